This design comes from an exercise in tuning for small area and a short achievable clock period on the open sky130 flow, not from production work. Function was checked by simulation only, so behaviour that the tests miss may differ from the original. Order is by start time. A run may have started before the one above it ended, and the first run may already hold edits. Some runs may be left out. An edit can pass the tests and still lose a function that they never use. Power figures rest on the tool's default switching activity, not on a simulated workload.

**flow/design.v**
```verilog
module memory_driver
    (
        input                               clk                 ,
        input                               rst                 ,
        input          [32      -1:0]       concatenated        ,
        input                               wr_en               ,
        input                               rd_en               ,
        output reg     [32      -1:0]       concatenated_out    ,
        output reg                          empty               ,
        output reg                          full
    );
    reg [31:0] fifo_ram [0:63];
    reg [6:0]  fifo_counter;
    reg [5:0]  wr_pointer;
    reg [5:0]  rd_pointer;
    reg [31:0] stage_data;
    reg [5:0]  stage_addr;
    reg        stage_valid;
    reg        stage_bypass;
    wire rd_ok = rd_en & ~empty;
    wire wr_ok = wr_en & (~full | rd_en);
    wire one      = (fifo_counter == 7'd1);
    wire almost   = (fifo_counter == 7'd63);
    always @(posedge clk) begin
        stage_data <= concatenated;
        stage_addr <= wr_pointer;
        if (stage_valid)
            fifo_ram[stage_addr] <= stage_data;
    end
    wire [63:0] rd_sel = 64'd1 << rd_pointer;
    reg  [31:0] read_data;
    integer i;
    always @(*) begin
        read_data = stage_bypass ? stage_data : 32'd0;
        for (i = 0; i < 64; i = i + 1)
            read_data = read_data | (fifo_ram[i] & {32{rd_sel[i] & ~stage_bypass}});
    end
    always @(posedge clk) begin
        if (rd_ok)
            concatenated_out <= read_data;
    end
    always @(posedge clk) begin
        if (rst) begin
            fifo_counter <= 7'd0;
            wr_pointer   <= 6'd0;
            rd_pointer   <= 6'd0;
            empty        <= 1'b1;
            full         <= 1'b0;
            stage_valid  <= 1'b0;
            stage_bypass <= 1'b0;
        end else begin
            fifo_counter <= fifo_counter + {6'd0, wr_ok} - {6'd0, rd_ok};
            if (wr_ok) wr_pointer <= wr_pointer + 6'd1;
            if (rd_ok) rd_pointer <= rd_pointer + 6'd1;
            empty        <= (empty & ~wr_en) | (one & rd_en & ~wr_en);
            full         <= (full & ~(rd_en & ~wr_en)) | (almost & wr_en & ~rd_en);
            stage_valid  <= wr_ok;
            stage_bypass <= wr_en & (empty | (one & rd_en));
        end
    end
endmodule
```
**flow/run.sh**
```bash
#!/bin/bash
# synth_recipe.tcl (not shown) runs the flow's synth.tcl, then flattens the netlist and writes it again
# the make line also repeats each setting of config.mk as NAME=value (left out here)
make -C /OpenROAD-flow-scripts/flow DESIGN_CONFIG=/design/flow/config.mk WORK_HOME=/design/flow/orfs CLKGATE_MAP_FILE= SYNTH_SCRIPT=/design/flow/synth_recipe.tcl finish
```
**flow/config.mk**
```make
export PLATFORM = sky130hd
export DESIGN_NAME = memory_driver
export DESIGN_NICKNAME = memory_driver
export VERILOG_FILES = /design/flow/design.v
export SDC_FILE = /design/flow/constraint.sdc
export NUM_CORES = 4
export LEC_CHECK = 0
export CAP_MARGIN = 20
export CORE_MARGIN = 2
export CORE_UTILIZATION = 40
export SLEW_MARGIN = 20
```
**flow/constraint.sdc**
```tcl
create_clock -name core_clock -period 5.0 [get_ports {clk}]
set_input_delay 1.0000 -clock core_clock [delete_from_list [all_inputs] [get_ports {clk}]]
set_output_delay 1.0000 -clock core_clock [all_outputs]
set_load 0.01 [all_outputs]
```
==> summary.txt, run 1 <==
Run status
  – Result of the run: timing/DRC/antenna clean

Detailed routing
  – Router iterations before antenna repair: 6
  – Average wire length per cell after detail routing: 45.12 µm
  – Number of design-rule violations left by the first detailed-router iteration: 12.30k
  – Routed wire length: 329900 µm
  – Via count: 50.70k
  – Remaining antenna violation count: 0
  – DRC violations left: 0
  – DR vias/cell: 6.935

Synthesis
  – Distinct cells, synth: 69
  – Total nets after synthesis: 4342
  – Share of synthesized registers carrying an async set or reset: 0%
  – Top area cells in the synthesized netlist: sky130_fd_sc_hd__edfxtp_1 81%, sky130_fd_sc_hd__a22oi_1 9.2%, sky130_fd_sc_hd__dfxtp_1 1.6%
  – Synthesized area: 0.07725 mm²
  – Fraction of the yosys area taken by sequential cells: 82.43%
  – Share of the synthesized area in the top cell type: 80.85%
  – FF+latch count, synth: 2141
  – Number of flops mapped to enable cells by yosys: 2080
  – Mean Syn Cell Area: 18.02 µm²
  – Instance count of the mapped netlist: 4287
  – Top FF cell, synth: sky130_fd_sc_hd__edfxtp_1
  – Cell accounting for the most synthesized area: sky130_fd_sc_hd__edfxtp_1
  – Number of synthesis warnings: 1

Power
  – Internal power consumption: 28.94 mW
  – Combinational group share of total power: 2.6%
  – Net switching share of the total power: 21.39%
  – Worst-case vdd ir drop: 0.0003099 V
  – Static power due to leakage: 28.57 nW
  – Pwr per Cell Area: 406.6 mW/mm²
  – Flop pwr share: 54.0%
  – Power share of the clock group: 43.4%
  – Net switching power figure: 7.877 mW

STA
  – Final hold violation count: 0
  – Number of max-slew violations in the final report: 0
  – Final setup viols: 0
  – Pin slew with the least headroom to its limit: 1266 ps
  – Worst slew margin relative to its limit: 15.41%
  – RSZ-0062 raised after global routing: no
  – Min cycle time layout: 4072 ps
  – Timing-limited maximum frequency: 0.2456 GHz
  – Period utilisation layout: 81.44%
  – Clock tree skew after final layout: 74.99 ps
  – Setup total negative slack: 0 ps
  – Post-route setup slack: 928.2 ps
  – Final hold slack: 367.0 ps

Clocking
  – Clk Tree Root Cell: sky130_fd_sc_hd__clkbuf_16
  – Number of H-tree levels: 4
  – CTS Hold Buffers Added: 0
  – Clock slew at the register clock pins of the worst setup and hold paths: 70 ps
  – Maximum clock path buffer count: 3
  – Number of buffers added by the clock tree synthesis step: 208
  – Count of cells resized by post-cts repair: 0
  – Post CTS Setup Buffer Count: 0
  – Clock latency at the later pin of the worst-skew pair: 890 ps
  – Number of sinks handled by clock tree synthesis: 2141
  – TritonCTS clock tree: done

Worst setup path
  – CP Depth: 8
  – Most used cell, CP: sky130_fd_sc_hd__buf_4
  – Number of buffers and inverters on the critical path: 2
  – Worst stage delay on the critical path: 950 ps
  – Kind of launch point of the worst setup path: register
  – Library cell contributing the largest single delay on the critical path: sky130_fd_sc_hd__buf_4
  – WS Path Type: register to register
  – Delay-heaviest family, CP: simple AND/OR/NAND/NOR gates
  – Maximum net fanout on the critical path: 24
  – Worst path required time: 5670 ps
  – Critical R2R Capture: concatenated_out[21]$_DFFE_PP_
  – Startpoint of the lowest-slack register-to-register path: rd_pointer[2]$_SDFFE_PP0P_
  – Register-to-Register Setup Slack: 930 ps
  – Data arrival at the endpoint of the critical path: 4740 ps
  – Worst Reg-to-Reg Cells: 8
  – Kind of end point of the critical path: register
  – Critical Path, Cell by Cell: or2_1 > buf_4 > nor3_2 > buf_4 > a21oi_1 > nand4_1 > nor4_1 > nand3_1

Global routing
  – Antenna violations before repair: 19
  – Number of global-route vias before repair: 46.28k
  – Maximum number of pins on one net before global-route repair: 66
  – Gr ovfl total: 0
  – Wire length of the first global-routing pass: 429500 µm
  – Total Routing Usage GR: 32.83%

Final layout
  – Area Overhead vs Synth: 17.23%
  – NumNets Final: 4648
  – Final non-filler cell total: 7311
  – Share of cells above drive strength 1: 15.63%

Placed design
  – Detailed-placement wirelength estimate: 182800 µm
  – Port-buffer cells: 69
  – Post-placement worst setup slack: 749.7 ps
  – Final estimated routing congestion in global placement: 0.9231
  – Count of placed standard cells including taps: 6908

Floorplan
  – DIE AREA: 0.1967 mm²
  – Initial core utilization: 40.20%
  – Io pins: 70
  – Width of the die: 443.5 µm
  – Cell Rows: 161
  – Height of the die: 443.5 µm
  – Core area: 0.1922 mm²

Hold path
  – Worst hold path startpoint: wr_pointer[5]$_SDFFE_PP0P_
  – Classification of the worst-slack hold path: register to register
  – Number of cells on the worst hold path: 0
  – Hold Path End: stage_addr[5]$_DFF_P_

Flow run
  – Max-cap violation count: 0
==> state kept, by name (all words and copies together) (netlist names), 6 cells and up <==
signal and flops:
fifo_counter 7, concatenated_out 32, stage_addr 6, stage_data 32, rd_pointer 6, wr_pointer 6, fifo_ram 2048
==> worst max-delay path by stage <==
| stage | from | to | slack [ps] |
|---|---|---|---|
| final | rd_pointer[2]$_SDFFE_PP0P_ | concatenated_out[21]$_DFFE_PP_ | 930 |
| after global routing | rd_pointer[2]$_SDFFE_PP0P_ | concatenated_out[14]$_DFFE_PP_ | 1120 |
| after CTS | rd_pointer[2]$_SDFFE_PP0P_ | concatenated_out[21]$_DFFE_PP_ | 1240 |
| after detailed placement | wr_en | fifo_counter[6]$_SDFF_PP0_ | 750 |
| after global placement | rd_en | fifo_counter[6]$_SDFF_PP0_ | 520 |
| after floorplan | rd_en | fifo_counter[6]$_SDFF_PP0_ | 350 |
==> per-layer routing <==
metal	share of wire, %	vias up	GRT usage (%)
met5	0.018	-	0
met4	7.4	8	19.64
met2	43	5476	47.92
li1	-	18400	-
met3	17	1207	11.32
met1	33	25610	42.36
==> cells by family after synthesis <==
family | Yosys count | share of synthesized area, %
AOI/OAI and AO/OA | 1054 | 10.27
xor gates and xnor gates | 12 | 0.1361
adders and majority gates | 19 | 0.3175
buffers and inverters | 247 | 1.356
DFF | 2141 | 82.43
muxes | 29 | 0.3871
and+or+nand+nor | 785 | 5.100
==> cells in the mapped netlist, types with 7 or more instances <==
cell type / n
sky130_fd_sc_hd__a2bb2oi_1: 7
sky130_fd_sc_hd__nor2_1: 150
sky130_fd_sc_hd__nor3_1: 88
sky130_fd_sc_hd__buf_4: 7
sky130_fd_sc_hd__a222oi_1: 7
sky130_fd_sc_hd__nand3_1: 29
sky130_fd_sc_hd__inv_1: 18
sky130_fd_sc_hd__a32oi_1: 17
sky130_fd_sc_hd__nand2_1: 235
sky130_fd_sc_hd__buf_1: 16
sky130_fd_sc_hd__xor2_1: 8
sky130_fd_sc_hd__ha_1: 18
sky130_fd_sc_hd__clkbuf_1: 151
sky130_fd_sc_hd__edfxtp_1: 2080
sky130_fd_sc_hd__mux2i_1: 22
sky130_fd_sc_hd__nor4_1: 34
sky130_fd_sc_hd__nand4_1: 160
sky130_fd_sc_hd__buf_2: 49
sky130_fd_sc_hd__and3_1: 8
sky130_fd_sc_hd__nor2b_1: 13
sky130_fd_sc_hd__a21oi_1: 26
sky130_fd_sc_hd__nand2b_1: 11
sky130_fd_sc_hd__dfxtp_1: 61
sky130_fd_sc_hd__a22oi_1: 945
sky130_fd_sc_hd__mux2_2: 7
sky130_fd_sc_hd__a22o_1: 24
==> per-stage QoR <==
stage | instance area (µm²) | power (mW) | utilization, %
2_1_floorplan | 77250 | 20.70 | -
3_3_place_gp | 83470 | 21.19 | 43.43
3_5_place_dp | 83630 | 21.19 | 43.52
4_1_cts | 90500 | 36.71 | 47.09
5_1_grt | 90530 | 37.46 | 47.11
6_report | 90560 | 36.82 | 47.12
==> final cells by class <==
class	instances	area, µm²
inverter	18	67.56
clock inverter	126	1319
antenna	12	30.03
sequential	2141	63740
timing repair buffer	325	3271
clock buffer	264	5559
multi-input combinational	1899	13410
fill	16060	101600
tap	2526	3161
==> cells in the final DEF (no fill, tap or decap), types with 47 or more instances in the layout <==
cell type / count
sky130_fd_sc_hd__nor2_4: 109
sky130_fd_sc_hd__a22oi_1: 945
sky130_fd_sc_hd__nor3_1: 78
sky130_fd_sc_hd__clkbuf_16: 211
sky130_fd_sc_hd__clkdlybuf4s50_1: 68
sky130_fd_sc_hd__edfxtp_1: 2080
sky130_fd_sc_hd__buf_4: 206
sky130_fd_sc_hd__nor2_1: 47
sky130_fd_sc_hd__nand2_1: 235
sky130_fd_sc_hd__nand4_1: 160
==> power by group through the flow <==
stage / logic, mW / clock network (mW) / registers, mW
after floorplan: 0.375 / 0 / 20.3
after global placement: 0.922 / 0 / 20.3
after detailed placement: 0.925 / 0 / 20.3
after CTS: 0.929 / 15.9 / 19.9
after global routing: 1.01 / 16.6 / 19.9
final: 0.973 / 16.0 / 19.9
==> inputs of run 2 (changes only) <==
==> flow/design.v (replaced) <==
module memory_driver
    (
        input                               clk                 ,
        input                               rst                 ,
        input          [32      -1:0]       concatenated        ,
        input                               wr_en               ,
        input                               rd_en               ,
        output reg     [32      -1:0]       concatenated_out    ,
        output reg                          empty               ,
        output reg                          full
    );
    reg [2047:0] fifo_ram;           
    reg [6:0]    fifo_counter;       
    reg [5:0]    wr_pointer;         
    reg [63:0]   rd_sel;             
    reg [31:0]   stage_data;
    reg [63:0]   row_we;             
    reg          stage_bypass;       
    reg          one;                
    reg          almost;             
    wire rd_ok = rd_en & ~empty;
    wire wr_ok = wr_en & (~full | rd_en);
    integer i;
    always @(posedge clk) begin
        stage_data <= concatenated;
        for (i = 0; i < 64; i = i + 1)
            if (row_we[i])
                fifo_ram[32*i +: 32] <= stage_data;
    end
    reg [31:0] read_data;
    always @(*) begin
        read_data = stage_bypass ? stage_data : 32'd0;
        for (i = 0; i < 64; i = i + 1)
            read_data = read_data | (fifo_ram[32*i +: 32] & {32{rd_sel[i] & ~stage_bypass}});
    end
    always @(posedge clk) begin
        if (rd_ok)
            concatenated_out <= read_data;
    end
    wire [6:0] count_up   = fifo_counter + 7'd1;
    wire [6:0] count_down = fifo_counter - 7'd1;
    wire       two        = (fifo_counter == 7'd2);
    wire       sixty_two  = (fifo_counter == 7'd62);
    always @(posedge clk) begin
        if (rst) begin
            fifo_counter <= 7'd0;
            wr_pointer   <= 6'd0;
            rd_sel       <= 64'd1;
            row_we       <= 64'd0;
            stage_bypass <= 1'b0;
            empty        <= 1'b1;
            full         <= 1'b0;
            one          <= 1'b0;
            almost       <= 1'b0;
        end else begin
            case ({wr_ok, rd_ok})
                2'b10:   fifo_counter <= count_up;
                2'b01:   fifo_counter <= count_down;
                default: fifo_counter <= fifo_counter;
            endcase
            if (wr_ok) wr_pointer <= wr_pointer + 6'd1;
            if (rd_ok) rd_sel <= {rd_sel[62:0], rd_sel[63]};
            for (i = 0; i < 64; i = i + 1)
                row_we[i] <= wr_ok & (wr_pointer == i);
            stage_bypass <= wr_en & (empty | (one & rd_en));
            empty  <= (empty & ~wr_en) | (one & rd_en & ~wr_en);
            full   <= (full & ~(rd_en & ~wr_en)) | (almost & wr_en & ~rd_en);
            one    <= wr_ok ? (rd_ok ? one    : empty)
                            : (rd_ok ? two    : one);
            almost <= wr_ok ? (rd_ok ? almost : sixty_two)
                            : (rd_ok ? full   : almost);
        end
    end
endmodule
--- a/flow/config.mk
+++ b/flow/config.mk
@@ -7,5 +7,6 @@
 export LEC_CHECK = 0
 export CAP_MARGIN = 20
 export CORE_MARGIN = 2
-export CORE_UTILIZATION = 40
+export CORE_UTILIZATION = 55
+export SETUP_SLACK_MARGIN = 2.6
 export SLEW_MARGIN = 20
==> run 2 against run 1 <==
  * Fmax rose by 54%
  * Highest routed layer unchanged
  * Sequential power rose by 5%
  * Critical path type is now register to output pin
  * Critical endpoint is now concatenated_out[15]
  * Utilization rose by 16 points
  * Global-route usage rose by 11 points
  * Die area fell by 25%
==> summary.txt, run 2 <==
Power
  – Net switching share of the total power: 20.47% (was 21.39%)
  – Power share of the clock group: 42.8% (was 43.4%)
  – Internal power consumption: 29.68 mW (was 28.94 mW)
  – Combinational group share of total power: 1.3% (was 2.6%)
  – Net switching power figure: 7.639 mW (was 7.877 mW)
  – Static power due to leakage: 28.38 nW (was 28.57 nW)
  – Pwr per Cell Area: 411.6 mW/mm² (was 406.6 mW/mm²)
  – Worst-case vdd ir drop: 0.0003882 V (was 0.0003099 V)
  – Flop pwr share: 55.9% (was 54.0%)
  – Overall Power: 37.32 mW (was 36.82 mW)

Floorplan
  – Cell Rows: 139 (was 161)
  – Io pins: 70 (unchanged)
  – Height of the die: 383.8 µm (was 443.5 µm)
  – Core area: 0.1435 mm² (was 0.1922 mm²)
  – DIE AREA: 0.1473 mm² (was 0.1967 mm²)
  – Width of the die: 383.8 µm (was 443.5 µm)
  – Initial core utilization: 55.30% (was 40.20%)

Global routing
  – Antenna violations before repair: 9 (was 19)
  – Wire length of the first global-routing pass: 421000 µm (was 429500 µm)
  – Number of global-route vias before repair: 45.68k (was 46.28k)
  – Gr ovfl total: 0 (unchanged)
  – Maximum number of pins on one net before global-route repair: 66 (unchanged)
  – Total Routing Usage GR: 43.69% (was 32.83%)

Final layout
  – Most common library cell in the layout ignoring fill and taps: sky130_fd_sc_hd__edfxtp_1 (unchanged)
  – Filler instances: 10.03k (was 16.06k)
  – Area of the multi-input gates: 0.01244 mm² (was 0.01341 mm²)
  – Flip-flop count of the largest register, all copies and words added: 2048 (unchanged)
  – Sequential standard cell area: 0.06646 mm² (was 0.06374 mm²)
  – Largest registers in the final layout: fifo_ram (2048), rd_sel (64), row_we (64) (was fifo_ram (2048), concatenated_out (32), stage_data (32))
  – Area Overhead vs Synth: 14.28% (was 17.23%)
  – NumNets Final: 4530 (was 4648)
  – Final core area utilization: 63.19% (was 47.12%)
  – Register ranked first by flip-flop count: fifo_ram (unchanged)
  – Most used cells in the layout excluding fill and tap cells: 2080 x sky130_fd_sc_hd__edfxtp_1, 484 x sky130_fd_sc_hd__a22oi_1, 239 x sky130_fd_sc_hd__a22o_1 (was 2080 x sky130_fd_sc_hd__edfxtp_1, 945 x sky130_fd_sc_hd__a22oi_1, 235 x sky130_fd_sc_hd__nand2_1)
  – Share of cells above drive strength 1: 16.10% (was 15.63%)

Clocking
  – Clock latency at the later pin of the worst-skew pair: 860 ps (was 890 ps)
  – Number of H-tree levels: 4 (unchanged)
  – Clk Tree Root Cell: sky130_fd_sc_hd__clkbuf_16 (unchanged)
  – Number of buffers added by the clock tree synthesis step: 217 (was 208)
  – TritonCTS clock tree: done (unchanged)
  – Maximum clock path buffer count: 3 (unchanged)
  – Number of sinks handled by clock tree synthesis: 2258 (was 2141)
  – Clock slew at the register clock pins of the worst setup and hold paths: 60 ps (was 70 ps)
  – CTS Hold Buffers Added: 0 (unchanged)

Placed design
  – Port-buffer cells: 69 (unchanged)
  – Post-placement worst setup slack: 1157 ps (was 749.7 ps)
  – Final estimated routing congestion in global placement: 0.8390 (was 0.9231)
  – Detailed-placement wirelength estimate: 161000 µm (was 182800 µm)

Detailed routing
  – Number of design-rule violations left by the first detailed-router iteration: 12.07k (was 12.30k)
  – Routed wire length: 325000 µm (was 329900 µm)
  – DRC violations left: 0 (unchanged)
  – Via count: 50.60k (was 50.70k)
  – Router iterations before antenna repair: 7 (was 6)
  – DR vias/cell: 7.688 (was 6.935)
  – Average wire length per cell after detail routing: 49.38 µm (was 45.12 µm)
  – Remaining antenna violation count: 0 (unchanged)

STA
  – Pin slew with the least headroom to its limit: 1312 ps (was 1266 ps)
  – Period utilisation layout: 53.03% (was 81.44%)
  – Number of max-slew violations in the final report: 0 (unchanged)
  – Min cycle time layout: 2651 ps (was 4072 ps)
  – Final hold slack: 510.7 ps (was 367.0 ps)
  – Timing-limited maximum frequency: 0.3772 GHz (was 0.2456 GHz)
  – Post-route setup slack: 2349 ps (was 928.2 ps)
  – Final setup viols: 0 (unchanged)
  – Setup total negative slack: 0 ps (unchanged)
  – RSZ-0062 raised after global routing: yes (was no)
  – Worst slew margin relative to its limit: 12.51% (was 15.41%)
  – Final hold violation count: 0 (unchanged)
  – Clock tree skew after final layout: 32.38 ps (was 74.99 ps)

Worst setup path
  – Kind of end point of the critical path: output pin (was register)
  – Library cell contributing the largest single delay on the critical path: sky130_fd_sc_hd__edfxtp_1 (was sky130_fd_sc_hd__buf_4)
  – Worst path required time: 4000 ps (was 5670 ps)
  – Maximum net fanout on the critical path: 1 (was 24)
  – Data arrival at the endpoint of the critical path: 1650 ps (was 4740 ps)
  – Number of buffers and inverters on the critical path: 1 (was 2)
  – WS Path Type: register to output pin (was register to register)
  – Delay-heaviest family, CP: flip-flops (was simple AND/OR/NAND/NOR gates)
  – Kind of launch point of the worst setup path: register (unchanged)
  – Critical Path, Cell by Cell: buf_6 (was or2_1 > buf_4 > nor3_2 > buf_4 > a21oi_1 > nand4_1 > nor4_1 > nand3_1)
  – Worst stage delay on the critical path: 570 ps (was 950 ps)

Synthesis
  – Instance count of the mapped netlist: 4307 (was 4287)
  – Number of flops mapped to enable cells by yosys: 2080 (unchanged)
  – Top area cells in the synthesized netlist: sky130_fd_sc_hd__edfxtp_1 79%, sky130_fd_sc_hd__a22oi_1 4.6%, sky130_fd_sc_hd__dfxtp_1 4.5% (was sky130_fd_sc_hd__edfxtp_1 81%, sky130_fd_sc_hd__a22oi_1 9.2%, sky130_fd_sc_hd__dfxtp_1 1.6%)
  – Mean Syn Cell Area: 18.42 µm² (was 18.02 µm²)
  – Most repeated cell in the gate-level netlist after synthesis: sky130_fd_sc_hd__edfxtp_1 (unchanged)
  – FF+latch count, synth: 2258 (was 2141)
  – Synthesized area: 0.07934 mm² (was 0.07725 mm²)
  – Cell accounting for the most synthesized area: sky130_fd_sc_hd__edfxtp_1 (unchanged)
  – Fraction of the yosys area taken by sequential cells: 83.22% (was 82.43%)
  – Commonest cells post-synth: 2080 x sky130_fd_sc_hd__edfxtp_1, 484 x sky130_fd_sc_hd__a22oi_1, 239 x sky130_fd_sc_hd__a22o_1 (was 2080 x sky130_fd_sc_hd__edfxtp_1, 945 x sky130_fd_sc_hd__a22oi_1, 235 x sky130_fd_sc_hd__nand2_1)
  – Share of the synthesized area in the top cell type: 78.73% (was 80.85%)
  – Top FF cell, synth: sky130_fd_sc_hd__edfxtp_1 (unchanged)
  – Number of synthesis warnings: 1 (unchanged)
  – Distinct cells, synth: 41 (was 69)
  – Share of synthesized registers carrying an async set or reset: 0% (unchanged)
  – Total nets after synthesis: 4354 (was 4342)

Flow run
  – Max-cap violation count: 0 (unchanged)

Hold path
  – Classification of the worst-slack hold path: register to register (unchanged)

Run status
  – Result of the run: timing/DRC/antenna clean (unchanged)
## run 2: area by class of cell
cell class | instances | area share, %
clock buffers | 310 | 6.782
clock inverters | 97 | 0.7673
repair buffers | 252 | 2.732
diodes | 7 | 0.01932
multi-input cells | 1744 | 13.73
flip-flops and latches | 2258 | 73.30
well taps | 1903 | 2.626
inverters | 10 | 0.04692
## run 2: path summary, 6_finish.rpt
| kind | startpoint | to | slack (ps) | depth (start not counted) |
|---|---|---|---|---|
| setup / recovery | concatenated_out[15]$_DFFE_PP_ | concatenated_out[15] | 2350 | 1 |
| hold / removal | rd_sel[52]$_SDFFE_PP0P_ | rd_sel[52]$_SDFFE_PP0P_ | 510 | 2 |
| setup reg to reg | rd_sel[26]$_SDFFE_PP0P_ | concatenated_out[22]$_DFFE_PP_ | 2500 | 5 |
| hold reg to reg | rd_sel[52]$_SDFFE_PP0P_ | rd_sel[52]$_SDFFE_PP0P_ | 510 | 2 |
## run 2: per-layer routing
layer | vias to the layer above | GRT usage [%] | routed length, µm | share of wire (%)
met5 | - | 0 | 50 | 0.015
met3 | 1167 | 12.27 | 55110 | 17
li1 | 18320 | - | - | -
met4 | 8 | 23.50 | 22960 | 7.1
met1 | 25940 | 60.78 | 109100 | 34
met2 | 5159 | 63.01 | 137700 | 42
## run 2: what timing repair did
item,CTS,global route
gates cloned,0,2
pin swaps,5,12
endpoints found under the setup margin,131,57
gates resized for setup,261,47
buffers inserted,9,20
## run 2: per-stage QoR
stage	cells	instance area, µm²
after floorplan	4307	79420
after global placement	6132	82800
after detailed placement	6132	82800
after CTS	6548	90070
after global routing	6574	90650
final	6581	90670
## run 2: kinds of logic (layout without fill, tap and decap cells)
group,after synthesis,after routing,synth area share (%)
buffers and inverters,305,669,1.550
AO/OA/AOI/OAI,1141,1141,11.28
adder cells (fa/ha/maj),11,11,0.1829
multiplexers,3,3,0.03943
flip-flops,2258,2258,83.22
AND/OR/NAND/NOR,582,582,3.649
XOR/XNOR,7,7,0.07728
other,0,7,0
## run 2: power groups by stage
stage | Clock, mW | Combinational, mW | Sequential, mW
after floorplan | 0 | 0.195 | 21.2
after global placement | 0 | 0.443 | 21.3
after detailed placement | 0 | 0.448 | 21.3
after CTS | 15.9 | 0.453 | 20.9
after global routing | 16.6 | 0.515 | 20.9
final | 16.0 | 0.492 | 20.9
==> inputs of run 3 (changes only) <==
--- a/flow/design.v
+++ b/flow/design.v
@@ -11,6 +11,8 @@
     );
     reg [2047:0] fifo_ram;           
     reg [6:0]    fifo_counter;       
+    reg          wr_last;            
+    reg          rd_last;            
     reg [5:0]    wr_pointer;         
     reg [63:0]   rd_sel;             
     reg [31:0]   stage_data;
@@ -34,16 +36,20 @@
             read_data = read_data | (fifo_ram[32*i +: 32] & {32{rd_sel[i] & ~stage_bypass}});
     end
     always @(posedge clk) begin
-        if (rd_ok)
+        if (rst)
+            concatenated_out <= 32'd0;
+        else if (rd_ok)
             concatenated_out <= read_data;
     end
-    wire [6:0] count_up   = fifo_counter + 7'd1;
-    wire [6:0] count_down = fifo_counter - 7'd1;
-    wire       two        = (fifo_counter == 7'd2);
-    wire       sixty_two  = (fifo_counter == 7'd62);
+    wire [6:0] count = wr_last ? (rd_last ? fifo_counter : fifo_counter + 7'd1)
+                               : (rd_last ? fifo_counter - 7'd1 : fifo_counter);
+    wire       two        = (count == 7'd2);
+    wire       sixty_two  = (count == 7'd62);
     always @(posedge clk) begin
         if (rst) begin
             fifo_counter <= 7'd0;
+            wr_last      <= 1'b0;
+            rd_last      <= 1'b0;
             wr_pointer   <= 6'd0;
             rd_sel       <= 64'd1;
             row_we       <= 64'd0;
@@ -53,11 +59,9 @@
             one          <= 1'b0;
             almost       <= 1'b0;
         end else begin
-            case ({wr_ok, rd_ok})
-                2'b10:   fifo_counter <= count_up;
-                2'b01:   fifo_counter <= count_down;
-                default: fifo_counter <= fifo_counter;
-            endcase
+            fifo_counter <= count;
+            wr_last      <= wr_ok;
+            rd_last      <= rd_ok;
             if (wr_ok) wr_pointer <= wr_pointer + 6'd1;
             if (rd_ok) rd_sel <= {rd_sel[62:0], rd_sel[63]};
             for (i = 0; i < 64; i = i + 1)
--- a/flow/config.mk
+++ b/flow/config.mk
@@ -8,5 +8,7 @@
 export CAP_MARGIN = 20
 export CORE_MARGIN = 2
 export CORE_UTILIZATION = 55
-export SETUP_SLACK_MARGIN = 2.6
+export CTS_CLUSTER_DIAMETER = 80
+export CTS_CLUSTER_SIZE = 25
+export SETUP_SLACK_MARGIN = 2.7
 export SLEW_MARGIN = 20
==> run 3 against run 2 <==
  * Still clean
  * Synthesized cell count grew 1.1%
  * Sequential share of layout area rose by 3.0 points
  * Critical path depth rose by 5
  * Fmax is 10% higher
  * Area after synthesis increased by 0.30%
  * Utilization shrank 2.7 points
  * Critical path type is now register to register
  * Largest power group unchanged
==> summary.txt, run 3 <==
Synthesis
  – FF+latch count, synth: 2260 (was 2258)
  – Synthesized area: 0.07958 mm² (was 0.07934 mm²)
  – Share of synthesized registers carrying an async set or reset: 0% (unchanged)
  – Instance count of the mapped netlist: 4353 (was 4307)
  – Top FF cell, synth: sky130_fd_sc_hd__edfxtp_1 (unchanged)
  – Main combinational cell family by area after synthesis: compound AO/OA/AOI/OAI gates (unchanged)
  – Distinct cells, synth: 52 (was 41)
  – Mean Syn Cell Area: 18.28 µm² (was 18.42 µm²)
  – Mux share of post-synthesis cell area: 0.01258% (was 0.03943%)
  – Total nets after synthesis: 4395 (was 4354)
  – Commonest cells post-synth: 2048 x sky130_fd_sc_hd__edfxtp_1, 456 x sky130_fd_sc_hd__a22oi_1, 279 x sky130_fd_sc_hd__a221oi_1 (was 2080 x sky130_fd_sc_hd__edfxtp_1, 484 x sky130_fd_sc_hd__a22oi_1, 239 x sky130_fd_sc_hd__a22o_1)
  – Top area cells in the synthesized netlist: sky130_fd_sc_hd__edfxtp_1 77%, sky130_fd_sc_hd__dfxtp_1 5.3%, sky130_fd_sc_hd__a22oi_1 4.3% (was sky130_fd_sc_hd__edfxtp_1 79%, sky130_fd_sc_hd__a22oi_1 4.6%, sky130_fd_sc_hd__dfxtp_1 4.5%)
  – Cell accounting for the most synthesized area: sky130_fd_sc_hd__edfxtp_1 (unchanged)
  – Adder and majority cell fraction of the synthesized area: 0.09434% (was 0.1829%)
  – Fraction of the yosys area taken by sequential cells: 82.61% (was 83.22%)
  – Share of the synthesized area in the top cell type: 77.28% (was 78.73%)
  – Number of synthesis warnings: 1 (unchanged)
  – Synthesized-area fraction occupied by xor and xnor cells: 0.1211% (was 0.07727%)
  – Number of flops mapped to enable cells by yosys: 2048 (was 2080)
  – Most repeated cell in the gate-level netlist after synthesis: sky130_fd_sc_hd__edfxtp_1 (unchanged)
  – Compound-gate portion of the synthesized area: 11.79% (was 11.28%)
  – Basic-gate share of the synthesized area counting and, or, nand and nor cells: 3.659% (was 3.649%)

Power
  – Overall Power: 31.58 mW (was 37.32 mW)
  – Worst-case vdd ir drop: 0.0002666 V (was 0.0003882 V)
  – Static power due to leakage: 26.42 nW (was 28.38 nW)
  – Pwr per Cell Area: 363.5 mW/mm² (was 411.6 mW/mm²)

Clocking
  – Maximum clock path buffer count: 3 (unchanged)
  – Clock latency at the later pin of the worst-skew pair: 790 ps (was 860 ps)
  – Clock slew at the register clock pins of the worst setup and hold paths: 100 ps (was 60 ps)
  – Number of sinks handled by clock tree synthesis: 2260 (was 2258)
  – Clk Tree Root Cell: sky130_fd_sc_hd__clkbuf_16 (unchanged)
  – TritonCTS clock tree: done (unchanged)
  – Number of buffers added by the clock tree synthesis step: 105 (was 217)
  – Number of H-tree levels: 3 (was 4)

Global routing
  – Antenna violations before repair: 20 (was 9)
  – Wire length of the first global-routing pass: 427500 µm (was 421000 µm)
  – Gr ovfl total: 0 (unchanged)
  – Total Routing Usage GR: 44.46% (was 43.69%)
  – Maximum number of pins on one net before global-route repair: 103 (was 66)
  – Number of global-route vias before repair: 45.37k (was 45.68k)

Worst setup path
  – Register-to-Register Setup Slack: 2600 ps (was 2500 ps)
  – Library cell contributing the largest single delay on the critical path: sky130_fd_sc_hd__dfxtp_2 (was sky130_fd_sc_hd__edfxtp_1)
  – Kind of launch point of the worst setup path: register (unchanged)
  – Worst path required time: 5670 ps (was 4000 ps)
  – Critical R2R Capture: concatenated_out[12]$_SDFFE_PP0P_ (was concatenated_out[22]$_DFFE_PP_)
  – Delay-heaviest family, CP: buffers and inverters (was flip-flops)
  – Kind of end point of the critical path: register (was output pin)
  – WS Path Type: register to register (was register to output pin)
  – Number of buffers and inverters on the critical path: 2 (was 1)
  – Data arrival at the endpoint of the critical path: 3070 ps (was 1650 ps)
  – Startpoint of the lowest-slack register-to-register path: rd_sel[50]$_SDFFE_PP0P_ (was rd_sel[26]$_SDFFE_PP0P_)
  – Worst Reg-to-Reg Cells: 6 (was 5)
  – Worst stage delay on the critical path: 740 ps (was 570 ps)
  – Maximum net fanout on the critical path: 19 (was 1)
  – Critical Path, Cell by Cell: buf_6 > buf_4 > a22oi_1 > nand4_1 > nor3_1 > a211oi_1 (was buf_6)

Placed design
  – Port-buffer cells: 69 (unchanged)
  – Cell area after placement: 0.08289 mm² (was 0.08280 mm²)
  – Final estimated routing congestion in global placement: 0.8598 (was 0.8390)
  – Detailed-placement wirelength estimate: 165900 µm (was 161000 µm)

STA
  – Number of max-slew violations in the final report: 0 (unchanged)
  – Period utilisation layout: 48.01% (was 53.03%)
  – Worst slew margin relative to its limit: 10.60% (was 12.51%)
  – Pin slew with the least headroom to its limit: 1341 ps (was 1312 ps)
  – Final hold slack: 477.1 ps (was 510.7 ps)
  – Final setup viols: 0 (unchanged)
  – Timing-limited maximum frequency: 0.4166 GHz (was 0.3772 GHz)
  – Setup total negative slack: 0 ps (unchanged)
  – Min cycle time layout: 2400 ps (was 2651 ps)
  – Final hold violation count: 0 (unchanged)
  – RSZ-0062 raised after global routing: yes (unchanged)
  – Clock tree skew after final layout: 35.71 ps (was 32.38 ps)

Detailed routing
  – Average wire length per cell after detail routing: 51.63 µm (was 49.38 µm)
  – Via count: 50.80k (was 50.60k)
  – Number of design-rule violations left by the first detailed-router iteration: 11.45k (was 12.07k)
  – Router iterations before antenna repair: 19 (was 7)
  – DRC violations left: 0 (unchanged)
  – DR vias/cell: 7.947 (was 7.688)
  – Remaining antenna violation count: 0 (unchanged)
  – Routed wire length: 330000 µm (was 325000 µm)

Flow run
  – Max-cap violation count: 0 (unchanged)

Floorplan
  – DIE AREA: 0.1477 mm² (was 0.1473 mm²)
  – Initial core utilization: 55.40% (was 55.30%)
  – Height of the die: 384.4 µm (was 383.8 µm)
  – Core area: 0.1437 mm² (was 0.1435 mm²)
  – Width of the die: 384.4 µm (was 383.8 µm)
  – Cell Rows: 139 (unchanged)
  – Io pins: 70 (unchanged)

Final layout
  – NumNets Final: 4439 (was 4530)
  – Largest registers in the final layout: fifo_ram (2048), rd_sel (64), row_we (64) (unchanged)
  – Filler instances: 10.51k (was 10.03k)
  – Most common library cell in the layout ignoring fill and taps: sky130_fd_sc_hd__edfxtp_1 (unchanged)
  – Register ranked first by flip-flop count: fifo_ram (unchanged)
  – Most used cells in the layout excluding fill and tap cells: 2048 x sky130_fd_sc_hd__edfxtp_1, 455 x sky130_fd_sc_hd__a22oi_1, 268 x sky130_fd_sc_hd__a221oi_1 (was 2080 x sky130_fd_sc_hd__edfxtp_1, 484 x sky130_fd_sc_hd__a22oi_1, 239 x sky130_fd_sc_hd__a22o_1)
  – Area Overhead vs Synth: 9.152% (was 14.28%)
  – Flip-flop count of the largest register, all copies and words added: 2048 (unchanged)
  – Final core area utilization: 60.47% (was 63.19%)
  – Finished layout cell area: 0.08686 mm² (was 0.09067 mm²)
  – Sequential standard cell area: 0.06624 mm² (was 0.06646 mm²)
  – Share of cells above drive strength 1: 13.17% (was 16.10%)
  – Area of the multi-input gates: 0.01269 mm² (was 0.01244 mm²)

Hold path
  – Worst hold path startpoint: row_we[0]$_SDFF_PP0_ (was rd_sel[52]$_SDFFE_PP0P_)
  – Number of cells on the worst hold path: 0 (was 2)
  – Hold Path End: fifo_ram[27]$_DFFE_PP_ (was rd_sel[52]$_SDFFE_PP0P_)
  – Classification of the worst-slack hold path: register to register (unchanged)

Run status
  – Result of the run: timing/DRC/antenna clean (unchanged)
[run 3: cell count changes after synthesis, sizes merged, moves of 34 or more]
cell	delta
nand3	-35
a21oi	-52
buf	+89
clkbuf	-77
dfxtp	+34
a221oi	+47
[run 3: how the worst max path moves through the flow]
stage / startpoint / to / slack, ps / depth (start not counted)
3_3_place_gp: rd_en / concatenated_out[0]$_SDFFE_PP0P_ / 1620 / 7
2_1_floorplan: rd_en / concatenated_out[10]$_SDFFE_PP0P_ / 2770 / 6
5_1_grt: concatenated_out[9]$_SDFFE_PP0P_ / concatenated_out[9] / 2620 / 1
4_1_cts: concatenated_out[9]$_SDFFE_PP0P_ / concatenated_out[9] / 2610 / 1
3_5_place_dp: rd_en / concatenated_out[1]$_SDFFE_PP0P_ / 1600 / 7
6_report: rd_sel[50]$_SDFFE_PP0P_ / concatenated_out[12]$_SDFFE_PP0P_ / 2600 / 6
[run 3: per-layer routing]
layer / vias up / wire [µm] / global-route usage (%)
met5: - / 354 / 0
met1: 26140 / 109000 / 60.37
met3: 1177 / 53740 / 12.39
met4: 22 / 24650 / 25.67
met2: 5318 / 142200 / 64.98
li1: 18140 / - / -
[run 3: worst register-to-register path, delay by kind of cell, from the launching register on]
kind	cells	cell delay, ps
buf+inv	2	840
simple gates	2	300
flops	1	740
compound gates	2	420
[run 3: timing repair]
item                                    4_1_cts  5_1_grt
gates resized for setup                     296       50
gates cloned                                  2        0
hold buffers                                  0        0
pin swaps                                     1        0
buffers inserted                             11        5
endpoints found under the setup margin      154      105
[run 3: layout make-up]
type	instances	share of cell area, %
multi-input cells	1778	14.61
diodes	8	0.02305
well taps	1903	2.741
flip-flops and latches	2260	76.26
clock inverters	24	0.2578
repair buffers	242	2.629
inverters	10	0.04609
clock buffers	167	3.440
[run 3: power breakdown]
group | switching (mW) | total (mW) | internal (mW)
registers | 0.255 | 20.8 | 20.6
logic | 0.359 | 0.524 | 0.165
clock network | 5.96 | 10.2 | 4.25
[run 3: metrics by stage]
step / worst slack, ps / instances
finish: 2600 / 6392
global route: 2621 / 6385
CTS: 2610 / 6377
detailed placement: 1600 / 6173
global placement: 1617 / 6173
floorplan: 2775 / 4353
[run 3: kinds of logic (layout without fill, tap and decap cells)]
family / count (synthesis) / after routing
compound gates: 1185 / 1185
xor+xnor: 11 / 11
fa+ha+maj: 6 / 6
buf+inv: 317 / 443
flops: 2260 / 2260
mux: 1 / 1
other cells: 0 / 8
simple gates: 573 / 575
==> inputs of run 4 (changes only) <==
--- a/flow/design.v
+++ b/flow/design.v
@@ -29,12 +29,19 @@
             if (row_we[i])
                 fifo_ram[32*i +: 32] <= stage_data;
     end
-    reg [31:0] read_data;
-    always @(*) begin
-        read_data = stage_bypass ? stage_data : 32'd0;
-        for (i = 0; i < 64; i = i + 1)
-            read_data = read_data | (fifo_ram[32*i +: 32] & {32{rd_sel[i] & ~stage_bypass}});
-    end
+    wire [31:0] ram_data;
+    genvar b;
+    generate
+        for (b = 0; b < 32; b = b + 1) begin : g_bit
+            wire [63:0] column;
+            genvar r;
+            for (r = 0; r < 64; r = r + 1) begin : g_row
+                assign column[r] = fifo_ram[32*r + b];
+            end
+            read_or64 u_or (.d(column), .s(rd_sel), .y(ram_data[b]));
+        end
+    endgenerate
+    wire [31:0] read_data = stage_bypass ? stage_data : ram_data;
     always @(posedge clk) begin
         if (rst)
             concatenated_out <= 32'd0;
@@ -76,3 +83,45 @@
         end
     end
 endmodule
+module read_or64
+    (
+        input  [63:0] d,
+        input  [63:0] s,
+        output        y
+    );
+    wire [21:0] n;
+    genvar g;
+    generate
+        for (g = 0; g < 21; g = g + 1) begin : g_aoi3
+            aoi222 u (.a(d[3*g +: 3]), .b(s[3*g +: 3]), .y(n[g]));
+        end
+    endgenerate
+    nand2 u21 (.a({d[63], s[63]}), .y(n[21]));
+    wire [5:0] p;
+    nand4 u_p0 (.a(n[3:0]),   .y(p[0]));
+    nand4 u_p1 (.a(n[7:4]),   .y(p[1]));
+    nand4 u_p2 (.a(n[11:8]),  .y(p[2]));
+    nand4 u_p3 (.a(n[15:12]), .y(p[3]));
+    nand4 u_p4 (.a(n[19:16]), .y(p[4]));
+    nand2 u_p5 (.a(n[21:20]), .y(p[5]));
+    wire [2:0] q;
+    nor2 u_q0 (.a(p[1:0]), .y(q[0]));
+    nor2 u_q1 (.a(p[3:2]), .y(q[1]));
+    nor2 u_q2 (.a(p[5:4]), .y(q[2]));
+    nand3 u_y (.a(q), .y(y));
+endmodule
+module aoi222 (input [2:0] a, input [2:0] b, output y);
+    assign y = ~((a[0] & b[0]) | (a[1] & b[1]) | (a[2] & b[2]));
+endmodule
+module nand4 (input [3:0] a, output y);
+    assign y = ~&a;
+endmodule
+module nand3 (input [2:0] a, output y);
+    assign y = ~&a;
+endmodule
+module nand2 (input [1:0] a, output y);
+    assign y = ~&a;
+endmodule
+module nor2 (input [1:0] a, output y);
+    assign y = ~|a;
+endmodule
--- a/flow/config.mk
+++ b/flow/config.mk
@@ -12,3 +12,5 @@
 export CTS_CLUSTER_SIZE = 25
 export SETUP_SLACK_MARGIN = 2.7
 export SLEW_MARGIN = 20
+export SYNTH_HIERARCHICAL = 1
+export SYNTH_MINIMUM_KEEP_SIZE = 0
==> run 4 against run 3 <==
  * Fmax shrank 1.6%
  * Cell count decreased by 4.4%
  * Register-to-register slack worse by 40 ps
  * Die area decreased by 3.3%
  * Critical path depth is 1 higher
  * Non-clock buffer count grew 26
  * Synthesized cell count shrank 13%
  * Utilization grew 1.5 points
  * Via count is 17% lower
  * Combinational power is 33% higher
  * Critical path type unchanged
  * Largest cell class unchanged
  * Highest routed layer unchanged
==> summary.txt, run 4 <==
Run status
  – Result of the run: timing/DRC/antenna clean (unchanged)

Detailed routing
  – Routed wire length: 216700 µm (was 330000 µm)
  – DRC violations left: 0 (unchanged)
  – DR vias/cell: 6.936 (was 7.947)
  – Number of design-rule violations left by the first detailed-router iteration: 8100 (was 11.45k)
  – Router iterations before antenna repair: 12 (was 19)
  – Remaining antenna violation count: 0 (unchanged)
  – Via count: 42.39k (was 50.80k)
  – Average wire length per cell after detail routing: 35.46 µm (was 51.63 µm)

Synthesis
  – Commonest cells post-synth: 2048 x sky130_fd_sc_hd__edfxtp_1, 672 x sky130_fd_sc_hd__a222oi_1, 212 x sky130_fd_sc_hd__dfxtp_1, 212 x sky130_fd_sc_hd__nand2_1, 208 x sky130_fd_sc_hd__nor2_1 (was 2048 x sky130_fd_sc_hd__edfxtp_1, 456 x sky130_fd_sc_hd__a22oi_1, 279 x sky130_fd_sc_hd__a221oi_1)
  – Share of synthesized registers carrying an async set or reset: 0% (unchanged)
  – Mean Syn Cell Area: 20.19 µm² (was 18.28 µm²)
  – Top area cells in the synthesized netlist: sky130_fd_sc_hd__edfxtp_1 80%, sky130_fd_sc_hd__a222oi_1 8.7%, sky130_fd_sc_hd__dfxtp_1 5.5% (was sky130_fd_sc_hd__edfxtp_1 77%, sky130_fd_sc_hd__dfxtp_1 5.3%, sky130_fd_sc_hd__a22oi_1 4.3%)
  – Share of the synthesized area in the top cell type: 79.98% (was 77.28%)
  – Synthesized area: 0.07689 mm² (was 0.07958 mm²)
  – Number of synthesis warnings: 7 (was 1)
  – Top FF cell, synth: sky130_fd_sc_hd__edfxtp_1 (unchanged)
  – Instance count of the mapped netlist: 3808 (was 4353)
  – Total nets after synthesis: 3850 (was 4395)
  – Most repeated cell in the gate-level netlist after synthesis: sky130_fd_sc_hd__edfxtp_1 (unchanged)
  – Distinct cells, synth: 39 (was 52)
  – FF+latch count, synth: 2260 (unchanged)
  – Number of flops mapped to enable cells by yosys: 2048 (unchanged)
  – Cell accounting for the most synthesized area: sky130_fd_sc_hd__edfxtp_1 (unchanged)
  – Fraction of the yosys area taken by sequential cells: 85.50% (was 82.61%)

Worst setup path
  – Worst path required time: 5630 ps (was 5670 ps)
  – Worst stage delay on the critical path: 470 ps (was 740 ps)
  – Kind of launch point of the worst setup path: register (unchanged)
  – Number of buffers and inverters on the critical path: 1 (was 2)
  – Kind of end point of the critical path: register (unchanged)
  – WS Path Type: register to register (unchanged)
  – Library cell contributing the largest single delay on the critical path: sky130_fd_sc_hd__nand4_1 (was sky130_fd_sc_hd__dfxtp_2)
  – Maximum net fanout on the critical path: 5 (was 19)
  – Data arrival at the endpoint of the critical path: 3070 ps (about the same)
  – Critical Path, Cell by Cell: clkbuf_16 > a222oi_1 > nand4_1 > nor2_4 > nand3_1 > mux2i_1 > a211oi_1 (was buf_6 > buf_4 > a22oi_1 > nand4_1 > nor3_1 > a211oi_1)
  – Delay-heaviest family, CP: simple AND/OR/NAND/NOR gates (was buffers and inverters)
  – Worst Reg-to-Reg Cells: 7 (was 6)
  – CP Depth: 7 (was 6)

Placed design
  – Detailed-placement wirelength estimate: 115500 µm (was 165900 µm)
  – Final estimated routing congestion in global placement: 0.8414 (was 0.8598)
  – Port-buffer cells: 69 (unchanged)
  – Post-placement worst setup slack: 1612 ps (was 1600 ps)

Floorplan
  – Initial core utilization: 55.24% (was 55.40%)
  – Width of the die: 377.9 µm (was 384.4 µm)
  – DIE AREA: 0.1428 mm² (was 0.1477 mm²)
  – Cell Rows: 137 (was 139)
  – Io pins: 70 (unchanged)
  – Height of the die: 377.9 µm (was 384.4 µm)
  – Core area: 0.1392 mm² (was 0.1437 mm²)

STA
  – Setup total negative slack: 0 ps (unchanged)
  – Worst slew margin relative to its limit: 20.68% (was 10.60%)
  – Post-route setup slack: 2560 ps (was 2600 ps)
  – Min cycle time layout: 2440 ps (was 2400 ps)
  – Period utilisation layout: 48.81% (was 48.01%)
  – Clock tree skew after final layout: 43.64 ps (was 35.71 ps)
  – Number of max-slew violations in the final report: 0 (unchanged)
  – Final hold slack: 500.4 ps (was 477.1 ps)
  – Pin slew with the least headroom to its limit: 1190 ps (was 1341 ps)
  – Final hold violation count: 0 (unchanged)
  – Timing-limited maximum frequency: 0.4098 GHz (was 0.4166 GHz)
  – RSZ-0062 raised after global routing: yes (unchanged)
  – Final setup viols: 0 (unchanged)

Final layout
  – Final core area utilization: 61.95% (was 60.47%)
  – Flip-flop count of the largest register, all copies and words added: 2048 (unchanged)
  – Share of cells above drive strength 1: 15.41% (was 13.17%)
  – NumNets Final: 4180 (was 4439)
  – Most common library cell in the layout ignoring fill and taps: sky130_fd_sc_hd__edfxtp_1 (unchanged)
  – Area Overhead vs Synth: 12.14% (was 9.152%)
  – Largest registers in the final layout: fifo_ram (2048), rd_sel (64), row_we (64) (unchanged)
  – Filler instances: 9902 (was 10.51k)
  – Register ranked first by flip-flop count: fifo_ram (unchanged)
  – Most used cells in the layout excluding fill and tap cells: 2048 x sky130_fd_sc_hd__edfxtp_1, 672 x sky130_fd_sc_hd__a222oi_1, 211 x sky130_fd_sc_hd__nand2_1 (was 2048 x sky130_fd_sc_hd__edfxtp_1, 455 x sky130_fd_sc_hd__a22oi_1, 268 x sky130_fd_sc_hd__a221oi_1)

Global routing
  – Gr ovfl total: 0 (unchanged)
  – Number of global-route vias before repair: 39.83k (was 45.37k)
  – Total Routing Usage GR: 30.13% (was 44.46%)
  – Maximum number of pins on one net before global-route repair: 80 (was 103)
  – Antenna violations before repair: 2 (was 20)
  – Wire length of the first global-routing pass: 301000 µm (was 427500 µm)

Hold path
  – Number of cells on the worst hold path: 2 (was 0)
  – Classification of the worst-slack hold path: register to register (unchanged)

Power
  – Pwr per Cell Area: 368.3 mW/mm² (was 363.5 mW/mm²)
  – Worst-case vdd ir drop: 0.0003011 V (was 0.0002666 V)
  – Overall Power: 31.76 mW (was 31.58 mW)
  – Net switching share of the total power: 20.19% (was 20.83%)
  – Combinational group share of total power: 2.2% (was 1.7%)
  – Net switching power figure: 6.411 mW (was 6.579 mW)
  – Power share of the clock group: 32.5% (was 32.4%)
  – Static power due to leakage: 26.59 nW (was 26.42 nW)
  – Flop pwr share: 65.3% (was 66.0%)
  – Internal power consumption: 25.34 mW (was 25.00 mW)

Clocking
  – Clock latency at the later pin of the worst-skew pair: 770 ps (was 790 ps)
  – TritonCTS clock tree: done (unchanged)
  – Clock slew at the register clock pins of the worst setup and hold paths: 100 ps (about the same)
  – Number of H-tree levels: 3 (unchanged)
  – Maximum clock path buffer count: 3 (unchanged)
  – Number of sinks handled by clock tree synthesis: 2260 (unchanged)
  – Number of buffers added by the clock tree synthesis step: 106 (was 105)
  – Clk Tree Root Cell: sky130_fd_sc_hd__clkbuf_16 (unchanged)
  – CTS Hold Buffers Added: 0 (unchanged)

Flow run
  – Max-cap violation count: 0 (unchanged)
-- run 4: cell types whose count changed after synthesis, moves of 50 or more --
cell / previous run / this run
sky130_fd_sc_hd__clkbuf_1: 150 / 43
sky130_fd_sc_hd__buf_2: 120 / 0
sky130_fd_sc_hd__a22o_1: 264 / 0
sky130_fd_sc_hd__nor2_1: 94 / 208
sky130_fd_sc_hd__a221oi_1: 279 / 0
sky130_fd_sc_hd__a22oi_1: 456 / 1
sky130_fd_sc_hd__a222oi_1: 8 / 672
sky130_fd_sc_hd__nand2_1: 162 / 212
-- run 4: routing by layer --
metal | GRT usage (%) | wire, µm
met1 | 44.24 | 84720
met2 | 46.52 | 100400
met3 | 5.046 | 23550
met4 | 10.01 | 7930
met5 | 0 | 107
-- run 4: power by group through the flow --
stage | Sequential [mW] | Clock [mW] | Combinational, mW
after floorplan | 21.2 | 0 | 0.170
after global placement | 21.2 | 0 | 0.618
after detailed placement | 21.2 | 0 | 0.627
after CTS | 20.7 | 10.4 | 0.674
after global routing | 20.8 | 11.1 | 0.734
final | 20.7 | 10.3 | 0.696
-- run 4: per-stage QoR --
stage                     area (µm²)  std cells
final                          86220       6111
after global routing           86220       6109
after CTS                      85590       6078
after detailed placement       80810       5825
after global placement         80800       5825
after floorplan                76890       3808
-- run 4: layout make-up --
cell class	count	area (µm²)	share of cell area [%]
clock buffer	182	3172	3.679
sequential	2260	66110	76.68
multi-input combinational	1496	11540	13.39
inverter	6	22.52	0.02612
timing repair buffer	268	2726	3.162
tap	1876	2347	2.722
clock inverter	20	290.3	0.3367
antenna	3	7.507	0.008707
-- run 4: worst reg2reg max path: stages (launching register included) --
cell	delay, ps
sky130_fd_sc_hd__dfxtp_4	430
sky130_fd_sc_hd__clkbuf_16	200
sky130_fd_sc_hd__a222oi_1	380
sky130_fd_sc_hd__nand4_1	470
sky130_fd_sc_hd__nor2_4	340
sky130_fd_sc_hd__nand3_1	130
sky130_fd_sc_hd__mux2i_1	250
sky130_fd_sc_hd__a211oi_1	120
-- run 4: logic make-up after synthesis --
kind of cell             after synthesis  synth area share, %
flip-flops                          2260                85.50
AO/OA/AOI/OAI                        789                9.648
AND/OR/NAND/NOR                      655                3.935
buffers and inverters                 54               0.2636
multiplexers                          34               0.4426
XOR/XNOR                              10               0.1139
adder cells (fa/ha/maj)                6              0.09763
-- run 4: per-module statistics from Yosys (local to each module, per instance), a selection --
module,area [µm²],copies in the design,flip-flops and latches
memory_driver,68400,1,2260
aoi222,10.01,672,0
nor2,3.754,96,0
nand2,3.754,64,0
nand4,6.256,160,0
nand3,5.005,32,0
-- run 4: what timing repair did --
action	CTS	global route
gates cloned	6	5
pin swaps	89	101
gates resized for setup	460	62
buffers inserted	45	24
setup endpoints to repair	176	52
endpoints found under the hold margin	0	0
-- run 4: path summary, 6_finish.rpt --
check                           slack (ps)                                end                               from
worst max register to register        2560  concatenated_out[13]$_SDFFE_PP0P_            rd_sel[12]$_SDFFE_PP0P_
worst min register to register         500  concatenated_out[10]$_SDFFE_PP0P_  concatenated_out[10]$_SDFFE_PP0P_
worst max-delay path                  2560  concatenated_out[13]$_SDFFE_PP0P_            rd_sel[12]$_SDFFE_PP0P_
worst min-delay path                   500  concatenated_out[10]$_SDFFE_PP0P_  concatenated_out[10]$_SDFFE_PP0P_
==> inputs of run 5 (changes only) <==
--- a/flow/design.v
+++ b/flow/design.v
@@ -15,19 +15,15 @@
     reg          rd_last;            
     reg [5:0]    wr_pointer;         
     reg [63:0]   rd_sel;             
-    reg [31:0]   stage_data;
-    reg [63:0]   row_we;             
-    reg          stage_bypass;       
     reg          one;                
     reg          almost;             
     wire rd_ok = rd_en & ~empty;
     wire wr_ok = wr_en & (~full | rd_en);
     integer i;
     always @(posedge clk) begin
-        stage_data <= concatenated;
         for (i = 0; i < 64; i = i + 1)
-            if (row_we[i])
-                fifo_ram[32*i +: 32] <= stage_data;
+            if (wr_ok && wr_pointer == i)
+                fifo_ram[32*i +: 32] <= concatenated;
     end
     wire [31:0] ram_data;
     genvar b;
@@ -41,12 +37,11 @@
             read_or64 u_or (.d(column), .s(rd_sel), .y(ram_data[b]));
         end
     endgenerate
-    wire [31:0] read_data = stage_bypass ? stage_data : ram_data;
     always @(posedge clk) begin
         if (rst)
             concatenated_out <= 32'd0;
         else if (rd_ok)
-            concatenated_out <= read_data;
+            concatenated_out <= ram_data;
     end
     wire [6:0] count = wr_last ? (rd_last ? fifo_counter : fifo_counter + 7'd1)
                                : (rd_last ? fifo_counter - 7'd1 : fifo_counter);
@@ -59,8 +54,6 @@
             rd_last      <= 1'b0;
             wr_pointer   <= 6'd0;
             rd_sel       <= 64'd1;
-            row_we       <= 64'd0;
-            stage_bypass <= 1'b0;
             empty        <= 1'b1;
             full         <= 1'b0;
             one          <= 1'b0;
@@ -71,9 +64,6 @@
             rd_last      <= rd_ok;
             if (wr_ok) wr_pointer <= wr_pointer + 6'd1;
             if (rd_ok) rd_sel <= {rd_sel[62:0], rd_sel[63]};
-            for (i = 0; i < 64; i = i + 1)
-                row_we[i] <= wr_ok & (wr_pointer == i);
-            stage_bypass <= wr_en & (empty | (one & rd_en));
             empty  <= (empty & ~wr_en) | (one & rd_en & ~wr_en);
             full   <= (full & ~(rd_en & ~wr_en)) | (almost & wr_en & ~rd_en);
             one    <= wr_ok ? (rd_ok ? one    : empty)
==> run 5 against run 4 <==
  * Sequential power down 4%
  * Non-clock buffer count up 112
  * Still clean
  * First-iteration DRC count up 32%
  * Die area is 2.8% lower
  * Highest routed layer unchanged
  * Register-to-register slack got worse by 400 ps
  * Largest power group unchanged
  * Synthesized cell count down 2.7%
  * Total power down 3.7%
  * Flip-flop and latch count shrank 97
  * Critical path depth grew 1
  * Sequential share of layout area down 2.3 points
  * Combinational power rose by about 40%
==> summary.txt, run 5 <==
Floorplan
  – Height of the die: 372.6 µm (was 377.9 µm)
  – Cell Rows: 135 (was 137)
  – Core area: 0.1351 mm² (was 0.1392 mm²)
  – Initial core utilization: 55.29% (was 55.24%)
  – Io pins: 70 (unchanged)
  – Width of the die: 372.6 µm (was 377.9 µm)
  – DIE AREA: 0.1388 mm² (was 0.1428 mm²)

Final layout
  – Final core area utilization: 63.69% (was 61.95%)
  – Share of cells above drive strength 1: 19.29% (was 15.41%)
  – Most used cells in the layout excluding fill and tap cells: 2048 x sky130_fd_sc_hd__edfxtp_1, 672 x sky130_fd_sc_hd__a222oi_1, 254 x sky130_fd_sc_hd__nand2_1 (was 2048 x sky130_fd_sc_hd__edfxtp_1, 672 x sky130_fd_sc_hd__a222oi_1, 211 x sky130_fd_sc_hd__nand2_1)
  – Flip-flop count of the largest register, all copies and words added: 2048 (unchanged)
  – Most common library cell in the layout ignoring fill and taps: sky130_fd_sc_hd__edfxtp_1 (unchanged)
  – Area Overhead vs Synth: 15.18% (was 12.14%)
  – Register ranked first by flip-flop count: fifo_ram (unchanged)
  – Largest registers in the final layout: fifo_ram (2048), rd_sel (64), concatenated_out (32) (was fifo_ram (2048), rd_sel (64), row_we (64))
  – NumNets Final: 4218 (was 4180)

Hold path
  – Worst hold path startpoint: rd_sel[62]$_SDFFE_PP0P_ (was concatenated_out[10]$_SDFFE_PP0P_)
  – Classification of the worst-slack hold path: register to register (unchanged)
  – Number of cells on the worst hold path: 2 (unchanged)

Synthesis
  – Total nets after synthesis: 3747 (was 3850)
  – Top area cells in the synthesized netlist: sky130_fd_sc_hd__edfxtp_1 82%, sky130_fd_sc_hd__a222oi_1 9.0%, sky130_fd_sc_hd__dfxtp_1 3.1% (was sky130_fd_sc_hd__edfxtp_1 80%, sky130_fd_sc_hd__a222oi_1 8.7%, sky130_fd_sc_hd__dfxtp_1 5.5%)
  – Most repeated cell in the gate-level netlist after synthesis: sky130_fd_sc_hd__edfxtp_1 (unchanged)
  – Number of flops mapped to enable cells by yosys: 2048 (unchanged)
  – Instance count of the mapped netlist: 3705 (was 3808)
  – Synthesized area: 0.07471 mm² (was 0.07689 mm²)
  – FF+latch count, synth: 2163 (was 2260)
  – Mean Syn Cell Area: 20.17 µm² (was 20.19 µm²)
  – Commonest cells post-synth: 2048 x sky130_fd_sc_hd__edfxtp_1, 672 x sky130_fd_sc_hd__a222oi_1, 276 x sky130_fd_sc_hd__nand2_1 (was 2048 x sky130_fd_sc_hd__edfxtp_1, 672 x sky130_fd_sc_hd__a222oi_1, 212 x sky130_fd_sc_hd__dfxtp_1, 212 x sky130_fd_sc_hd__nand2_1, 208 x sky130_fd_sc_hd__nor2_1)
  – Cell accounting for the most synthesized area: sky130_fd_sc_hd__edfxtp_1 (unchanged)
  – Top FF cell, synth: sky130_fd_sc_hd__edfxtp_1 (unchanged)
  – Number of synthesis warnings: 7 (unchanged)
  – Distinct cells, synth: 44 (was 39)
  – Share of the synthesized area in the top cell type: 82.31% (was 79.98%)
  – Fraction of the yosys area taken by sequential cells: 85.39% (was 85.50%)
  – Share of synthesized registers carrying an async set or reset: 0% (unchanged)

Power
  – Net switching share of the total power: 20.94% (was 20.19%)
  – Pwr per Cell Area: 355.5 mW/mm² (was 368.3 mW/mm²)
  – Internal power consumption: 24.19 mW (was 25.34 mW)
  – Net switching power figure: 6.407 mW (was 6.411 mW)
  – Overall Power: 30.59 mW (was 31.76 mW)
  – Power share of the clock group: 31.8% (was 32.5%)
  – Static power due to leakage: 26.64 nW (was 26.59 nW)
  – Flop pwr share: 65.0% (was 65.3%)
  – Combinational group share of total power: 3.2% (was 2.2%)
  – Worst-case vdd ir drop: 0.0003444 V (was 0.0003011 V)

STA
  – Clock tree skew after final layout: 30.95 ps (was 43.64 ps)
  – Final hold violation count: 0 (unchanged)
  – Final setup viols: 0 (unchanged)
  – Number of max-slew violations in the final report: 0 (unchanged)
  – RSZ-0062 raised after global routing: yes (unchanged)
  – Min cycle time layout: 2842 ps (was 2440 ps)
  – Pin slew with the least headroom to its limit: 1200 ps (was 1190 ps)
  – Setup total negative slack: 0 ps (unchanged)
  – Period utilisation layout: 56.84% (was 48.81%)
  – Post-route setup slack: 2158 ps (was 2560 ps)
  – Timing-limited maximum frequency: 0.3518 GHz (was 0.4098 GHz)
  – Worst slew margin relative to its limit: 19.97% (was 20.68%)

Global routing
  – Routing usage on met2: 48.53% (was 46.52%)
  – Wire length of the first global-routing pass: 318000 µm (was 301000 µm)
  – Total Routing Usage GR: 33.63% (was 30.13%)
  – Gr ovfl total: 0 (unchanged)
  – Maximum number of pins on one net before global-route repair: 72 (was 80)
  – GRT busiest layer: met1 (was met2)
  – Number of global-route vias before repair: 40.23k (was 39.83k)
  – Antenna violations before repair: 6 (was 2)
  – Fraction of met3 tracks used by global routing: 8.040% (was 5.046%)
  – Fraction of met1 tracks used by global routing: 50.21% (was 44.24%)

Clocking
  – Clk Tree Root Cell: sky130_fd_sc_hd__clkbuf_16 (unchanged)
  – TritonCTS clock tree: done (unchanged)
  – Clock slew at the register clock pins of the worst setup and hold paths: 100 ps (about the same)
  – Number of sinks handled by clock tree synthesis: 2163 (was 2260)
  – CTS Hold Buffers Added: 0 (unchanged)
  – Maximum clock path buffer count: 3 (unchanged)
  – Number of H-tree levels: 3 (unchanged)
  – Number of buffers added by the clock tree synthesis step: 102 (was 106)
  – Clock latency at the later pin of the worst-skew pair: 760 ps (was 770 ps)

Worst setup path
  – Kind of launch point of the worst setup path: register (unchanged)
  – Startpoint of the lowest-slack register-to-register path: rd_sel[41]$_SDFFE_PP0P_ (was rd_sel[12]$_SDFFE_PP0P_)
  – WS Path Type: register to register (unchanged)
  – Worst setup path startpoint: rd_sel[41]$_SDFFE_PP0P_ (was rd_sel[12]$_SDFFE_PP0P_)
  – Kind of end point of the critical path: register (unchanged)
  – Worst Reg-to-Reg Cells: 8 (was 7)
  – Maximum net fanout on the critical path: 8 (was 5)
  – Worst path required time: 5610 ps (was 5630 ps)
  – Data arrival at the endpoint of the critical path: 3460 ps (was 3070 ps)

Flow run
  – Max-cap violation count: 0 (unchanged)

Placed design
  – Post-placement worst setup slack: 915.1 ps (was 1612 ps)
  – Final estimated routing congestion in global placement: 0.9153 (was 0.8414)
  – Detailed-placement wirelength estimate: 133600 µm (was 115500 µm)
  – Port-buffer cells: 69 (unchanged)

Detailed routing
  – Average wire length per cell after detail routing: 38.93 µm (was 35.46 µm)
  – Routed wire length: 235300 µm (was 216700 µm)
  – Router iterations before antenna repair: 12 (unchanged)
  – Number of design-rule violations left by the first detailed-router iteration: 10.67k (was 8100)
  – DRC violations left: 0 (unchanged)
  – DR vias/cell: 7.221 (was 6.936)
  – Via count: 43.64k (was 42.39k)
  – Remaining antenna violation count: 0 (unchanged)

Run status
  – Result of the run: timing/DRC/antenna clean (unchanged)
[run 5: path summary, 6_finish.rpt]
kind                                                    endpoint  slack (ps)
worst max-delay path            concatenated_out[9]$_SDFFE_PP0P_        2160
worst min-delay path                     rd_sel[62]$_SDFFE_PP0P_         460
worst max register to register  concatenated_out[9]$_SDFFE_PP0P_        2160
worst min register to register           rd_sel[62]$_SDFFE_PP0P_         460
[run 5: layout make-up]
| class | count | area [µm²] |
|---|---|---|
| multi-input combinational | 1522 | 12400 |
| clock inverter | 23 | 249.0 |
| clock buffer | 166 | 2940 |
| antenna | 2 | 5.005 |
| inverter | 7 | 26.28 |
| sequential | 2163 | 63980 |
| timing repair buffer | 380 | 4229 |
| fill | 9169 | 49070 |
| tap | 1781 | 2228 |
[run 5: per-stage QoR]
| stage | cells | area [µm²] | hold slack, ps |
|---|---|---|---|
| after global routing | 6042 | 86050 | 475.2 |
| after floorplan | 3705 | 75210 | 480.5 |
| after CTS | 6018 | 85590 | 437.6 |
| after global placement | 5629 | 78760 | 444.7 |
| after detailed placement | 5629 | 78770 | 448.1 |
| final | 6044 | 86060 | 462.1 |
[run 5: logic make-up after synthesis]
| group | Yosys count | share of synthesized area, % |
|---|---|---|
| xor gates and xnor gates | 12 | 0.1507 |
| muxes | 4 | 0.05359 |
| adders and majority gates | 6 | 0.1005 |
| and+or+nand+nor | 683 | 4.172 |
| DFF | 2163 | 85.39 |
| AOI/OAI and AO/OA | 785 | 9.812 |
| buffers and inverters | 52 | 0.3182 |
[run 5: worst max-delay path, stage by stage, from the launching register on]
cell and delay (ps):
sky130_fd_sc_hd__dfxtp_4 380, sky130_fd_sc_hd__buf_6 130, sky130_fd_sc_hd__buf_16 140, sky130_fd_sc_hd__a222oi_1 900
sky130_fd_sc_hd__nand4_1 530, sky130_fd_sc_hd__nor2_4 320, sky130_fd_sc_hd__nand3_2 140, sky130_fd_sc_hd__nand2_2 100
sky130_fd_sc_hd__a21oi_2 60
[run 5: what timing repair did]
action	CTS	global route
gates resized for setup	558	60
hold endpoints to repair	0	0
pin swaps	242	51
gates cloned	44	4
setup endpoints to repair	2117	1279
setup buffers	156	18
[run 5: per-module statistics from Yosys, one instance, submodules excluded, a selection]
module | cells | times used | flops+latches | cell area (µm²)
aoi222 | 1 | 672 | 0 | 10.01
memory_driver | 2681 | 1 | 2163 | 66230
nand2 | 1 | 64 | 0 | 3.754
nand3 | 1 | 32 | 0 | 5.005
nand4 | 1 | 160 | 0 | 6.256
nor2 | 1 | 96 | 0 | 3.754
[run 5: power groups by stage]
| stage | Clock, mW | Sequential [mW] | Combinational, mW |
|---|---|---|---|
| floorplan | 0 | 20.3 | 0.196 |
| global placement | 0 | 20.3 | 0.848 |
| detailed placement | 0 | 20.3 | 0.880 |
| CTS | 9.79 | 19.9 | 0.938 |
| global route | 10.4 | 19.9 | 0.987 |
| finish | 9.74 | 19.9 | 0.974 |
[run 5: routing by layer]
metal	vias to the layer above	share of wire, %
li1	17510	-
met1	22370	37
met2	3443	44
met3	324	15
met4	2	4.2
met5	-	0.0055
==> inputs of run 6 (changes only) <==
--- a/flow/design.v
+++ b/flow/design.v
@@ -15,17 +15,21 @@
     reg          rd_last;            
     reg [5:0]    wr_pointer;         
     reg [63:0]   rd_sel;             
+    reg [31:0]   stage_data;
+    reg [63:0]   row_we;             
+    reg          stage_bypass;       
     reg          one;                
     reg          almost;             
     wire rd_ok = rd_en & ~empty;
     wire wr_ok = wr_en & (~full | rd_en);
     integer i;
     always @(posedge clk) begin
+        stage_data <= concatenated;
         for (i = 0; i < 64; i = i + 1)
-            if (wr_ok && wr_pointer == i)
-                fifo_ram[32*i +: 32] <= concatenated;
+            if (row_we[i])
+                fifo_ram[32*i +: 32] <= stage_data;
     end
-    wire [31:0] ram_data;
+    wire [31:0] read_data;
     genvar b;
     generate
         for (b = 0; b < 32; b = b + 1) begin : g_bit
@@ -34,19 +38,24 @@
             for (r = 0; r < 64; r = r + 1) begin : g_row
                 assign column[r] = fifo_ram[32*r + b];
             end
-            read_or64 u_or (.d(column), .s(rd_sel), .y(ram_data[b]));
+            read_or64 u_or (.d(column), .s(rd_sel),
+                            .e(stage_data[b]), .es(stage_bypass),
+                            .y(read_data[b]));
         end
     endgenerate
     always @(posedge clk) begin
         if (rst)
             concatenated_out <= 32'd0;
         else if (rd_ok)
-            concatenated_out <= ram_data;
+            concatenated_out <= read_data;
     end
     wire [6:0] count = wr_last ? (rd_last ? fifo_counter : fifo_counter + 7'd1)
                                : (rd_last ? fifo_counter - 7'd1 : fifo_counter);
     wire       two        = (count == 7'd2);
     wire       sixty_two  = (count == 7'd62);
+    wire [63:0] rd_row      = rd_sel | (row_we & {64{stage_bypass}});
+    wire [63:0] rd_row_next = rd_ok ? {rd_row[62:0], rd_row[63]} : rd_row;
+    wire        bypass_next = wr_en & (empty | (one & rd_en));
     always @(posedge clk) begin
         if (rst) begin
             fifo_counter <= 7'd0;
@@ -54,6 +63,8 @@
             rd_last      <= 1'b0;
             wr_pointer   <= 6'd0;
             rd_sel       <= 64'd1;
+            row_we       <= 64'd0;
+            stage_bypass <= 1'b0;
             empty        <= 1'b1;
             full         <= 1'b0;
             one          <= 1'b0;
@@ -63,7 +74,10 @@
             wr_last      <= wr_ok;
             rd_last      <= rd_ok;
             if (wr_ok) wr_pointer <= wr_pointer + 6'd1;
-            if (rd_ok) rd_sel <= {rd_sel[62:0], rd_sel[63]};
+            rd_sel       <= bypass_next ? 64'd0 : rd_row_next;
+            for (i = 0; i < 64; i = i + 1)
+                row_we[i] <= wr_ok & (wr_pointer == i);
+            stage_bypass <= bypass_next;
             empty  <= (empty & ~wr_en) | (one & rd_en & ~wr_en);
             full   <= (full & ~(rd_en & ~wr_en)) | (almost & wr_en & ~rd_en);
             one    <= wr_ok ? (rd_ok ? one    : empty)
@@ -77,9 +91,11 @@
     (
         input  [63:0] d,
         input  [63:0] s,
+        input         e,
+        input         es,
         output        y
     );
-    wire [21:0] n;
+    wire [22:0] n;
     genvar g;
     generate
         for (g = 0; g < 21; g = g + 1) begin : g_aoi3
@@ -87,13 +103,14 @@
         end
     endgenerate
     nand2 u21 (.a({d[63], s[63]}), .y(n[21]));
+    nand2 u22 (.a({e, es}), .y(n[22]));
     wire [5:0] p;
     nand4 u_p0 (.a(n[3:0]),   .y(p[0]));
     nand4 u_p1 (.a(n[7:4]),   .y(p[1]));
     nand4 u_p2 (.a(n[11:8]),  .y(p[2]));
     nand4 u_p3 (.a(n[15:12]), .y(p[3]));
     nand4 u_p4 (.a(n[19:16]), .y(p[4]));
-    nand2 u_p5 (.a(n[21:20]), .y(p[5]));
+    nand3 u_p5 (.a(n[22:20]), .y(p[5]));
     wire [2:0] q;
     nor2 u_q0 (.a(p[1:0]), .y(q[0]));
     nor2 u_q1 (.a(p[3:2]), .y(q[1]));
==> run 6 against run 5 <==
  * Wire length fell by 6.3%
  * Hold slack improved by 17 ps
  * Cell count grew 3.3%
  * Still clean
  * Via count is 0.16% lower
  * Critical path depth decreased by 1
  * Non-clock buffer count shrank 150
  * Largest cell class unchanged
  * Clock skew rose by 27 ps
  * Cell area increased by 0.51%
==> summary.txt, run 6 <==
Detailed routing
  – DR vias/cell: 6.979 (was 7.221)
  – Routed wire length: 220500 µm (was 235300 µm)
  – DRC violations left: 0 (unchanged)
  – Number of design-rule violations left by the first detailed-router iteration: 8201 (was 10.67k)
  – Average wire length per cell after detail routing: 35.31 µm (was 38.93 µm)
  – Via count: 43.57k (was 43.64k)
  – Remaining antenna violation count: 0 (unchanged)
  – Router iterations before antenna repair: 13 (was 12)

Clocking
  – Clk Tree Root Cell: sky130_fd_sc_hd__clkbuf_16 (unchanged)
  – Clock slew at the register clock pins of the worst setup and hold paths: 100 ps (about the same)
  – Number of buffers added by the clock tree synthesis step: 109 (was 102)
  – TritonCTS clock tree: done (unchanged)
  – Maximum clock path buffer count: 3 (unchanged)
  – Clock latency at the later pin of the worst-skew pair: 780 ps (was 760 ps)
  – Number of H-tree levels: 3 (unchanged)
  – CTS Hold Buffers Added: 0 (unchanged)
  – Number of sinks handled by clock tree synthesis: 2260 (was 2163)

Power
  – Power share of the clock group: 32.5% (was 31.8%)
  – Flop pwr share: 65.4% (was 65.0%)
  – Static power due to leakage: 26.60 nW (was 26.64 nW)
  – Combinational group share of total power: 2.0% (was 3.2%)
  – Net switching share of the total power: 20.46% (was 20.94%)
  – Internal power consumption: 25.23 mW (was 24.19 mW)
  – Net switching power figure: 6.492 mW (was 6.407 mW)
  – Pwr per Cell Area: 366.8 mW/mm² (was 355.5 mW/mm²)
  – Worst-case vdd ir drop: 0.0003531 V (was 0.0003444 V)

STA
  – Min cycle time layout: 2384 ps (was 2842 ps)
  – RSZ-0062 raised after global routing: yes (unchanged)
  – Clock tree skew after final layout: 57.45 ps (was 30.95 ps)
  – Period utilisation layout: 47.67% (was 56.84%)
  – Setup total negative slack: 0 ps (unchanged)
  – Pin slew with the least headroom to its limit: 1175 ps (was 1200 ps)
  – Final setup viols: 0 (unchanged)
  – Worst slew margin relative to its limit: 21.70% (was 19.97%)
  – Final hold slack: 479.5 ps (was 462.1 ps)
  – Number of max-slew violations in the final report: 0 (unchanged)
  – Final hold violation count: 0 (unchanged)
  – Timing-limited maximum frequency: 0.4195 GHz (was 0.3518 GHz)

Final layout
  – Flip-flop count of the largest register, all copies and words added: 2048 (unchanged)
  – Register ranked first by flip-flop count: fifo_ram (unchanged)
  – Largest registers in the final layout: fifo_ram (2048), rd_sel (64), row_we (64) (was fifo_ram (2048), rd_sel (64), concatenated_out (32))
  – NumNets Final: 4306 (was 4218)
  – Final non-filler cell total: 6243 (was 6044)
  – Most used cells in the layout excluding fill and tap cells: 2048 x sky130_fd_sc_hd__edfxtp_1, 672 x sky130_fd_sc_hd__a222oi_1, 335 x sky130_fd_sc_hd__nand2_1 (was 2048 x sky130_fd_sc_hd__edfxtp_1, 672 x sky130_fd_sc_hd__a222oi_1, 254 x sky130_fd_sc_hd__nand2_1)
  – Area Overhead vs Synth: 11.04% (was 15.18%)
  – Share of cells above drive strength 1: 15.30% (was 19.29%)
  – Most common library cell in the layout ignoring fill and taps: sky130_fd_sc_hd__edfxtp_1 (unchanged)

Floorplan
  – Cell Rows: 138 (was 135)
  – Initial core utilization: 55.22% (was 55.29%)
  – Width of the die: 380.3 µm (was 372.6 µm)
  – Core area: 0.1411 mm² (was 0.1351 mm²)
  – DIE AREA: 0.1447 mm² (was 0.1388 mm²)
  – Height of the die: 380.3 µm (was 372.6 µm)
  – Io pins: 70 (unchanged)

Worst setup path
  – Worst setup path startpoint: rd_sel[12]$_SDFF_PP0_ (was rd_sel[41]$_SDFFE_PP0P_)
  – Data arrival at the endpoint of the critical path: 3020 ps (was 3460 ps)
  – Kind of launch point of the worst setup path: register (unchanged)
  – Startpoint of the lowest-slack register-to-register path: rd_sel[12]$_SDFF_PP0_ (was rd_sel[41]$_SDFFE_PP0P_)
  – Maximum net fanout on the critical path: 9 (was 8)
  – Kind of end point of the critical path: register (unchanged)
  – WS Path Type: register to register (unchanged)
  – Worst path required time: 5640 ps (was 5610 ps)

Placed design
  – Detailed-placement wirelength estimate: 119600 µm (was 133600 µm)
  – Final estimated routing congestion in global placement: 0.8437 (was 0.9153)
  – Port-buffer cells: 69 (unchanged)
  – Count of placed standard cells including taps: 6016 (was 5629)

Synthesis
  – Most repeated cell in the gate-level netlist after synthesis: sky130_fd_sc_hd__edfxtp_1 (unchanged)
  – Fraction of the yosys area taken by sequential cells: 84.40% (was 85.39%)
  – Commonest cells post-synth: 2048 x sky130_fd_sc_hd__edfxtp_1, 672 x sky130_fd_sc_hd__a222oi_1, 338 x sky130_fd_sc_hd__nand2_1 (was 2048 x sky130_fd_sc_hd__edfxtp_1, 672 x sky130_fd_sc_hd__a222oi_1, 276 x sky130_fd_sc_hd__nand2_1)
  – Share of the synthesized area in the top cell type: 78.95% (was 82.31%)
  – Top area cells in the synthesized netlist: sky130_fd_sc_hd__edfxtp_1 79%, sky130_fd_sc_hd__a222oi_1 8.6%, sky130_fd_sc_hd__dfxtp_1 5.4% (was sky130_fd_sc_hd__edfxtp_1 82%, sky130_fd_sc_hd__a222oi_1 9.0%, sky130_fd_sc_hd__dfxtp_1 3.1%)
  – Number of synthesis warnings: 7 (unchanged)
  – Synthesized area: 0.07790 mm² (was 0.07471 mm²)
  – Instance count of the mapped netlist: 3979 (was 3705)
  – FF+latch count, synth: 2260 (was 2163)
  – Distinct cells, synth: 49 (was 44)
  – Mean Syn Cell Area: 19.58 µm² (was 20.17 µm²)
  – Cell accounting for the most synthesized area: sky130_fd_sc_hd__edfxtp_1 (unchanged)
  – Top FF cell, synth: sky130_fd_sc_hd__edfxtp_1 (unchanged)
  – Share of synthesized registers carrying an async set or reset: 0% (unchanged)
  – Number of flops mapped to enable cells by yosys: 2048 (unchanged)
  – Total nets after synthesis: 4021 (was 3747)

Global routing
  – Total Routing Usage GR: 29.91% (was 33.63%)
  – Wire length of the first global-routing pass: 307700 µm (was 318000 µm)
  – Number of global-route vias before repair: 41.15k (was 40.23k)
  – Gr ovfl total: 0 (unchanged)
  – Maximum number of pins on one net before global-route repair: 98 (was 72)
  – Antenna violations before repair: 7 (was 6)

Flow run
  – Max-cap violation count: 0 (unchanged)

Hold path
  – Classification of the worst-slack hold path: register to register (unchanged)
  – Worst hold path startpoint: concatenated_out[24]$_SDFFE_PP0P_ (was rd_sel[62]$_SDFFE_PP0P_)

Run status
  – Result of the run: timing/DRC/antenna clean (unchanged)
[run 6: changes by cell type in the layout (fill, tap and decap cells not counted), sizes merged, moves of 62 or more]
cell / delta
a21oi: -62
a31oi: +62
buf: -175
dfxtp: +97
mux2: +63
nand2: +62
[run 6: area by class of cell]
class                   instances  area (µm²)
fillers                     10190       54570
well taps                    1890        2365
flip-flops and latches       2260       66060
clock buffers                 156        3049
clock inverters                37       390.4
repair buffers                230        2287
multi-input cells            1654       12290
diodes                          7       17.52
inverters                       9       33.78
[run 6: final timing paths]
kind | to | slack, ps | cells past startpoint
hold / removal | concatenated_out[24]$_SDFFE_PP0P_ | 480 | 2
hold reg to reg | concatenated_out[24]$_SDFFE_PP0P_ | 480 | 2
setup reg to reg | concatenated_out[16]$_SDFFE_PP0P_ | 2620 | 7
setup / recovery | concatenated_out[16]$_SDFFE_PP0P_ | 2620 | 7
[run 6: modules after synthesis, one instance, submodules excluded, excerpt]
module,area [µm²],times used,cells inside
memory_driver,69250,1,2923
aoi222,10.01,672,1
nand4,6.256,160,1
nand3,5.005,64,1
nand2,3.754,64,1
nor2,3.754,96,1
[run 6: through the flow]
stage	area [µm²]	util, %	setup slack (ps)	total power, mW
CTS	86020	60.98	2610	31.85
global placement	81900	58.05	1733	21.80
detailed placement	81950	58.09	1710	21.81
floorplan	77900	-	2874	21.42
global route	86480	61.30	2577	32.52
finish	86490	61.31	2616	31.73
[run 6: per-layer routing]
metal | global-route usage, % | routed length [µm] | vias up
met5 | 0 | 0 | -
met4 | 9.414 | 6255 | 0
met3 | 5.134 | 24560 | 249
met2 | 46.39 | 103000 | 2601
met1 | 43.82 | 86670 | 22650
li1 | - | - | 18070
[run 6: power by group through the flow]
stage | clock network [mW] | logic [mW] | registers [mW]
2_1_floorplan | 0 | 0.193 | 21.2
4_1_cts | 10.5 | 0.628 | 20.8
6_report | 10.3 | 0.637 | 20.8
5_1_grt | 11.1 | 0.675 | 20.8
3_3_place_gp | 0 | 0.592 | 21.2
3_5_place_dp | 0 | 0.603 | 21.2
[run 6: what timing repair did]
item                       CTS  global route
pin swaps                   39            50
setup buffers               12             4
setup endpoints to repair  107           163
gates resized for setup    347            67
gates cloned                 4             7
[run 6: cells by family after synthesis]
group | count (synthesis) | synth area share, %
xor+xnor | 11 | 0.1237
fa+ha+maj | 6 | 0.09637
buf+inv | 68 | 0.3518
mux | 66 | 0.9493
simple gates | 778 | 4.522
compound gates | 790 | 9.559
flops | 2260 | 84.40
[run 6: worst max-delay path, stage by stage, from the launching register on]
cell                        delay, ps
sky130_fd_sc_hd__dfxtp_4          430
sky130_fd_sc_hd__clkbuf_16        200
sky130_fd_sc_hd__a222oi_1         330
sky130_fd_sc_hd__nand4_1          500
sky130_fd_sc_hd__nor2_1           480
sky130_fd_sc_hd__nand3_1          150
sky130_fd_sc_hd__nand2_1           90
sky130_fd_sc_hd__a21oi_1           60
==> inputs of run 7 (changes only) <==
--- a/flow/config.mk
+++ b/flow/config.mk
@@ -10,7 +10,7 @@
 export CORE_UTILIZATION = 55
 export CTS_CLUSTER_DIAMETER = 80
 export CTS_CLUSTER_SIZE = 25
-export SETUP_SLACK_MARGIN = 2.7
+export SETUP_SLACK_MARGIN = 2.85
 export SLEW_MARGIN = 20
 export SYNTH_HIERARCHICAL = 1
 export SYNTH_MINIMUM_KEEP_SIZE = 0
==> run 7 against run 6 <==
  * Still clean
  * Via count is 0.89% higher
  * Register-to-register slack lost 50 ps
  * Die area unchanged
  * Wire length rose by 1.0%
  * Sequential share of layout area fell by 0.52 points
  * Synthesized cell count unchanged
  * Critical path type unchanged
  * Highest routed layer unchanged
==> summary.txt, run 7 <==
Worst setup path
  – WS Path Type: register to register (unchanged)
  – Kind of launch point of the worst setup path: register (unchanged)
  – Data arrival at the endpoint of the critical path: 3080 ps (was 3020 ps)
  – Kind of end point of the critical path: register (unchanged)
  – Delay-heaviest family, CP: simple AND/OR/NAND/NOR gates (unchanged)
  – Worst path required time: 5640 ps (about the same)
  – Library cell contributing the largest single delay on the critical path: sky130_fd_sc_hd__nand4_1 (unchanged)
  – Critical Path, Cell by Cell: buf_12 > a222oi_1 > nand4_1 > nor2_2 > nand3_1 > nand2_1 > a21oi_1 (was clkbuf_16 > a222oi_1 > nand4_1 > nor2_1 > nand3_1 > nand2_1 > a21oi_1)
  – Maximum net fanout on the critical path: 9 (unchanged)
  – Number of buffers and inverters on the critical path: 1 (unchanged)
  – Worst stage delay on the critical path: 630 ps (was 500 ps)

Final layout
  – Area Overhead vs Synth: 11.85% (was 11.04%)
  – Share of cells above drive strength 1: 16.22% (was 15.30%)
  – Most common library cell in the layout ignoring fill and taps: sky130_fd_sc_hd__edfxtp_1 (unchanged)
  – Final non-filler cell total: 6265 (was 6243)
  – NumNets Final: 4330 (was 4306)
  – Register ranked first by flip-flop count: fifo_ram (unchanged)
  – Most used cells in the layout excluding fill and tap cells: 2048 x sky130_fd_sc_hd__edfxtp_1, 672 x sky130_fd_sc_hd__a222oi_1, 335 x sky130_fd_sc_hd__nand2_1 (unchanged)
  – Largest registers in the final layout: fifo_ram (2048), rd_sel (64), row_we (64) (unchanged)
  – Flip-flop count of the largest register, all copies and words added: 2048 (unchanged)
  – Final core area utilization: 61.76% (was 61.31%)

STA
  – Period utilisation layout: 48.73% (was 47.67%)
  – Setup total negative slack: 0 ps (unchanged)
  – Final hold slack: 478.3 ps (was 479.5 ps)
  – Final hold violation count: 0 (unchanged)
  – RSZ-0062 raised after global routing: yes (unchanged)
  – Number of max-slew violations in the final report: 0 (unchanged)
  – Pin slew with the least headroom to its limit: 1191 ps (was 1175 ps)
  – Final setup viols: 0 (unchanged)
  – Worst slew margin relative to its limit: 20.58% (was 21.70%)
  – Min cycle time layout: 2437 ps (was 2384 ps)
  – Clock tree skew after final layout: 49.68 ps (was 57.45 ps)
  – Timing-limited maximum frequency: 0.4104 GHz (was 0.4195 GHz)

Synthesis
  – Cell accounting for the most synthesized area: sky130_fd_sc_hd__edfxtp_1 (unchanged)
  – Fraction of the yosys area taken by sequential cells: 84.40% (unchanged)
  – Distinct cells, synth: 49 (unchanged)
  – Number of synthesis warnings: 7 (unchanged)
  – FF+latch count, synth: 2260 (unchanged)
  – Instance count of the mapped netlist: 3979 (unchanged)
  – Mean Syn Cell Area: 19.58 µm² (unchanged)
  – Share of synthesized registers carrying an async set or reset: 0% (unchanged)
  – Total nets after synthesis: 4021 (unchanged)
  – Number of flops mapped to enable cells by yosys: 2048 (unchanged)
  – Synthesized area: 0.07790 mm² (unchanged)
  – Most repeated cell in the gate-level netlist after synthesis: sky130_fd_sc_hd__edfxtp_1 (unchanged)
  – Share of the synthesized area in the top cell type: 78.95% (unchanged)
  – Commonest cells post-synth: 2048 x sky130_fd_sc_hd__edfxtp_1, 672 x sky130_fd_sc_hd__a222oi_1, 338 x sky130_fd_sc_hd__nand2_1 (unchanged)
  – Top FF cell, synth: sky130_fd_sc_hd__edfxtp_1 (unchanged)
  – Top area cells in the synthesized netlist: sky130_fd_sc_hd__edfxtp_1 79%, sky130_fd_sc_hd__a222oi_1 8.6%, sky130_fd_sc_hd__dfxtp_1 5.4% (unchanged)

Floorplan
  – DIE AREA: 0.1447 mm² (unchanged)
  – Cell Rows: 138 (unchanged)
  – Io pins: 70 (unchanged)
  – Core area: 0.1411 mm² (unchanged)
  – Width of the die: 380.3 µm (unchanged)
  – Initial core utilization: 55.22% (unchanged)
  – Height of the die: 380.3 µm (unchanged)

Power
  – Overall Power: 31.75 mW (was 31.73 mW)
  – Pwr per Cell Area: 364.4 mW/mm² (was 366.8 mW/mm²)
  – Static power due to leakage: 26.85 nW (was 26.60 nW)
  – Net switching share of the total power: 20.49% (was 20.46%)
  – Power share of the clock group: 32.5% (about the same)
  – Internal power consumption: 25.25 mW (was 25.23 mW)
  – Flop pwr share: 65.4% (about the same)
  – Net switching power figure: 6.506 mW (was 6.492 mW)
  – Combinational group share of total power: 2.1% (was 2.0%)
  – Worst-case vdd ir drop: 0.0003525 V (was 0.0003531 V)

Clocking
  – Maximum clock path buffer count: 3 (unchanged)
  – Clock latency at the later pin of the worst-skew pair: 770 ps (was 780 ps)
  – Number of H-tree levels: 3 (unchanged)
  – Clock slew at the register clock pins of the worst setup and hold paths: 100 ps (about the same)
  – Clk Tree Root Cell: sky130_fd_sc_hd__clkbuf_16 (unchanged)
  – TritonCTS clock tree: done (unchanged)
  – Number of buffers added by the clock tree synthesis step: 109 (unchanged)
  – Number of sinks handled by clock tree synthesis: 2260 (unchanged)

Global routing
  – Maximum number of pins on one net before global-route repair: 98 (unchanged)
  – Number of global-route vias before repair: 41.40k (was 41.15k)
  – Total Routing Usage GR: 30.18% (was 29.91%)
  – Antenna violations before repair: 5 (was 7)
  – Gr ovfl total: 0 (unchanged)
  – Wire length of the first global-routing pass: 310000 µm (was 307700 µm)

Detailed routing
  – DR vias/cell: 7.016 (was 6.979)
  – Average wire length per cell after detail routing: 35.54 µm (was 35.31 µm)
  – DRC violations left: 0 (unchanged)
  – Routed wire length: 222700 µm (was 220500 µm)
  – Via count: 43.96k (was 43.57k)
  – Number of design-rule violations left by the first detailed-router iteration: 8334 (was 8201)
  – Remaining antenna violation count: 0 (unchanged)
  – Router iterations before antenna repair: 14 (was 13)

Flow run
  – Max-cap violation count: 0 (unchanged)

Placed design
  – Count of placed standard cells including taps: 6016 (unchanged)
  – Final estimated routing congestion in global placement: 0.8437 (unchanged)
  – Detailed-placement wirelength estimate: 119600 µm (unchanged)
  – Port-buffer cells: 69 (unchanged)

Hold path
  – Classification of the worst-slack hold path: register to register (unchanged)

Run status
  – Result of the run: timing/DRC/antenna clean (unchanged)
run 7: final timing paths:
check	slack (ps)	from	depth (start not counted)	end
max	2560	rd_sel[15]$_SDFF_PP0_	7	concatenated_out[19]$_SDFFE_PP0P_
min	480	concatenated_out[24]$_SDFFE_PP0P_	2	concatenated_out[24]$_SDFFE_PP0P_
max reg2reg	2560	rd_sel[15]$_SDFF_PP0_	7	concatenated_out[19]$_SDFFE_PP0P_
min reg2reg	480	concatenated_out[24]$_SDFFE_PP0P_	2	concatenated_out[24]$_SDFFE_PP0P_
run 7: repair_timing:
action / 4_1_cts / 5_1_grt
hold buffers: 0 / 0
endpoints found under the setup margin: 149 / 112
pin swaps: 93 / 58
gates resized for setup: 461 / 39
buffers inserted: 24 / 11
gates cloned: 11 / 4
run 7: per-stage QoR:
step	area, µm²	setup WS [ps]
finish	87130	2563
global route	87120	2559
CTS	86730	2640
detailed placement	81950	1710
global placement	81900	1733
floorplan	77900	2874
run 7: worst reg2reg max path, delay by kind of cell (launching register included):
| family | cells | cell delay (ps) |
|---|---|---|
| AND/OR/NAND/NOR | 4 | 1250 |
| buffers and inverters | 1 | 150 |
| AO/OA/AOI/OAI | 2 | 550 |
| flip-flops | 1 | 380 |
run 7: cell type report:
type	instances	area (µm²)
timing repair buffer	253	2759
fill	10110	53940
multi-input combinational	1655	12430
clock inverter	37	390.4
sequential	2260	66090
tap	1890	2365
antenna	5	12.51
clock buffer	156	3049
inverter	9	33.78
run 7: modules after synthesis (local to each module, per instance), excerpt:
module         copies in the design  flip-flops and latches
aoi222                          672                       0
nand4                           160                       0
memory_driver                     1                    2260
nor2                             96                       0
nand2                            64                       0
nand3                            64                       0
run 7: layer usage:
metal	track usage, %	share of wire, %
met1	44.07	39
met2	46.65	47
met3	5.289	11
met4	9.965	3.3
met5	0	0
run 7: power groups by stage:
| stage | registers (mW) | clock network, mW | logic [mW] |
|---|---|---|---|
| floorplan | 21.2 | 0 | 0.193 |
| global placement | 21.2 | 0 | 0.592 |
| finish | 20.8 | 10.3 | 0.672 |
| detailed placement | 21.2 | 0 | 0.603 |
| CTS | 20.8 | 10.5 | 0.650 |
| global route | 20.8 | 11.1 | 0.707 |
run 7: kinds of logic (layout without fill, tap and decap cells):
family | after synthesis | count (layout) | synth area share [%]
other | 0 | 5 | 0
xor gates and xnor gates | 11 | 11 | 0.1237
buffers and inverters | 68 | 455 | 0.3518
and+or+nand+nor | 778 | 782 | 4.522
muxes | 66 | 66 | 0.9493
AOI/OAI and AO/OA | 790 | 790 | 9.559
DFF | 2260 | 2260 | 84.40
adders and majority gates | 6 | 6 | 0.09637
==> inputs of run 8 (changes only) <==
--- a/flow/config.mk
+++ b/flow/config.mk
@@ -7,10 +7,10 @@
 export LEC_CHECK = 0
 export CAP_MARGIN = 20
 export CORE_MARGIN = 2
-export CORE_UTILIZATION = 55
+export CORE_UTILIZATION = 62
 export CTS_CLUSTER_DIAMETER = 80
 export CTS_CLUSTER_SIZE = 25
-export SETUP_SLACK_MARGIN = 2.85
+export SETUP_SLACK_MARGIN = 2.7
 export SLEW_MARGIN = 20
 export SYNTH_HIERARCHICAL = 1
 export SYNTH_MINIMUM_KEEP_SIZE = 0
==> run 8 against run 7 <==
  * Die area shrank 11%
  * Hold slack lost 16 ps
  * Register-to-register slack lost 110 ps
  * Area after synthesis is the same
  * Sequential share of layout area grew 0.96 points
==> summary.txt, run 8 <==
Run status
  – Result of the run: timing/DRC/antenna clean (unchanged)

Placed design
  – Post-placement worst setup slack: 1542 ps (was 1710 ps)
  – Cell area after placement: 0.08165 mm² (was 0.08195 mm²)
  – Port-buffer cells: 69 (unchanged)
  – Detailed-placement wirelength estimate: 120500 µm (was 119600 µm)
  – Final estimated routing congestion in global placement: 0.8800 (was 0.8437)

Power
  – Overall Power: 31.08 mW (was 31.75 mW)
  – Static power due to leakage: 26.54 nW (was 26.85 nW)
  – Worst-case vdd ir drop: 0.0002900 V (was 0.0003525 V)
  – Pwr per Cell Area: 361.5 mW/mm² (was 364.4 mW/mm²)

Global routing
  – Total Routing Usage GR: 35.06% (was 30.18%)
  – Gr ovfl total: 0 (unchanged)
  – Number of global-route vias before repair: 42.53k (was 41.40k)
  – Wire length of the first global-routing pass: 313800 µm (was 310000 µm)
  – Maximum number of pins on one net before global-route repair: 66 (was 98)
  – Antenna violations before repair: 9 (was 5)

Floorplan
  – Initial core utilization: 62.28% (was 55.22%)
  – Io pins: 70 (unchanged)
  – DIE AREA: 0.1285 mm² (was 0.1447 mm²)
  – Width of the die: 358.5 µm (was 380.3 µm)
  – Core area: 0.1251 mm² (was 0.1411 mm²)
  – Height of the die: 358.5 µm (was 380.3 µm)
  – Cell Rows: 130 (was 138)

Detailed routing
  – DRC violations left: 0 (unchanged)
  – Average wire length per cell after detail routing: 37.55 µm (was 35.54 µm)
  – DR vias/cell: 7.388 (was 7.016)
  – Via count: 44.43k (was 43.96k)
  – Router iterations before antenna repair: 14 (unchanged)
  – Routed wire length: 225800 µm (was 222700 µm)
  – Remaining antenna violation count: 0 (unchanged)
  – Number of design-rule violations left by the first detailed-router iteration: 9405 (was 8334)

Synthesis
  – Total nets after synthesis: 4021 (unchanged)
  – Number of synthesis warnings: 7 (unchanged)
  – Number of flops mapped to enable cells by yosys: 2048 (unchanged)
  – Mean Syn Cell Area: 19.58 µm² (unchanged)
  – Fraction of the yosys area taken by sequential cells: 84.40% (unchanged)
  – Distinct cells, synth: 49 (unchanged)
  – Share of synthesized registers carrying an async set or reset: 0% (unchanged)
  – Commonest cells post-synth: 2048 x sky130_fd_sc_hd__edfxtp_1, 672 x sky130_fd_sc_hd__a222oi_1, 338 x sky130_fd_sc_hd__nand2_1 (unchanged)
  – Most repeated cell in the gate-level netlist after synthesis: sky130_fd_sc_hd__edfxtp_1 (unchanged)
  – Top area cells in the synthesized netlist: sky130_fd_sc_hd__edfxtp_1 79%, sky130_fd_sc_hd__a222oi_1 8.6%, sky130_fd_sc_hd__dfxtp_1 5.4% (unchanged)
  – Cell accounting for the most synthesized area: sky130_fd_sc_hd__edfxtp_1 (unchanged)
  – Instance count of the mapped netlist: 3979 (unchanged)
  – Synthesized area: 0.07790 mm² (unchanged)
  – Share of the synthesized area in the top cell type: 78.95% (unchanged)
  – FF+latch count, synth: 2260 (unchanged)
  – Top FF cell, synth: sky130_fd_sc_hd__edfxtp_1 (unchanged)

STA
  – Final setup viols: 0 (unchanged)
  – Post-route setup slack: 2452 ps (was 2563 ps)
  – Setup total negative slack: 0 ps (unchanged)
  – Final hold violation count: 0 (unchanged)
  – Period utilisation layout: 50.96% (was 48.73%)
  – Min cycle time layout: 2548 ps (was 2437 ps)
  – Pin slew with the least headroom to its limit: 1205 ps (was 1191 ps)
  – Clock tree skew after final layout: 24.05 ps (was 49.68 ps)
  – Timing-limited maximum frequency: 0.3924 GHz (was 0.4104 GHz)
  – RSZ-0062 raised after global routing: yes (unchanged)
  – Final hold slack: 462.5 ps (was 478.3 ps)
  – Worst slew margin relative to its limit: 19.65% (was 20.58%)
  – Number of max-slew violations in the final report: 0 (unchanged)

Final layout
  – Most common library cell in the layout ignoring fill and taps: sky130_fd_sc_hd__edfxtp_1 (unchanged)
  – Finished layout cell area: 0.08598 mm² (was 0.08713 mm²)
  – Register ranked first by flip-flop count: fifo_ram (unchanged)
  – Share of cells above drive strength 1: 15.40% (was 16.22%)
  – NumNets Final: 4319 (was 4330)
  – Largest registers in the final layout: fifo_ram (2048), rd_sel (64), row_we (64) (unchanged)
  – Area Overhead vs Synth: 10.38% (was 11.85%)
  – Flip-flop count of the largest register, all copies and words added: 2048 (unchanged)
  – Most used cells in the layout excluding fill and tap cells: 2048 x sky130_fd_sc_hd__edfxtp_1, 672 x sky130_fd_sc_hd__a222oi_1, 336 x sky130_fd_sc_hd__nand2_1 (was 2048 x sky130_fd_sc_hd__edfxtp_1, 672 x sky130_fd_sc_hd__a222oi_1, 335 x sky130_fd_sc_hd__nand2_1)

Worst setup path
  – WS Path Type: register to register (unchanged)
  – Kind of launch point of the worst setup path: register (unchanged)
  – Maximum net fanout on the critical path: 7 (was 9)
  – Kind of end point of the critical path: register (unchanged)
  – Register-to-Register Setup Slack: 2450 ps (was 2560 ps)
  – Data arrival at the endpoint of the critical path: 3170 ps (was 3080 ps)
  – Worst path required time: 5620 ps (was 5640 ps)

Clocking
  – Clock latency at the later pin of the worst-skew pair: 760 ps (was 770 ps)
  – Clock slew at the register clock pins of the worst setup and hold paths: 100 ps (about the same)
  – Number of sinks handled by clock tree synthesis: 2260 (unchanged)
  – Number of buffers added by the clock tree synthesis step: 103 (was 109)
  – Clk Tree Root Cell: sky130_fd_sc_hd__clkbuf_16 (unchanged)
  – Maximum clock path buffer count: 3 (unchanged)
  – TritonCTS clock tree: done (unchanged)
  – CTS Hold Buffers Added: 0 (unchanged)
  – Number of H-tree levels: 3 (unchanged)

Flow run
  – Max-cap violation count: 0 (unchanged)

Hold path
  – Classification of the worst-slack hold path: register to register (unchanged)
==> run 8: power by group <==
group / total, mW / internal [mW] / switching, mW
logic: 0.725 / 0.174 / 0.551
registers: 20.7 / 20.6 / 0.115
clock network: 9.65 / 4.06 / 5.58
==> run 8: final cells by class <==
cell class | count | area, µm²
repair buffers | 248 | 2265
clock inverters | 20 | 142.6
well taps | 1650 | 2064
fillers | 7899 | 39100
multi-input cells | 1655 | 12510
clock buffers | 165 | 2909
inverters | 9 | 33.78
flip-flops and latches | 2260 | 66040
diodes | 6 | 15.01
==> run 8: repair_timing <==
action	4_1_cts	5_1_grt
endpoints found under the hold margin	0	0
endpoints found under the setup margin	109	93
setup buffers	26	8
gates cloned	7	1
pin swaps	51	80
resized for setup	397	51
==> run 8: worst max-delay path, cell delays in order (launching register included) <==
cell and delay, ps:
sky130_fd_sc_hd__dfxtp_4 400, sky130_fd_sc_hd__buf_12 170, sky130_fd_sc_hd__a222oi_1 450, sky130_fd_sc_hd__nand4_1 610
sky130_fd_sc_hd__nor2_4 490, sky130_fd_sc_hd__nand3_4 150, sky130_fd_sc_hd__nand2_2 90, sky130_fd_sc_hd__a21oi_2 50
==> run 8: metrics by stage <==
| stage | std cells | util (%) |
|---|---|---|
| after CTS | 5998 | 68.49 |
| after floorplan | 3979 | - |
| after detailed placement | 5780 | 65.28 |
| after global routing | 6009 | 68.73 |
| final | 6013 | 68.74 |
| after global placement | 5779 | 65.25 |
==> run 8: worst paths after layout <==
check / start / endpoint / depth (start not counted)
setup / recovery: rd_sel[21]$_SDFF_PP0_ / concatenated_out[9]$_SDFFE_PP0P_ / 7
hold reg to reg: concatenated_out[6]$_SDFFE_PP0P_ / concatenated_out[6]$_SDFFE_PP0P_ / 2
hold / removal: concatenated_out[6]$_SDFFE_PP0P_ / concatenated_out[6]$_SDFFE_PP0P_ / 2
setup reg to reg: rd_sel[21]$_SDFF_PP0_ / concatenated_out[9]$_SDFFE_PP0P_ / 7
==> run 8: kinds of logic (layout without fill, tap and decap cells) <==
logic type	count (synthesis)	count (layout)	synth area share [%]
DFF	2260	2260	84.40
AOI/OAI and AO/OA	790	790	9.559
and+or+nand+nor	778	782	4.522
buffers and inverters	68	442	0.3518
muxes	66	66	0.9493
xor gates and xnor gates	11	11	0.1237
adders and majority gates	6	6	0.09637
other	0	6	0
==> run 8: per-module statistics from Yosys, one instance, submodules excluded, a selection <==
module | cells inside | flops+latches
memory_driver | 2923 | 2260
aoi222 | 1 | 0
nand4 | 1 | 0
nand3 | 1 | 0
nand2 | 1 | 0
nor2 | 1 | 0
==> run 8: per-layer routing <==
metal	vias up	routed length (µm)	share of wire, %	track usage, %
met5	-	37	0.016	0
li1	18090	-	-	-
met1	22560	81980	36	50.21
met4	6	8419	3.7	13.44
met2	3404	105600	47	54.04
met3	369	29720	13	7.157
==> inputs of run 9 (changes only) <==
--- a/flow/config.mk
+++ b/flow/config.mk
@@ -7,7 +7,7 @@
 export LEC_CHECK = 0
 export CAP_MARGIN = 20
 export CORE_MARGIN = 2
-export CORE_UTILIZATION = 62
+export CORE_UTILIZATION = 50
 export CTS_CLUSTER_DIAMETER = 80
 export CTS_CLUSTER_SIZE = 25
 export SETUP_SLACK_MARGIN = 2.7
==> run 9 against run 8 <==
  * Wire length down 1.8%
  * Critical path depth unchanged
  * First-iteration DRC count down 21%
  * Clock skew up 22 ps
  * Hold slack worse by 3.4 ps
  * Die area up 24%
  * Flip-flop and latch count unchanged
  * Synthesized cell count unchanged
  * Global-route usage down 7.6 points
  * Cell count up 7.2%
  * Cell area up 0.92%
  * Critical path type unchanged
==> summary.txt, run 9 <==
STA
  – Period utilisation layout: 46.74% (was 50.96%)
  – Worst slew margin relative to its limit: 22.63% (was 19.65%)
  – Min cycle time layout: 2337 ps (was 2548 ps)
  – Pin slew with the least headroom to its limit: 1160 ps (was 1205 ps)
  – Number of max-slew violations in the final report: 0 (unchanged)
  – Timing-limited maximum frequency: 0.4279 GHz (was 0.3924 GHz)
  – Clock tree skew after final layout: 46.28 ps (was 24.05 ps)
  – Final setup viols: 0 (unchanged)
  – Post-route setup slack: 2663 ps (was 2452 ps)
  – Final hold violation count: 0 (unchanged)
  – RSZ-0062 raised after global routing: yes (unchanged)
  – Setup total negative slack: 0 ps (unchanged)

Synthesis
  – Commonest cells post-synth: 2048 x sky130_fd_sc_hd__edfxtp_1, 672 x sky130_fd_sc_hd__a222oi_1, 338 x sky130_fd_sc_hd__nand2_1 (unchanged)
  – Number of synthesis warnings: 7 (unchanged)
  – Mean Syn Cell Area: 19.58 µm² (unchanged)
  – Number of flops mapped to enable cells by yosys: 2048 (unchanged)
  – Fraction of the yosys area taken by sequential cells: 84.40% (unchanged)
  – Top FF cell, synth: sky130_fd_sc_hd__edfxtp_1 (unchanged)
  – Top area cells in the synthesized netlist: sky130_fd_sc_hd__edfxtp_1 79%, sky130_fd_sc_hd__a222oi_1 8.6%, sky130_fd_sc_hd__dfxtp_1 5.4% (unchanged)
  – Distinct cells, synth: 49 (unchanged)
  – Share of the synthesized area in the top cell type: 78.95% (unchanged)
  – Cell accounting for the most synthesized area: sky130_fd_sc_hd__edfxtp_1 (unchanged)
  – FF+latch count, synth: 2260 (unchanged)
  – Instance count of the mapped netlist: 3979 (unchanged)
  – Share of synthesized registers carrying an async set or reset: 0% (unchanged)
  – Most repeated cell in the gate-level netlist after synthesis: sky130_fd_sc_hd__edfxtp_1 (unchanged)
  – Synthesized area: 0.07790 mm² (unchanged)
  – Total nets after synthesis: 4021 (unchanged)

Clocking
  – Number of H-tree levels: 3 (unchanged)
  – Clk Tree Root Cell: sky130_fd_sc_hd__clkbuf_16 (unchanged)
  – Number of sinks handled by clock tree synthesis: 2260 (unchanged)
  – Number of buffers added by the clock tree synthesis step: 106 (was 103)
  – CTS Hold Buffers Added: 0 (unchanged)
  – Maximum clock path buffer count: 3 (unchanged)
  – Clock latency at the later pin of the worst-skew pair: 760 ps (about the same)
  – Clock slew at the register clock pins of the worst setup and hold paths: 90 ps (was 100 ps)
  – TritonCTS clock tree: done (unchanged)

Detailed routing
  – Router iterations before antenna repair: 14 (unchanged)
  – Number of design-rule violations left by the first detailed-router iteration: 7444 (was 9405)
  – DR vias/cell: 6.813 (was 7.388)
  – DRC violations left: 0 (unchanged)
  – Via count: 43.91k (was 44.43k)
  – Average wire length per cell after detail routing: 34.39 µm (was 37.55 µm)
  – Remaining antenna violation count: 0 (unchanged)
  – Routed wire length: 221700 µm (was 225800 µm)

Global routing
  – Number of global-route vias before repair: 41.49k (was 42.53k)
  – Maximum number of pins on one net before global-route repair: 66 (unchanged)
  – Total Routing Usage GR: 27.48% (was 35.06%)
  – Wire length of the first global-routing pass: 308700 µm (was 313800 µm)
  – Antenna violations before repair: 9 (unchanged)
  – Gr ovfl total: 0 (unchanged)

Placed design
  – Detailed-placement wirelength estimate: 123600 µm (was 120500 µm)
  – Count of placed standard cells including taps: 6196 (was 5780)
  – Post-placement worst setup slack: 1567 ps (was 1542 ps)
  – Cell area after placement: 0.08228 mm² (was 0.08165 mm²)
  – Final estimated routing congestion in global placement: 0.8399 (was 0.8800)
  – Port-buffer cells: 69 (unchanged)

Worst setup path
  – Critical R2R Capture: concatenated_out[9]$_SDFFE_PP0P_ (unchanged)
  – Maximum net fanout on the critical path: 22 (was 7)
  – Worst Reg-to-Reg Cells: 7 (unchanged)
  – Startpoint of the lowest-slack register-to-register path: rd_sel[39]$_SDFF_PP0_ (was rd_sel[21]$_SDFF_PP0_)
  – Kind of end point of the critical path: register (unchanged)
  – Register-to-Register Setup Slack: 2660 ps (was 2450 ps)
  – Worst path required time: 5620 ps (about the same)
  – Data arrival at the endpoint of the critical path: 2960 ps (was 3170 ps)
  – Kind of launch point of the worst setup path: register (unchanged)
  – WS Path Type: register to register (unchanged)

Final layout
  – Final non-filler cell total: 6445 (was 6013)
  – Flip-flop count of the largest register, all copies and words added: 2048 (unchanged)
  – Largest registers in the final layout: fifo_ram (2048), rd_sel (64), row_we (64) (unchanged)
  – Sequential standard cell area: 0.06604 mm² (about the same)
  – Most used cells in the layout excluding fill and tap cells: 2048 x sky130_fd_sc_hd__edfxtp_1, 672 x sky130_fd_sc_hd__a222oi_1, 336 x sky130_fd_sc_hd__nand2_1 (unchanged)
  – Most common library cell in the layout ignoring fill and taps: sky130_fd_sc_hd__edfxtp_1 (unchanged)
  – Share of cells above drive strength 1: 15.65% (was 15.40%)
  – Final core area utilization: 56.19% (was 68.74%)
  – NumNets Final: 4344 (was 4319)
  – Filler instances: 11.65k (was 7899)
  – Area Overhead vs Synth: 11.39% (was 10.38%)
  – Register ranked first by flip-flop count: fifo_ram (unchanged)
  – Area of the multi-input gates: 0.01237 mm² (was 0.01251 mm²)
  – Finished layout cell area: 0.08677 mm² (was 0.08598 mm²)

Floorplan
  – Core area: 0.1544 mm² (was 0.1251 mm²)
  – Cell Rows: 144 (was 130)
  – Initial core utilization: 50.45% (was 62.28%)
  – DIE AREA: 0.1590 mm² (was 0.1285 mm²)
  – Io pins: 70 (unchanged)
  – Width of the die: 398.7 µm (was 358.5 µm)
  – Height of the die: 398.7 µm (was 358.5 µm)

Hold path
  – Worst hold path startpoint: concatenated_out[29]$_SDFFE_PP0P_ (was concatenated_out[6]$_SDFFE_PP0P_)
  – Classification of the worst-slack hold path: register to register (unchanged)
  – Hold Path End: concatenated_out[29]$_SDFFE_PP0P_ (was concatenated_out[6]$_SDFFE_PP0P_)
  – Number of cells on the worst hold path: 2 (unchanged)

Flow run
  – Max-cap violation count: 0 (unchanged)

Power
  – Worst-case vdd ir drop: 0.0003898 V (was 0.0002900 V)
  – Static power due to leakage: 26.73 nW (was 26.54 nW)
  – Pwr per Cell Area: 363.5 mW/mm² (was 361.5 mW/mm²)

Run status
  – Result of the run: timing/DRC/antenna clean (unchanged)
run 9: cell counts after synthesis:
Identical to the previous run, type by type.
run 9: where the power goes:
group / total, mW / internal, mW / switching [mW]
combinational: 0.637 / 0.168 / 0.469
clock: 10.1 / 4.41 / 5.70
sequential: 20.8 / 20.6 / 0.199
run 9: routing by layer:
metal  up-vias  wire [µm]  GRT usage [%]
met5         -         13              0
met1     22840      87810          39.99
met3       283      22460          3.661
li1      18140          -              -
met4         2       8273          10.18
met2      2646     103100          42.79
run 9: layout make-up:
cell class	count	share of cell area (%)
repair buffers	271	2.805
inverters	9	0.03893
clock buffers	172	3.451
flip-flops and latches	2260	76.11
multi-input cells	1654	14.26
diodes	11	0.03172
well taps	2044	2.947
clock inverters	24	0.3576
run 9: cell families after synthesis:
logic type / after synthesis / synth area share [%]
simple gates: 778 / 4.522
xor+xnor: 11 / 0.1237
compound gates: 790 / 9.559
fa+ha+maj: 6 / 0.09637
flops: 2260 / 84.40
buf+inv: 68 / 0.3518
mux: 66 / 0.9493
run 9: worst max-delay path by stage:
| stage | from | end | depth (start not counted) |
|---|---|---|---|
| floorplan | rd_en | rd_sel[10]$_SDFF_PP0_ | 6 |
| global placement | rd_en | rd_sel[46]$_SDFF_PP0_ | 6 |
| detailed placement | rd_en | rd_sel[45]$_SDFF_PP0_ | 6 |
| CTS | concatenated_out[10]$_SDFFE_PP0P_ | concatenated_out[10] | 1 |
| global route | rd_sel[7]$_SDFF_PP0_ | concatenated_out[14]$_SDFFE_PP0P_ | 7 |
| finish | rd_sel[39]$_SDFF_PP0_ | concatenated_out[9]$_SDFFE_PP0P_ | 7 |
run 9: critical path: stages, from the launching register on:
cell and delay (ps):
sky130_fd_sc_hd__dfxtp_2 450, sky130_fd_sc_hd__buf_6 250, sky130_fd_sc_hd__a222oi_1 360, sky130_fd_sc_hd__nand4_1 420, sky130_fd_sc_hd__nor2_1 350, sky130_fd_sc_hd__nand3_1 150
sky130_fd_sc_hd__nand2_1 130, sky130_fd_sc_hd__a21oi_1 70
run 9: per-module statistics from Yosys, one instance, submodules excluded, excerpt:
| module | flops+latches | cell area [µm²] |
|---|---|---|
| memory_driver | 2260 | 69250 |
| aoi222 | 0 | 10.01 |
| nand4 | 0 | 6.256 |
| nand3 | 0 | 5.005 |
| nand2 | 0 | 3.754 |
| nor2 | 0 | 3.754 |
run 9: repair_timing:
item                       CTS  global route
setup endpoints to repair  109           105
buffers inserted            14            23
resized for setup          348            74
pin swaps                   42            64
gates cloned                 2             2
run 9: through the flow:
stage                     total power, mW  hold WS (ps)
final                               31.54         459.1
after global routing                32.36         479.9
after CTS                           31.67         460.0
after detailed placement            21.83         451.7
after global placement              21.82         452.8
after floorplan                     21.42         480.5

-- separate check: timing with driven ports --
The flow's constraints put no driver on any port. The routed layouts listed below were extracted and timed again, unchanged, in two steps.
Step 1 assumes that a clkbuf_16 drives the clock port and a buf_2 every other input.
Step 2 moves the port delays by t, midway between the first and last clock arrival at a register: inputs arrive t later, outputs are due t later. That takes back most of the time a late clock gives input paths.
a / b / c = no drivers / after step 1 / after step 2; a / b = the first two.
run | t (ns) | slack for setup (ns) | hold slack, ns | slew at the worst register clock pin (ns) | worst data-port slew with drivers (ns)
run 1 | 0.941 | 0.928 / 0.928 / 0.706 | 0.367 / 0.367 / 0.367 | 0.07 / 0.07 | 0.07
run 2 | 0.931 | 2.349 / 2.264 / 1.886 | 0.511 / 0.491 / 0.511 | 0.07 / 0.07 | 0.16
run 3 | 0.853 | 2.600 / 2.566 / 1.899 | 0.477 / 0.477 / 0.477 | 0.11 / 0.11 | 0.13
run 4 | 0.831 | 2.560 / 2.560 / 2.079 | 0.500 / 0.500 / 0.500 | 0.10 / 0.10 | 0.11
run 5 | 0.828 | 2.158 / 2.158 / 2.020 | 0.462 / 0.427 / 0.462 | 0.10 / 0.10 | 0.04
run 6 | 0.836 | 2.616 / 2.590 / 2.066 | 0.479 / 0.479 / 0.479 | 0.10 / 0.10 | 0.10
run 7 | 0.834 | 2.563 / 2.563 / 2.032 | 0.478 / 0.478 / 0.478 | 0.10 / 0.10 | 0.10
run 8 | 0.835 | 2.452 / 2.452 / 1.907 | 0.462 / 0.462 / 0.462 | 0.10 / 0.10 | 0.12
run 9 | 0.828 | 2.663 / 2.616 / 1.939 | 0.459 / 0.459 / 0.459 | 0.10 / 0.10 | 0.09
After both steps setup and hold are still met in every run listed. The setup slack of run 9, which loses most, moves by -0.047 ns with the drivers and by -0.724 ns with both steps.
